This design comes from an exercise in tuning for small area on the open sky130 flow, not from production work.
At most, simulation tests tie the RTL to the original design; equivalence was not proved.
The runs stand in the order in which they began. Some may have run side by side, so a run need not build on the results above it, and the first need not be the original design.
Some runs may be left out. An edit can pass the tests and still lose a function that they never use.
Only the layout flow was run in runs 3 to 5; the RTL was not checked for function there.
The clock cells of runs 9 to 17 come from the design's own scripts or RTL, not from TritonCTS.
The clock input has no modelled driver; a real chip could not lean on it and would need a root buffer or a full tree.
Power is estimated from default activity; no workload was simulated.

### flow/run.sh
#!/bin/bash
# synth_recipe.tcl (not shown) runs the flow's synth.tcl, then flattens the netlist and writes it again
# the make line also repeats each setting of config.mk as NAME=value (left out here)
make -C /OpenROAD-flow-scripts/flow DESIGN_CONFIG=/design/flow/config.mk WORK_HOME=/design/flow/orfs CLKGATE_MAP_FILE= SYNTH_SCRIPT=/design/flow/synth_recipe.tcl finish
### flow/config.mk
export PLATFORM = sky130hd
export DESIGN_NAME = alu_fpga_top
export DESIGN_NICKNAME = alu_fpga_top
export VERILOG_FILES = /design/flow/design.v
export SDC_FILE = /design/flow/constraint.sdc
export NUM_CORES = 4
export LEC_CHECK = 0
export CAP_MARGIN = 20
export CORE_MARGIN = 2
export CORE_UTILIZATION = 40
export SLEW_MARGIN = 20
### flow/constraint.sdc
create_clock -name core_clock -period 10.0 [get_ports {clk}]
set_input_delay 2.0000 -clock core_clock [delete_from_list [all_inputs] [get_ports {clk}]]
set_output_delay 2.0000 -clock core_clock [all_outputs]
set_load 0.01 [all_outputs]
### flow/design.v
`timescale 1ns / 1ps
module hack_alu (
    input  logic [15:0] x,    
    input  logic [15:0] y,    
    input  logic        zx,   
    input  logic        nx,   
    input  logic        zy,   
    input  logic        ny,   
    input  logic        f,    
    input  logic        no,   
    output logic [15:0] out,  
    output logic        zr,   
    output logic        ng    
);
    logic [15:0] x_z, x_n;      
    logic [15:0] y_z, y_n;      
    logic [15:0] result_f;      
    logic [15:0] result_final;  
    always_comb begin
        x_z = zx ? 16'h0000 : x;
        x_n = nx ? ~x_z     : x_z;
        y_z = zy ? 16'h0000 : y;
        y_n = ny ? ~y_z     : y_z;
        if (f) begin
            result_f = x_n + y_n;
        end else begin
            result_f = x_n & y_n;
        end
        result_final = no ? ~result_f : result_f;
        out = result_final;
        zr = (result_final == 16'h0000);
        ng = result_final[15];
    end
endmodule
`timescale 1ns / 1ps
module button_debouncer #(
    parameter int CNT_W = 16
) (
    input  logic clk,
    input  logic reset_n,
    input  logic btn_in,
    output logic btn_out  
);
    logic sync_0, sync_1;
    always_ff @(posedge clk) begin
        if (!reset_n) begin
            sync_0 <= 1'b0;
            sync_1 <= 1'b0;
        end else begin
            sync_0 <= btn_in;
            sync_1 <= sync_0;
        end
    end
    logic [CNT_W-1:0] counter;
    logic        debounced_state;
    always_ff @(posedge clk) begin
        if (!reset_n) begin
            counter <= '0;
            debounced_state <= 1'b0;
        end else begin
            if (sync_1 != debounced_state) begin
                counter <= counter + 1;
                if (counter == {CNT_W{1'b1}}) begin
                    debounced_state <= sync_1;
                    counter <= '0;
                end
            end else begin
                counter <= '0;
            end
        end
    end
    logic prev_state;
    always_ff @(posedge clk) begin
        if (!reset_n) begin
            prev_state <= 1'b0;
            btn_out    <= 1'b0;
        end else begin
            prev_state <= debounced_state;
            btn_out    <= debounced_state & ~prev_state;  
        end
    end
endmodule
`timescale 1ns / 1ps
module alu_fpga_top (
    input  logic        clk,       
    input  logic        btnC,      
    input  logic        btnU,      
    input  logic        btnD,      
    input  logic        btnL,      
    input  logic [15:0] sw,        
    output logic [15:0] led        
);
    logic reset_n;
    assign reset_n = ~btnC;  
    logic [15:0] reg_x;
    logic [15:0] reg_y;
    logic [5:0]  reg_ctrl;
    logic pulse_load_x;
    logic pulse_load_y;
    logic pulse_load_ctrl;
    button_debouncer db_u (.clk(clk), .reset_n(reset_n), .btn_in(btnU), .btn_out(pulse_load_x));
    button_debouncer db_d (.clk(clk), .reset_n(reset_n), .btn_in(btnD), .btn_out(pulse_load_y));
    button_debouncer db_l (.clk(clk), .reset_n(reset_n), .btn_in(btnL), .btn_out(pulse_load_ctrl));
    always_ff @(posedge clk) begin
        if (!reset_n) begin
            reg_x    <= '0;
            reg_y    <= '0;
            reg_ctrl <= 6'b101010;  
        end else begin
            if (pulse_load_x)    reg_x    <= sw;
            if (pulse_load_y)    reg_y    <= sw;
            if (pulse_load_ctrl) reg_ctrl <= sw[5:0];  
        end
    end
    logic [15:0] alu_out;
    logic        zr_flag;
    logic        ng_flag;
    hack_alu u_alu (
        .x   (reg_x),
        .y   (reg_y),
        .zx  (reg_ctrl[5]),
        .nx  (reg_ctrl[4]),
        .zy  (reg_ctrl[3]),
        .ny  (reg_ctrl[2]),
        .f   (reg_ctrl[1]),
        .no  (reg_ctrl[0]),
        .out (alu_out),
        .zr  (zr_flag),
        .ng  (ng_flag)
    );
    assign led = alu_out;
endmodule
==> notes.md, run 1 <==
Status = complete, no violations
Iteration-0 DRC Markers = 190
Reg clk slew, reported paths = 60 ps
CP Data Required Time = 8000 ps
Placeable Area = 13090 um^2
WS Path Type = reg -> out
# fillers = 1272
Final HPWL DP = 7.281 mm
Max_cap viols = 0
Crit path DAT = 4110 ps
Die X = 119.2 um
Hold Path Sink = db_d.btn_out
Initial antenna violation count = 0
Drt total wl = 9.912 mm
Post-Syn Area per Cell = 8.869 um^2
Crit-path leading delay family = compound AO/OA/AOI/OAI gates
Antenna-violating nets left = 0
Htree depth = 3
Worst rel slew slack = 32.68%
Num ports = 37
Gp weighted congestion = 0.8436
Skew final = 4.761 ps
Worst Path Buf+Inv = 1
Tmin final = 6107 ps
Vias = 3911
RR Startpoint = db_l.counter[2]
Async SR Flop Fraction = 0%
CP endpoint kind = primary output
Total CTS buffers = 9
Syn Inst Count = 598
WHS Path Cells = 1
Cts repair resizes = 0
Clock root cell = clkbuf_16
Dominant synthesized flop cell = dfxtp_1
First-pass GRT wire length = 17.72 mm
Final Hold Viols = 0
CTS Hold Bufs = 0
I/O Buffers = 36
Setup Buffers After CTS = 0
Seq/Total Area, Yosys = 38.12%
Setup crit start = reg_ctrl[2]
Commonest cells after routing, fill and taps aside = 104 x nor2_1, 101 x dfxtp_1, 65 x xnor2_1
GRT Total Usage = 15.00%
Number of clock sinks = 101
Crit-path cells = xnor2_1, ha_1, fa_1, a21o_1, a221oi_2, o211ai_1, a41o_1, xor2_1, mux2i_1, xnor2_1, clkdlybuf4s50_1
Max incr delay on CP = 920 ps
DRC = 0
Clk buf depth = 2
Die area = 14200 um^2
CTS tree = done
Largest net degree at the start of global routing = 54
Worst-margin pin slew = 1008 ps
Placed cell area = 5768 um^2
Worst Hold Class = reg -> reg
Area grow syn2layout = 15.31%
Register area = 2022 um^2
Period utilization = 61.07%
Commonest non-fill, non-tap cell in the layout = nor2_1
Core Rows = 42
Slew Limit Fails = 0
YS warnings = 3
Remaining global-route overflow = 0
Clock latency at the later pin of the worst-skew pair = 330 ps
Initial Utilization = 40.53%
R2r endpoint = db_l.counter[4]
Drt pass-1 iters = 4
Area of the multi-input gates = 3129 um^2
Crit-path max FO = 17
Drt wl/cell = 12.42 um
#FFs+latches synth = 101
Final setup fails = 0
R2r setup slk = 8040 ps
DR vias/cell = 4.901
Layout Utilization = 46.74%
Total negative slack = 0 ps
Net Count, Synth = 639
Top cell by count, worst path = xnor2_1
Vias in the first global route = 3770
Fmax = 163.7 MHz
Die Ht = 119.2 um
Design area = 6116 um^2
Startpoint Class = flip-flop
Diode count = 0
Share of layout cells above drive strength 1 = 3.376%
Post-synth EDFFs = 0
Slowest cell on the critical path = dfxtp_1
Worst Reg-to-Reg Cells = 7
Post-synth cell types = 46
Hold Crit Start = db_d.prev_state
Final nets = 659
Post-synth design cell area = 5304 um^2
RSZ-0062 raised after global routing = false
[layout make-up]
class / instances / share of cell area [%]
clock buffer: 11 / 4.133
clock inverter: 4 / 1.555
inverter: 9 / 0.5524
multi-input combinational: 460 / 51.17
sequential: 101 / 33.06
tap: 176 / 3.601
timing repair buffer: 37 / 5.933
[sequential cells by signal, indices dropped and copies added (netlist names)]
signal / cells
reg_x: 16
db_u.sync_0: 1
db_d.prev_state: 1
db_d.counter: 16
db_u.prev_state: 1
db_l.debounced_state: 1
db_d.sync_1: 1
db_l.sync_0: 1
db_u.btn_out: 1
db_l.btn_out: 1
db_u.sync_1: 1
db_l.prev_state: 1
db_d.btn_out: 1
reg_y: 16
db_u.counter: 16
db_u.debounced_state: 1
db_d.debounced_state: 1
db_l.sync_1: 1
db_d.sync_0: 1
db_l.counter: 16
reg_ctrl: 6
[Yosys cell counts, drive strengths merged (2+ instances only)]
library cell    n  area [um^2]
or3             5        31.28
and3            7        43.79
o21ai           9        48.79
a21o            6        45.04
o21bai          2        15.01
buf             7        40.04
o211ai          5        37.54
inv             9        33.78
xor2           32        280.3
and2            2        13.77
xnor2          65        569.3
mux2i          46        460.4
nor3            3        15.01
ha             19        237.7
nand2b         36        225.2
a31oi           5        31.28
dfxtp         101         2022
nand3          22        110.1
nand2          20        75.07
nand4          11        68.82
a211o           4        35.03
a21oi          14        70.07
clkbuf         21        78.83
or4             2        15.01
nor2          104        390.4
nor2b          20        125.1
o22ai           2        12.51
o31ai           2        15.01
or2             3        18.77
and4            4        35.03
[through the flow]
step / cells / worst slack [ps] / hold WS, ps
after global routing: 798 / 3646 / 391.7
after CTS: 798 / 3876 / 381.9
after global placement: 783 / 4316 / 372.0
final: 798 / 3893 / 380.9
after floorplan: 598 / 4829 / 367.4
after detailed placement: 783 / 4254 / 372.6
[layer usage]
layer | GRT usage (%) | up-vias | part of all wire (%)
met3 | 2.682 | 12 | 2.7
met1 | 20.10 | 1807 | 51
li1 | - | 2044 | -
met4 | 5.580 | 0 | 1.6
met5 | 0 | - | 0
met2 | 24.10 | 48 | 45
[cells by family (layout without fill, tap and decap cells)]
| group | count (synthesis) | in the layout | share of synthesized area (%) |
|---|---|---|---|
| AO/OA/AOI/OAI | 54 | 54 | 6.841 |
| multiplexers | 46 | 46 | 8.681 |
| AND/OR/NAND/NOR | 243 | 243 | 22.60 |
| XOR/XNOR | 97 | 97 | 16.02 |
| adder cells (fa/ha/maj) | 20 | 20 | 4.860 |
| flip-flops | 101 | 101 | 38.12 |
| buffers and inverters | 37 | 61 | 2.878 |
[worst max path at each step]
stage	endpoint	slack, ps	cells after the start
4_1_cts	led[14]	3880	11
2_1_floorplan	led[14]	4830	12
3_5_place_dp	led[14]	4250	11
5_1_grt	led[14]	3650	11
3_3_place_gp	led[14]	4320	11
6_report	led[14]	3890	11
Power of run 1 is not shown: the default activity estimate is doubtful for this run.
==> inputs of run 2 (changes only) <==
==> flow/design.v (replaced) <==
module hack_alu (
    input  logic [15:0] x, y,
    input  logic zx, nx, zy, ny, f, no,
    output logic [15:0] out
);
    logic nxe, nye;
    assign nxe = nx ^ no;
    assign nye = ny ^ no;
    logic [15:0] a, b, s, co;
    logic [16:0] cg;
    assign a = (x & {16{~zx}}) ^ {16{nxe}};
    assign b = (y & {16{~zy}}) ^ {16{nye}};
    assign cg[0] = f & no;
    genvar i;
    for (i = 0; i < 16; i++) begin : g
        assign s[i]  = a[i] ^ b[i] ^ cg[i];
        assign co[i] = (a[i] & b[i]) | (a[i] & cg[i]) | (b[i] & cg[i]);
        assign cg[i+1] = f & co[i];
        assign out[i] = (s[i] & (f | no)) | (co[i] & ~f);
    end
endmodule
`timescale 1ns / 1ps
module button_debouncer (
    input  logic clk,
    input  logic rst,
    input  logic btn_in,
    output logic btn_out
);
    logic sync_0, sync_1;
    always_ff @(posedge clk) begin
        if (rst) begin
            sync_0 <= 1'b0;
            sync_1 <= 1'b0;
        end else begin
            sync_0 <= btn_in;
            sync_1 <= sync_0;
        end
    end
    localparam logic [15:0] P = 16'hAAAA;
    logic [15:0] q;
    logic [15:0] c, c_next;
    logic        debounced_state;
    logic        mismatch, term;
    assign mismatch = sync_1 ^ debounced_state;
    assign c        = q ^ P;
    assign term     = &q;
    assign c_next   = {c[14:0], c[15] ^ c[13] ^ c[12] ^ c[10] ^ (c[14:0] == 15'd0)};
    always_ff @(posedge clk) begin
        if (!mismatch) q <= '0;
        else           q <= c_next ^ P;
    end
    always_ff @(posedge clk) begin
        if (rst)                  debounced_state <= 1'b0;
        else if (mismatch & term) debounced_state <= sync_1;
    end
    logic prev_state;
    always_ff @(posedge clk) begin
        prev_state <= debounced_state;
        if (rst) btn_out <= 1'b0;
        else     btn_out <= debounced_state & ~prev_state;
    end
endmodule
`timescale 1ns / 1ps
module alu_fpga_top (
    input  logic        clk,
    input  logic        btnC,
    input  logic        btnU,
    input  logic        btnD,
    input  logic        btnL,
    input  logic [15:0] sw,
    output logic [15:0] led
);
    logic pulse_load_x, pulse_load_y, pulse_load_ctrl;
    button_debouncer db_u (.clk(clk), .rst(btnC), .btn_in(btnU), .btn_out(pulse_load_x));
    button_debouncer db_d (.clk(clk), .rst(btnC), .btn_in(btnD), .btn_out(pulse_load_y));
    button_debouncer db_l (.clk(clk), .rst(btnC), .btn_in(btnL), .btn_out(pulse_load_ctrl));
    logic [15:0] reg_x, reg_y;
    logic        x_zero, y_zero;
    logic [5:0]  reg_ctrl;
    always_ff @(posedge clk) begin
        if (pulse_load_x) reg_x <= sw;
        if (pulse_load_y) reg_y <= sw;
    end
    always_ff @(posedge clk) begin
        if (btnC) begin
            x_zero   <= 1'b1;
            y_zero   <= 1'b1;
            reg_ctrl <= 6'b101010;
        end else begin
            if (pulse_load_x)    x_zero   <= 1'b0;
            if (pulse_load_y)    y_zero   <= 1'b0;
            if (pulse_load_ctrl) reg_ctrl <= sw[5:0];
        end
    end
    hack_alu u_alu (
        .x   (reg_x),
        .y   (reg_y),
        .zx  (reg_ctrl[5] | x_zero),
        .nx  (reg_ctrl[4]),
        .zy  (reg_ctrl[3] | y_zero),
        .ny  (reg_ctrl[2]),
        .f   (reg_ctrl[1]),
        .no  (reg_ctrl[0]),
        .out (led)
    );
endmodule
==> notes.md, run 2 <==
Commonest non-fill, non-tap cell in the layout = dfxtp_1
Most frequent cell after synthesis = dfxtp_1
I/O Buffers = 36
# fillers = 926
Peak supply drop = 0.08818 mV
Leakage power = 1.930 nW
Final HPWL DP = 5.139 mm
Die Ht = 106.3 um
Clock power share = 34.6%
CP endpoint kind = primary output
Max incr delay on CP = 520 ps
Worst rel slew slack = 40.74%
Die X = 106.3 um
Vias in the first global route = 2640
Placeable Area = 10230 um^2
Worst-margin pin slew = 887.7 ps
Die area = 11300 um^2
Crit path DAT = 9200 ps
Clk buf depth = 2
Iteration-0 DRC Markers = 113
DR vias/cell = 4.713
Remaining global-route overflow = 0
PwrDens = 139.0 nW/um^2
Max_cap viols = 0
Startpoint Class = flip-flop
CP Data Required Time = 8000 ps
#FFs+latches synth = 103
Core Rows = 37
Skew final = 13.45 ps
Design area = 5172 um^2
Period utilization = 112.0%
Area grow syn2layout = 23.59%
Commonest cells after routing, fill and taps aside = 68 x dfxtp_1, 54 x nor2_1, 34 x nand2_1
Syn Inst Count = 361
Top cell by count, worst path = fa_2
Seq/Total Area, Yosys = 56.92%
Htree depth = 3
Clock root cell = clkbuf_8
Sw Ratio = 20.97%
Largest net degree at the start of global routing = 34
Worst Hold Class = reg -> reg
Post-synth cell types = 24
Logic pwr share = 3.5%
Post-synth design cell area = 4185 um^2
Setup ws final = -1205 ps
Synth cell count leaders = 71 x dfxtp_1, 57 x nor2_1, 36 x nand2_1, 33 x xor2_1, 32 x edfxtp_1
Layout Utilization = 50.56%
CTS tree = done
GRT Total Usage = 13.93%
Largest cells by area after synthesis = dfxtp_1 34%, edfxtp_1 23%, fa_1 7.7%
Tmin final = 11200 ps
Total CTS buffers = 9
WS Path Type = reg -> out
Initial antenna violation count = 0
Dominant synthesized flop cell = dfxtp_1
Part of the power in registers = 61.8%
Internal power = 568.0 uW
Number of clock sinks = 103
Fmax = 89.25 MHz
Final Hold Viols = 0
Diode count = 0
Drt pass-1 iters = 4
Post-Syn Area per Cell = 11.59 um^2
Net Switching = 150.7 uW
DP Worst Slack = -1401 ps
Synth top area share = 33.96%
Placed cell area = 4866 um^2
Async SR Flop Fraction = 0%
Slowest cell on the critical path = fa_1
YS warnings = 2
Worst Reg-to-Reg Cells = 4
WHS Path Cells = 1
Gp weighted congestion = 0.7692
Worst Hold Margin = 384.8 ps
Final nets = 453
RSZ-0062 raised after global routing = true
Reg clk slew, reported paths = 90 ps
Antenna-violating nets left = 0
DRC = 0
Dominant cell type by area after synthesis = dfxtp_1
Num ports = 37
Share of layout cells above drive strength 1 = 21.62%
Slew Limit Fails = 0
Blocking Checks = setup timing
Vias = 2625
Crit-path max FO = 3
Initial Utilization = 40.91%
Clock latency at the later pin of the worst-skew pair = 360 ps
Status = complete, but fails checks
CTS Hold Bufs = 0
Net Count, Synth = 398
Drt wl/cell = 13.17 um
Drt total wl = 7.334 mm
Post-synth EDFFs = 32
First-pass GRT wire length = 12.33 mm
Final setup fails = 3
==> run 2: cell count changes after synthesis, sizes merged, moves of 11 or more <==
cell / previous run / this run
nor2: 104 / 57
xnor2: 65 / 14
edfxtp: 0 / 32
a21oi: 14 / 0
o22ai: 2 / 15
nand2: 20 / 36
ha: 19 / 0
nand2b: 36 / 20
mux2i: 46 / 6
nand3: 22 / 3
fa: 1 / 16
dfxtp: 101 / 71
nor2b: 20 / 9
==> run 2: critical path: cells and delay by family, from the launching register on <==
| family | cells | cell delay [ps] |
|---|---|---|
| adders and majority gates | 16 | 5710 |
| and+or+nand+nor | 15 | 2170 |
| DFF | 1 | 390 |
| xor gates and xnor gates | 2 | 360 |
| buffers and inverters | 1 | 170 |
| AOI/OAI and AO/OA | 1 | 60 |
==> run 2: kinds of logic (layout without fill, tap and decap cells) <==
kind of cell | after synthesis | in the layout | synth area share [%]
muxes | 6 | 6 | 1.435
adders and majority gates | 16 | 16 | 7.653
buffers and inverters | 18 | 78 | 2.392
xor gates and xnor gates | 49 | 49 | 11.15
AOI/OAI and AO/OA | 22 | 22 | 3.468
DFF | 103 | 103 | 56.92
and+or+nand+nor | 147 | 147 | 16.98
==> run 2: through the flow <==
stage               instances  power [mW]  TNS (ps)
floorplan                 361      0.4664     -1102
global placement          537      0.4787     -2163
detailed placement        537      0.4798     -2737
CTS                       556      0.7266     -2265
global route              557      0.7471     -3017
finish                    557      0.7187     -2146
==> run 2: worst paths after layout <==
| kind | endpoint | slack [ps] | start |
|---|---|---|---|
| max reg2reg | db_l.q[0] | 8550 | db_l.q[0] |
| min | db_l.btn_out | 380 | db_l.prev_state |
| max | led[15] | -1200 | reg_ctrl[0] |
| min reg2reg | db_l.btn_out | 380 | db_l.prev_state |
==> run 2: repair_timing <==
action | 4_1_cts | 5_1_grt
cloned | 0 | 0
setup buffers | 3 | 1
gates resized for setup | 25 | 3
pin swaps | 5 | 0
setup endpoints to repair | 4 | 4
==> run 2: final cells by class <==
class,instances,area (um^2),share of cell area (%)
clock buffer,10,127.6,2.467
clock inverter,6,61.31,1.185
inverter,3,11.26,0.2177
multi-input combinational,240,1901,36.74
sequential,103,2389,46.18
tap,136,170.2,3.290
timing repair buffer,59,513.0,9.918
==> run 2: layer usage <==
metal | track usage [%] | vias up | part of all wire, %
li1 | - | 1316 | -
met1 | 18.28 | 1263 | 47
met2 | 22.53 | 36 | 48
met3 | 2.514 | 10 | 2.9
met4 | 6.203 | 0 | 1.6
met5 | 0 | - | 0
==> run 2: power groups by stage <==
stage          combinational [mW]  sequential, mW  clock [mW]
3_3_place_gp               0.0248           0.454           0
5_1_grt                    0.0282           0.446       0.273
3_5_place_dp               0.0257           0.454           0
4_1_cts                    0.0257           0.444       0.256
2_1_floorplan              0.0139           0.453           0
6_report                   0.0253           0.445       0.249
==> inputs of run 3 (changes only) <==
--- a/flow/design.v
+++ b/flow/design.v
@@ -8,13 +8,17 @@
     assign nye = ny ^ no;
-    logic [15:0] a, b, s, co;
-    logic [16:0] cg;
+    logic [15:0] a, b, p, g, s;
+    logic [16:0] c;
+    logic k1, k2;
+    assign k1 = f | no;
+    assign k2 = ~f;
     assign a = (x & {16{~zx}}) ^ {16{nxe}};
     assign b = (y & {16{~zy}}) ^ {16{nye}};
-    assign cg[0] = f & no;
+    assign p = a ^ b;
+    assign g = a & b;
+    assign c[0] = f & no;
     genvar i;
-    for (i = 0; i < 16; i++) begin : g
-        assign s[i]  = a[i] ^ b[i] ^ cg[i];
-        assign co[i] = (a[i] & b[i]) | (a[i] & cg[i]) | (b[i] & cg[i]);
-        assign cg[i+1] = f & co[i];
-        assign out[i] = (s[i] & (f | no)) | (co[i] & ~f);
+    for (i = 0; i < 16; i++) begin : gg
+        assign c[i+1] = (f & g[i]) | (p[i] & c[i]);
+        assign s[i] = p[i] ^ c[i];
+        assign out[i] = (s[i] & k1) | (g[i] & k2);
     end
@@ -38,5 +42,7 @@
     end
-    localparam logic [15:0] P = 16'hAAAA;
-    logic [15:0] q;
-    logic [15:0] c, c_next;
+    localparam logic [16:0] P     = 17'h0AAAA;
+    localparam logic [16:0] TERM  = 17'h02E55;
+    localparam logic [16:0] TMASK = 17'h1BE7D;
+    logic [16:0] q;
+    logic [16:0] c;
     logic        debounced_state;
@@ -45,7 +51,6 @@
     assign c        = q ^ P;
-    assign term     = &q;
-    assign c_next   = {c[14:0], c[15] ^ c[13] ^ c[12] ^ c[10] ^ (c[14:0] == 15'd0)};
+    assign term     = (q & TMASK) == TERM;
     always_ff @(posedge clk) begin
-        if (!mismatch) q <= '0;
-        else           q <= c_next ^ P;
+        if (!mismatch || term) q <= '0;
+        else                   q <= {c[15:0], c[16] ^ c[10]} ^ P;
     end
==> flow/flow/run.sh (new file) <==
#!/bin/bash
# The standard layout (standard.sh) with these changes:
#  - synthesis maps logic with an area-oriented ABC script and without the
#    full-adder extraction (registers are mapped exactly as in standard.sh),
#  - port buffers use sky130_fd_sc_hd__buf_1,
#  - CTS uses clkbuf_8 and no dummy loads,
#  - non-critical gates are downsized after global routing.
set -euo pipefail
W=$PWD
export MY_ABC_SCRIPT=$W/flow/area.abc
export RECOVER_POWER=100
export BUFFER_PORTS_ARGS="-buffer_cell sky130_fd_sc_hd__buf_1"
export CTS_ARGS="-sink_clustering_enable -repair_clock_nets -dont_use_dummy_load -buf_list sky130_fd_sc_hd__clkbuf_8"
sed -e "s|SYNTH_SCRIPT=[^ ]*|SYNTH_SCRIPT=$W/flow/synth.tcl ADDER_MAP_FILE=|" standard.sh > own.sh
bash own.sh > own_sh.log 2>&1
==> flow/flow/area.abc (new file) <==
strash
&get -n
&st
&dc2
&syn3
&dch
&nf -p -F 8 -A 4
&put
topo
==> flow/flow/synth.tcl (new file) <==
# synth_recipe.tcl with one change: Yosys's abc runs the area-oriented script
# flow/area.abc instead of ORFS's speed script. Registers are mapped before
# abc, exactly as in the standard synthesis.
proc synth {args} { yosys synth -nofsm -noshare {*}$args }
proc abc {args} {
  set i [lsearch $args -script]
  if {$i >= 0} { lset args [expr {$i+1}] $::env(MY_ABC_SCRIPT) }
  yosys abc {*}$args
}
source $::env(SCRIPTS_DIR)/synth.tcl
# left out here: clear keep_hierarchy, flatten, clean up, hide names made inside functions, write 1_2_yosys.v
==> flow/standard.sh (new file) <==
#!/bin/bash
# synth_recipe.tcl (not shown) runs the flow's synth.tcl, then flattens the netlist and writes it again
# the make line also repeats each setting of config.mk as NAME=value (left out here)
make -C /OpenROAD-flow-scripts/flow DESIGN_CONFIG=/design/flow/config.mk WORK_HOME=/design/flow/orfs CLKGATE_MAP_FILE= SYNTH_SCRIPT=/design/flow/synth_recipe.tcl "${@:-finish}"
removed: flow/run.sh
==> notes.md, run 3 <==
Final setup fails = 0
Startpoint Class = flip-flop
Diode count = 0
Die X = 105.1 um
Leakage power = 1.591 nW
Max_cap viols = 1
Total Power Consumption = 669.3 uW
DP Worst Slack = 2847 ps
Final Non-Filler Cells = 567
Dominant synthesized flop cell = dfxtp_1
Total CTS buffers = 9
Final nets = 457
Net Count, Synth = 408
Final HPWL DP = 5.178 mm
Final Hold Viols = 0
Largest regs = db_d.q x17, db_l.q x17, db_u.q x17
Area grow syn2layout = 11.05%
Remaining global-route overflow = 0
Dominant cell type by area after synthesis = dfxtp_1
CP endpoint kind = primary output
Commonest non-fill, non-tap cell in the layout = nor2_1
Core Rows = 36
Drt pass-1 iters = 6
Sw Ratio = 19.73%
Number of clock sinks = 106
Hold Path Sink = db_l.btn_out
Drt wl/cell = 12.86 um
CTS tree = done
Tmin final = 8142 ps
Crit path DAT = 6140 ps
Setup Buffers After CTS = 0
Worst Reg-to-Reg Cells = 5
YS warnings = 2
Post-Syn Area per Cell = 10.56 um^2
Seq/Total Area, Yosys = 59.75%
Htree depth = 3
Clock root cell = clkbuf_8
Num ports = 37
Total negative slack = 0 ps
Largest net degree at the start of global routing = 22
Synth top area share = 36.24%
Iteration-0 DRC Markers = 133
First-pass GRT wire length = 12.07 mm
Gp weighted congestion = 0.8164
Post-synth cell types = 29
Syn Inst Count = 387
Net Switching = 132.1 uW
Vias = 2686
Reg clk slew, reported paths = 110 ps
Die Ht = 105.1 um
Initial Utilization = 41.44%
Post-synth EDFFs = 32
Skew final = 34.31 ps
Crit-path max FO = 16
R2r setup slk = 8130 ps
Internal power = 537.2 uW
Largest cells by area after synthesis = dfxtp_1 36%, edfxtp_1 24%, xor2_1 7.5%
WS Path Type = reg -> out
Drt total wl = 7.290 mm
Setup ws final = 1858 ps
#FFs+latches synth = 106
Most frequent cell after synthesis = nor2_1
DR vias/cell = 4.737
RSZ-0062 raised after global routing = false
Peak supply drop = 0.07141 mV
Post-synth design cell area = 4088 um^2
Worst rel slew slack = -18.19%
Clock latency at the later pin of the worst-skew pair = 370 ps
CTS Hold Bufs = 0
Clk buf depth = 2
Commonest cells after routing, fill and taps aside = 79 x nor2_1, 74 x dfxtp_1, 36 x nand2_1
Part of the power in registers = 68.1%
GRT Total Usage = 13.89%
Period utilization = 81.42%
Cts repair resizes = 0
Async SR Flop Fraction = 0%
WHS Path Cells = 1
Hold Crit Start = db_l.prev_state
Worst-margin pin slew = 1767 ps
Logic pwr share = 2.0%
Share of layout cells above drive strength 1 = 2.765%
Status = complete, but fails checks
Antenna-violating nets left = 0
I/O Buffers = 36
PwrDens = 147.4 nW/um^2
RR Startpoint = db_l.q[5]
Fmax = 122.8 MHz
Blocking Checks = capacitance limit, slew limit
Worst Hold Class = reg -> reg
Placeable Area = 9864 um^2
Clock power share = 29.9%
Slew Limit Fails = 17
Initial antenna violation count = 0
Synth cell count leaders = 79 x nor2_1, 74 x dfxtp_1, 36 x nand2_1, 35 x xor2_1, 32 x edfxtp_1
Cells after DPL = 557
Vias in the first global route = 2467
Setup crit start = reg_ctrl[0]
Die area = 11040 um^2
CP Data Required Time = 8000 ps
R2r endpoint = db_l.q[13]
DRC = 0
-- run 3: cell count changes after synthesis, sizes merged, moves of 5 or more --
cell,before,now
nor2,57,79
nand2b,20,2
fa,16,0
nor3,0,15
clkinv,0,14
clkbuf,13,0
o22ai,15,2
o32ai,0,12
nor3b,0,9
o21a,0,9
xnor2,14,23
or4,6,0
a21oi,0,5
o21ai,2,7
-- run 3: power groups by stage --
stage | logic [mW] | registers, mW | clock network (mW)
after floorplan | 0.00652 | 0.464 | 0
after global placement | 0.0131 | 0.465 | 0
final | 0.0134 | 0.456 | 0.200
after global routing | 0.0157 | 0.457 | 0.230
after CTS | 0.0137 | 0.456 | 0.210
after detailed placement | 0.0137 | 0.465 | 0
-- run 3: cell families (layout without fill, tap and decap cells) --
logic type | after synthesis | count (layout) | synth area share (%)
simple gates | 161 | 161 | 17.57
flops | 106 | 106 | 59.75
xor+xnor | 58 | 58 | 12.43
compound gates | 41 | 41 | 7.254
buf+inv | 14 | 61 | 1.286
mux | 7 | 7 | 1.714
-- run 3: worst max-delay path, cell delays in order, from the launching register on --
cell	delay, ps
dfxtp_1	500
xor2_1	1390
xnor2_1	390
xor2_1	280
o2111a_1	170
o21a_1	210
o21a_1	210
o21ai_0	230
a21oi_1	130
o21a_1	230
o21a_1	210
o21a_1	210
o21a_1	220
o21a_1	210
o21a_1	220
o21a_1	220
o21ai_0	270
o21ai_0	150
o32ai_1	140
buf_1	190
-- run 3: worst max-delay path by stage --
stage | to | cells past startpoint
3_3_place_gp | led[14] | 19
3_5_place_dp | led[14] | 19
5_1_grt | led[14] | 19
4_1_cts | led[14] | 19
6_report | led[14] | 19
2_1_floorplan | led[14] | 18
-- run 3: cell type report --
cell class                      instances  area [um^2]
Tap cell                              133        166.4
Fill cell                             953         5325
Clock buffer                            9        123.9
Sequential cell                       106         2442
Multi-Input combinational cell        267         1600
Timing Repair Buffer                   38        153.9
Inverter                               14        52.55
-- run 3: routing by layer --
metal,vias to the layer above,GRT usage [%],part of all wire (%)
met1,1209,19.11,51
li1,1413,-,-
met4,0,6.857,2.1
met5,-,0,0
met2,53,19.94,43
met3,11,3.930,4.5
-- run 3: metrics by stage --
| step | utilization (%) | instance area (um^2) | hold WS [ps] |
|---|---|---|---|
| 2_1_floorplan | - | 4088 | 368.2 |
| 3_3_place_gp | 44.72 | 4412 | 369.2 |
| 3_5_place_dp | 44.72 | 4412 | 371.0 |
| 4_1_cts | 45.98 | 4536 | 368.8 |
| 5_1_grt | 46.02 | 4539 | 376.9 |
| 6_report | 46.02 | 4539 | 366.9 |
==> inputs of run 4 (changes only) <==
--- a/flow/config.mk
+++ b/flow/config.mk
@@ -7,5 +7,5 @@
 export LEC_CHECK = 0
-export CAP_MARGIN = 20
+export CAP_MARGIN = 50
 export CORE_MARGIN = 2
 export CORE_UTILIZATION = 40
-export SLEW_MARGIN = 20
+export SLEW_MARGIN = 50
==> notes.md, run 4 <==
Status = complete, but fails checks
Blocking Checks = capacitance limit, slew limit
Post-Syn Area per Cell = 10.56 um^2
Cts repair resizes = 0
Commonest cells after routing, fill and taps aside = 76 x nor2_1, 74 x dfxtp_1, 36 x nand2_1
Total Power Consumption = 666.1 uW
Design area = 4547 um^2
Share of layout cells above drive strength 1 = 3.233%
Drt wl/cell = 12.71 um
Total CTS buffers = 9
CP Data Required Time = 8000 ps
Synth cell count leaders = 79 x nor2_1, 74 x dfxtp_1, 36 x nand2_1, 35 x xor2_1, 32 x edfxtp_1
Largest cells by area after synthesis = dfxtp_1 36%, edfxtp_1 24%, xor2_1 7.5%
CTS Hold Bufs = 0
Net Count, Synth = 408
Num ports = 37
GR Layer Usage met1 = 18.81%
Remaining global-route overflow = 0
Die Ht = 105.1 um
Area grow syn2layout = 11.23%
DR vias/cell = 4.726
Drt total wl = 7.194 mm
CTS tree = done
Seq/Total Area, Yosys = 59.75%
Global routing's busiest layer = met2
Peak supply drop = 0.08270 mV
Final HPWL DP = 5.183 mm
Synth top area share = 36.24%
Crit-path cells = xor2_1, xnor2_1, xor2_1, o2111a_1, o21a_1, o21a_1, o21ai_0, a21oi_1, o21a_1, o21a_1, o21a_1, o21a_1, o21a_1, o21a_1, o21a_1, o21ai_0, o21ai_0, o32ai_1, buf_1
Commonest non-fill, non-tap cell in the layout = nor2_1
Reg clk slew, reported paths = 80 ps
Initial Utilization = 41.44%
Period utilization = 81.33%
Worst Hold Class = reg -> reg
Post-synth design cell area = 4088 um^2
Top cell by count, worst path = o21a_1
Max incr delay on CP = 1360 ps
PwrDens = 146.5 nW/um^2
Drt pass-1 iters = 4
Iteration-0 DRC Markers = 102
Syn Inst Count = 387
Vias in the first global route = 2534
#FFs+latches synth = 106
Worst-margin pin slew = 1721 ps
WS Path Type = reg -> out
Dominant synthesized flop cell = dfxtp_1
Antenna-violating nets left = 0
Setup Buffers After CTS = 0
Tmin final = 8133 ps
GRT Total Usage = 13.70%
I/O Buffers = 36
Initial antenna violation count = 0
Hold Crit Start = db_u.q[8]
Total negative slack = 0 ps
Slew Limit Fails = 17
Most frequent cell after synthesis = nor2_1
Slowest cell on the critical path = xor2_1
Met3 Use GR = 4.055%
Largest net degree at the start of global routing = 22
Startpoint Class = flip-flop
DRC = 0
Leakage power = 1.586 nW
Final Hold Viols = 0
Fmax = 123.0 MHz
Vias = 2675
Post-synth cell types = 29
Dominant cell type by area after synthesis = dfxtp_1
RSZ-0062 raised after global routing = false
CP endpoint kind = primary output
Clock root cell = clkbuf_8
Max_cap viols = 1
Die X = 105.1 um
Core Rows = 36
Final setup fails = 0
YS warnings = 2
Final nets = 456
Crit path DAT = 6130 ps
Worst rel slew slack = -15.11%
Gp weighted congestion = 0.8164
Number of clock sinks = 106
Clk buf depth = 2
Skew final = 32.50 ps
Diode count = 0
Largest regs = db_d.q x17, db_l.q x17, db_u.q x17
RR Startpoint = db_l.q[5]
Met2 Use GR = 20.50%
Die area = 11040 um^2
Async SR Flop Fraction = 0%
Clock latency at the later pin of the worst-skew pair = 360 ps
Crit-path max FO = 16
Setup crit start = reg_ctrl[0]
Post-synth EDFFs = 32
Placed cell area = 4446 um^2
First-pass GRT wire length = 12.08 mm
Placeable Area = 9864 um^2
Htree depth = 3
-- run 4: cell types whose count changed in the layout (fill, tap and decap cells not counted) --
| cell | previous run | this run |
|---|---|---|
| xnor2_4 | 0 | 1 |
| xnor2_2 | 1 | 0 |
| nor2_1 | 79 | 76 |
| nor2_2 | 0 | 3 |
| buf_6 | 1 | 0 |
-- run 4: power by group --
| part | internal (mW) | switching [mW] | leakage [nW] |
|---|---|---|---|
| logic | 0.00513 | 0.00825 | 0.629 |
| registers | 0.451 | 0.00438 | 0.892 |
| clock network | 0.0810 | 0.116 | 0.0647 |
-- run 4: worst paths after layout --
path                     end  slack [ps]  cells after the start
hold reg to reg    db_u.q[9]         380                      1
setup reg to reg  db_l.q[14]        8130                      5
setup / recovery     led[14]        1870                     19
hold / removal     db_u.q[9]         380                      1
-- run 4: layout make-up --
class / count / area, um^2
Tap cell: 133 / 166.4
Sequential cell: 106 / 2442
Timing Repair Buffer: 37 / 142.6
Multi-Input combinational cell: 267 / 1619
Inverter: 14 / 52.55
Fill cell: 914 / 5318
Clock buffer: 9 / 123.9
-- run 4: critical path, delay by kind of cell (launching register included) --
| kind | cells | cell delay, ps |
|---|---|---|
| flops | 1 | 550 |
| compound gates | 15 | 3050 |
| buf+inv | 1 | 190 |
| xor+xnor | 3 | 1990 |
-- run 4: cells by family (layout without fill, tap and decap cells) --
group	after synthesis	in the layout	share of synthesized area (%)
flip-flops	106	106	59.75
AO/OA/AOI/OAI	41	41	7.254
multiplexers	7	7	1.714
buffers and inverters	14	60	1.286
XOR/XNOR	58	58	12.43
AND/OR/NAND/NOR	161	161	17.57
-- run 4: layer usage --
layer / vias up / share of wire, %
met4: 0 / 1.4
met3: 7 / 3.9
met2: 44 / 43
met1: 1221 / 52
li1: 1403 / -
met5: - / 0
-- run 4: per-stage QoR --
stage	std cells	setup WS, ps	utilization [%]	hold WS, ps
3_5_place_dp	557	3040	45.07	371.0
5_1_grt	566	1320	46.09	393.4
2_1_floorplan	387	3119	-	368.2
3_3_place_gp	557	2963	44.72	369.2
6_report	566	1867	46.09	381.6
4_1_cts	566	2641	46.32	382.6
==> inputs of run 5 (changes only) <==
--- a/flow/flow/run.sh
+++ b/flow/flow/run.sh
@@ -12,3 +12,3 @@
 export BUFFER_PORTS_ARGS="-buffer_cell sky130_fd_sc_hd__buf_1"
-export CTS_ARGS="-sink_clustering_enable -repair_clock_nets -dont_use_dummy_load -buf_list sky130_fd_sc_hd__clkbuf_8"
+export CTS_ARGS="-sink_clustering_enable -repair_clock_nets -dont_use_dummy_load -buf_list sky130_fd_sc_hd__clkbuf_8 -sink_clustering_size 30 -sink_clustering_max_diameter 100"
 sed -e "s|SYNTH_SCRIPT=[^ ]*|SYNTH_SCRIPT=$W/flow/synth.tcl ADDER_MAP_FILE=|" standard.sh > own.sh
==> notes.md, run 5 <==
Status = complete, but fails checks
Blocking Checks = capacitance limit, slew limit
Num ports = 37
Drt wl/cell = 12.71 um
GRT Total Usage = 13.70%
Cells after DPL = 557
Drt pass-1 iters = 4
Post-synth design cell area = 4088 um^2
Crit-path cells = xor2_1, xnor2_1, xor2_1, o2111a_1, o21a_1, o21a_1, o21ai_0, a21oi_1, o21a_1, o21a_1, o21a_1, o21a_1, o21a_1, o21a_1, o21a_1, o21ai_0, o21ai_0, o32ai_1, buf_1
PwrDens = 146.5 nW/um^2
Commonest cells after routing, fill and taps aside = 76 x nor2_1, 74 x dfxtp_1, 36 x nand2_1
Final nets = 456
I/O Buffers = 36
Final Non-Filler Cells = 566
Slowest cell on the critical path = xor2_1
Tmin final = 8133 ps
#FFs+latches synth = 106
Worst rel slew slack = -15.11%
Setup Buffers After CTS = 0
Final setup fails = 0
Slew Limit Fails = 17
Startpoint Class = flip-flop
Htree depth = 3
Area grow syn2layout = 11.23%
Die X = 105.1 um
Top cell by count, worst path = o21a_1
Initial Utilization = 41.44%
CP endpoint kind = primary output
Iteration-0 DRC Markers = 102
Die Ht = 105.1 um
Most frequent cell after synthesis = nor2_1
DP Worst Slack = 3040 ps
DR vias/cell = 4.726
Max incr delay on CP = 1360 ps
Dominant cell type by area after synthesis = dfxtp_1
RSZ-0062 raised after global routing = false
Post-Syn Area per Cell = 10.56 um^2
CTS tree = done
Dominant synthesized flop cell = dfxtp_1
Largest cells by area after synthesis = dfxtp_1 36%, edfxtp_1 24%, xor2_1 7.5%
Commonest non-fill, non-tap cell in the layout = nor2_1
Initial antenna violation count = 0
WS Path Type = reg -> out
Net Count, Synth = 408
Placeable Area = 9864 um^2
Seq/Total Area, Yosys = 59.75%
Synth top area share = 36.24%
Total negative slack = 0 ps
Share of layout cells above drive strength 1 = 3.233%
Remaining global-route overflow = 0
Drt total wl = 7.194 mm
Vias in the first global route = 2534
Final Hold Viols = 0
Diode count = 0
Leakage power = 1.586 nW
Worst-margin pin slew = 1721 ps
Crit path DAT = 6130 ps
Antenna-violating nets left = 0
Setup ws final = 1867 ps
Peak supply drop = 0.08270 mV
Core Rows = 36
First-pass GRT wire length = 12.08 mm
CP Data Required Time = 8000 ps
CTS Hold Bufs = 0
YS warnings = 2
Post-synth EDFFs = 32
DRC = 0
Number of clock sinks = 106
Cts repair resizes = 0
Period utilization = 81.33%
Largest regs = db_d.q x17, db_l.q x17, db_u.q x17
Gp weighted congestion = 0.8164
Crit-path max FO = 16
Max_cap viols = 1
Die area = 11040 um^2
Post-synth cell types = 29
Async SR Flop Fraction = 0%
Total CTS buffers = 9
Fmax = 123.0 MHz
Clock latency at the later pin of the worst-skew pair = 360 ps
Clock root cell = clkbuf_8
Skew final = 32.50 ps
Reg clk slew, reported paths = 80 ps
Worst Hold Margin = 381.6 ps
Vias = 2675
Worst Hold Class = reg -> reg
Synth cell count leaders = 79 x nor2_1, 74 x dfxtp_1, 36 x nand2_1, 35 x xor2_1, 32 x edfxtp_1
Syn Inst Count = 387
Final HPWL DP = 5.183 mm
Largest net degree at the start of global routing = 22
Clk buf depth = 2
-- run 5: final timing paths --
check	startpoint	to	slack, ps	depth (start not counted)
max	reg_ctrl[0]	led[14]	1870	19
min	db_u.q[8]	db_u.q[9]	380	1
max reg2reg	db_l.q[5]	db_l.q[14]	8130	5
min reg2reg	db_u.q[8]	db_u.q[9]	380	1
-- run 5: cells by family after synthesis --
| logic type | Yosys count | share of synthesized area (%) |
|---|---|---|
| and+or+nand+nor | 161 | 17.57 |
| xor gates and xnor gates | 58 | 12.43 |
| AOI/OAI and AO/OA | 41 | 7.254 |
| buffers and inverters | 14 | 1.286 |
| muxes | 7 | 1.714 |
| DFF | 106 | 59.75 |
-- run 5: power by group --
group,internal (mW),total (mW),switching [mW]
clock network,0.0810,0.197,0.116
logic,0.00513,0.0134,0.00825
registers,0.451,0.455,0.00438
total,0.537,0.666,0.129
-- run 5: layout make-up --
cell class	instances	area, um^2
fillers	914	5318
flip-flops and latches	106	2442
multi-input cells	267	1619
well taps	133	166.4
repair buffers	37	142.6
clock buffers	9	123.9
inverters	14	52.55
-- run 5: metrics by stage --
step / util (%) / power, mW / area, um^2
after global placement: 44.72 / 0.4782 / 4412
final: 46.09 / 0.6661 / 4547
after CTS: 46.32 / 0.6771 / 4569
after global routing: 46.09 / 0.6965 / 4547
after detailed placement: 45.07 / 0.4791 / 4446
after floorplan: - / 0.4708 / 4088
-- run 5: routing by layer --
layer | GRT usage, % | vias to the layer above | share of wire [%]
li1 | - | 1403 | -
met1 | 18.81 | 1221 | 52
met2 | 20.50 | 44 | 43
met3 | 4.055 | 7 | 3.9
met4 | 4.857 | 0 | 1.4
met5 | 0 | - | 0
-- run 5: worst max-delay path: cells and delay by family, from the launching register on --
| kind | cells | cell delay (ps) |
|---|---|---|
| buffers and inverters | 1 | 190 |
| xor gates and xnor gates | 3 | 1990 |
| AOI/OAI and AO/OA | 15 | 3050 |
| DFF | 1 | 550 |
==> inputs of run 6 (changes only) <==
--- a/flow/design.v
+++ b/flow/design.v
@@ -1,25 +1,86 @@
+`timescale 1ns / 1ps
 module hack_alu (
-    input  logic [15:0] x, y,
-    input  logic zx, nx, zy, ny, f, no,
+    input  logic [15:0] x,
+    input  logic [15:0] y,
+    input  logic        zx,
+    input  logic        nx,
+    input  logic        zy,
+    input  logic        ny,
+    input  logic        f,
+    input  logic        no,
     output logic [15:0] out
 );
-    logic nxe, nye;
-    assign nxe = nx ^ no;
-    assign nye = ny ^ no;
-    logic [15:0] a, b, p, g, s;
-    logic [16:0] c;
-    logic k1, k2;
-    assign k1 = f | no;
-    assign k2 = ~f;
-    assign a = (x & {16{~zx}}) ^ {16{nxe}};
-    assign b = (y & {16{~zy}}) ^ {16{nye}};
-    assign p = a ^ b;
-    assign g = a & b;
-    assign c[0] = f & no;
+    logic nxe, nye, nxen, nyen;
+    alu_xor2 u_nxe (.a(nx), .b(no), .y(nxe));
+    alu_xor2 u_nye (.a(ny), .b(no), .y(nye));
+    alu_inv  u_nxen (.a(nxe), .y(nxen));
+    alu_inv  u_nyen (.a(nye), .y(nyen));
+    logic ka1, ka0, kb1, kb0, ka1n, ka0n, kb1n, kb0n;
+    alu_xnor2 u_ka1 (.a(nxe), .b(zx), .y(ka1));
+    alu_xnor2 u_kb1 (.a(nye), .b(zy), .y(kb1));
+    alu_inv   u_ka1n (.a(ka1), .y(ka1n));
+    alu_inv   u_kb1n (.a(kb1), .y(kb1n));
+    assign ka0 = nxe;
+    assign kb0 = nye;
+    assign ka0n = nxen;
+    assign kb0n = nyen;
+    logic k1, k1n, k2, k2n;
+    alu_nor2 u_k1n (.a(f), .b(no), .y(k1n));
+    alu_inv  u_k1 (.a(k1n), .y(k1));
+    alu_inv  u_k2 (.a(f), .y(k2));
+    assign k2n = f;
+    logic [16:0] cc;   
+    assign cc[0] = f & no;
     genvar i;
-    for (i = 0; i < 16; i++) begin : gg
-        assign c[i+1] = (f & g[i]) | (p[i] & c[i]);
-        assign s[i] = p[i] ^ c[i];
-        assign out[i] = (s[i] & k1) | (g[i] & k2);
+    for (i = 0; i < 16; i++) begin : bit_
+        logic av, bv, pv, gv, sv;
+        if (i % 2 == 0) begin : ev
+            alu_mux2i ma (.a0(ka0), .a1(ka1), .s(x[i]), .y(av));
+            alu_mux2i mb (.a0(kb0), .a1(kb1), .s(y[i]), .y(bv));
+            alu_xor2  xp (.a(av), .b(bv), .y(pv));
+            alu_nor2  ng (.a(av), .b(bv), .y(gv));
+            alu_xor2  xs (.a(pv), .b(cc[i]), .y(sv));
+            alu_a22o  oo (.a1(sv), .a2(k1), .b1(gv), .b2(k2), .y(out[i]));
+            if (i < 15) begin : cy
+                alu_a22oi cn (.a1(pv), .a2(cc[i]), .b1(f), .b2(gv), .y(cc[i+1]));
+            end
+        end else begin : od
+            alu_mux2i ma (.a0(ka0n), .a1(ka1n), .s(x[i]), .y(av));
+            alu_mux2i mb (.a0(kb0n), .a1(kb1n), .s(y[i]), .y(bv));
+            alu_xnor2 xp (.a(av), .b(bv), .y(pv));
+            alu_nand2 ng (.a(av), .b(bv), .y(gv));
+            alu_xnor2 xs (.a(pv), .b(cc[i]), .y(sv));
+            alu_o22ai oo (.a1(sv), .a2(k1n), .b1(gv), .b2(k2n), .y(out[i]));
+            if (i < 15) begin : cy
+                alu_o22ai cn (.a1(pv), .a2(cc[i]), .b1(k2), .b2(gv), .y(cc[i+1]));
+            end
+        end
     end
+endmodule
+module alu_mux2i (input logic a0, input logic a1, input logic s, output logic y);
+    assign y = ~(s ? a1 : a0);
+endmodule
+module alu_inv (input logic a, output logic y);
+    assign y = ~a;
+endmodule
+module alu_xor2 (input logic a, input logic b, output logic y);
+    assign y = a ^ b;
+endmodule
+module alu_xnor2 (input logic a, input logic b, output logic y);
+    assign y = ~(a ^ b);
+endmodule
+module alu_nor2 (input logic a, input logic b, output logic y);
+    assign y = ~(a | b);
+endmodule
+module alu_nand2 (input logic a, input logic b, output logic y);
+    assign y = ~(a & b);
+endmodule
+module alu_a22o (input logic a1, input logic a2, input logic b1, input logic b2, output logic y);
+    assign y = (a1 & a2) | (b1 & b2);
+endmodule
+module alu_a22oi (input logic a1, input logic a2, input logic b1, input logic b2, output logic y);
+    assign y = ~((a1 & a2) | (b1 & b2));
+endmodule
+module alu_o22ai (input logic a1, input logic a2, input logic b1, input logic b2, output logic y);
+    assign y = ~((a1 | a2) & (b1 | b2));
 endmodule
==> flow/flow/run.sh (replaced) <==
#!/bin/bash
# The standard layout (standard.sh) with these changes:
#  - synthesis maps logic with an area-oriented ABC script, without the
#    full-adder extraction, and keeps the ALU's one-cell modules (alu_*) apart
#    while mapping so each becomes its cell; registers are mapped exactly as
#    in standard.sh, and the netlist is flattened as standard.sh does,
#  - port buffers use sky130_fd_sc_hd__buf_1,
#  - CTS uses clkbuf_8 and no dummy loads.
set -euo pipefail
W=$PWD
export MY_ABC_SCRIPT=$W/flow/area.abc
export SYNTH_KEEP_MODULES="alu_inv alu_mux2i alu_xor2 alu_xnor2 alu_nor2 alu_nand2 alu_a22o alu_a22oi alu_o22ai"
export BUFFER_PORTS_ARGS="-buffer_cell sky130_fd_sc_hd__buf_1"
export CTS_ARGS="-sink_clustering_enable -repair_clock_nets -dont_use_dummy_load -buf_list sky130_fd_sc_hd__clkbuf_8"
sed -e "s|SYNTH_SCRIPT=[^ ]*|SYNTH_SCRIPT=$W/flow/synth.tcl ADDER_MAP_FILE=|" standard.sh > own.sh
bash own.sh > own_sh.log 2>&1
==> notes.md, run 6 <==
DR vias/cell = 4.760
Peak supply drop = 0.1173 mV
CTS Hold Bufs = 0
DRC = 0
Max_cap viols = 0
Vias in the first global route = 2453
Dominant synthesized flop cell = dfxtp_1
Top cell by count, worst path = o22ai_1
Drt total wl = 7.082 mm
Largest net degree at the start of global routing = 21
Commonest non-fill, non-tap cell in the layout = dfxtp_1
I/O Buffers = 36
Total Power Consumption = 666.5 uW
Post-synth design cell area = 3984 um^2
Part of the power in registers = 68.3%
Async SR Flop Fraction = 0%
Final Hold Viols = 0
Setup Buffers After CTS = 0
Cells after DPL = 511
Worst rel slew slack = 54.00%
Tmin final = 7962 ps
Synth cell count leaders = 74 x dfxtp_1, 66 x nor2_1, 36 x mux2i_1, 32 x edfxtp_1
Skew final = 23.42 ps
Post-Syn Area per Cell = 11.65 um^2
Reg clk slew, reported paths = 90 ps
Final Non-Filler Cells = 520
RSZ-0062 raised after global routing = false
Most frequent cell after synthesis = dfxtp_1
Drt pass-1 iters = 4
Slew Limit Fails = 0
Area grow syn2layout = 11.53%
Max incr delay on CP = 480 ps
GRT Total Usage = 13.87%
Internal power = 537.9 uW
Antenna-violating nets left = 0
Drt wl/cell = 13.62 um
PwrDens = 150.0 nW/um^2
Iteration-0 DRC Markers = 105
Logic pwr share = 2.1%
Clock power share = 29.6%
R2r setup slk = 8140 ps
Commonest cells after routing, fill and taps aside = 72 x dfxtp_1, 66 x nor2_1, 36 x mux2i_1
Period utilization = 79.62%
Initial antenna violation count = 0
R2r endpoint = db_u.q[0]
Worst Path Buf+Inv = 2
Worst Hold Class = reg -> reg
Final setup fails = 0
Sw Ratio = 19.30%
Slowest cell on the critical path = dfxtp_1
Diode count = 0
Remaining global-route overflow = 0
RR Startpoint = db_u.q[12]
Synth top area share = 37.19%
Startpoint Class = flip-flop
Placed cell area = 4289 um^2
Post-synth EDFFs = 32
Share of layout cells above drive strength 1 = 4.134%
Num ports = 37
Total CTS buffers = 9
Die X = 103.8 um
Largest cells by area after synthesis = dfxtp_1 37%, edfxtp_1 24%, mux2i_1 9.0%
Setup crit start = reg_ctrl[0]
Net Count, Synth = 363
Crit-path leading delay family = compound AO/OA/AOI/OAI gates
Cts repair resizes = 0
Placeable Area = 9729 um^2
CP endpoint kind = primary output
First-pass GRT wire length = 11.89 mm
Htree depth = 3
CTS tree = done
Leakage power = 1.693 nW
Die Ht = 103.8 um
Layout Utilization = 45.67%
Clock root cell = clkbuf_8
YS warnings = 2
Clk buf depth = 2
Core Rows = 36
Worst Reg-to-Reg Cells = 4
Number of clock sinks = 106
Final nets = 410
Crit-path cells = xor2_2, xnor2_2, clkinv_1, mux2i_1, xnor2_1, o22ai_1, a22oi_1, o22ai_1, a22oi_1, o22ai_1, a22oi_1, o22ai_1, a22oi_1, o22ai_1, a22oi_1, o22ai_1, a22oi_1, o22ai_1, a22oi_1, xnor2_1, o22ai_1, buf_1
Dominant cell type by area after synthesis = dfxtp_1
Vias = 2475
WS Path Type = reg -> out
CP Data Required Time = 8000 ps
Clock latency at the later pin of the worst-skew pair = 350 ps
Worst-margin pin slew = 689.1 ps
Final HPWL DP = 5.135 mm
Crit path depth = 22
Total negative slack = 0 ps
Net Switching = 128.6 uW
Crit path DAT = 5960 ps
Post-synth cell types = 30
Design area = 4443 um^2
Largest regs = db_d.q x17, db_l.q x17, db_u.q x17
Fmax = 125.6 MHz
Status = complete, no violations
Crit-path max FO = 10
Syn Inst Count = 342
Seq/Total Area, Yosys = 61.31%
Initial Utilization = 40.95%
Critical Path End = led[15]
#FFs+latches synth = 106
Die area = 10770 um^2
Gp weighted congestion = 0.8083
-- run 6: cell types whose count changed after synthesis, sizes merged, moves of 4 or more --
cell | previous run | this run
o32ai | 12 | 0
a22o | 0 | 8
nor3 | 15 | 2
mux2i | 7 | 36
a22oi | 0 | 8
o21ai | 7 | 3
nor2 | 79 | 66
o22ai | 2 | 15
o21a | 9 | 0
xor2 | 35 | 21
nand2 | 36 | 11
nor3b | 9 | 3
-- run 6: logic make-up after synthesis --
kind of cell / share of synthesized area, %
compound gates: 6.941
xor+xnor: 9.234
buf+inv: 1.131
flops: 61.31
mux: 9.045
simple gates: 12.34
-- run 6: through the flow --
stage / hold WS (ps) / setup slack, ps
2_1_floorplan: 366.5 / 3051
3_3_place_gp: 370.1 / 2374
3_5_place_dp: 372.3 / 2017
4_1_cts: 386.8 / 1622
5_1_grt: 397.4 / 1373
6_report: 382.0 / 2038
-- run 6: worst min path at each step --
stage	from	end	slack [ps]	depth (start not counted)
2_1_floorplan	db_d.debounced_state	db_d.prev_state	370	0
3_3_place_gp	db_u.q[8]	db_u.q[9]	370	1
3_5_place_dp	db_u.prev_state	db_u.btn_out	370	1
4_1_cts	db_d.prev_state	db_d.btn_out	390	1
5_1_grt	db_l.prev_state	db_l.btn_out	400	1
6_report	db_d.prev_state	db_d.btn_out	380	1
-- run 6: power groups by stage --
stage | Clock [mW] | Combinational, mW | Sequential [mW]
after floorplan | 0 | 0.00720 | 0.464
after global placement | 0 | 0.0136 | 0.465
after detailed placement | 0 | 0.0141 | 0.465
after CTS | 0.206 | 0.0142 | 0.455
after global routing | 0.225 | 0.0162 | 0.456
final | 0.197 | 0.0138 | 0.455
-- run 6: worst reg2reg max path: stages, from the launching register on --
cell and delay (ps):
dfxtp_1 310, or3_1 370, or4_1 520, nand2_1 410, nor2_1 90
-- run 6: modules after synthesis, one instance, submodules excluded --
module	flip-flops and latches	cell area (um^2)
alu_o22ai	0	6.256
alu_a22o	0	8.758
alu_fpga_top	106	3038
alu_nand2	0	3.754
alu_xor2	0	8.758
alu_mux2i	0	10.01
alu_a22oi	0	7.507
alu_nor2	0	3.754
alu_inv	0	3.754
alu_xnor2	0	8.758
-- run 6: layer usage --
| metal | global-route usage [%] | routed length (um) | up-vias |
|---|---|---|---|
| li1 | - | - | 1277 |
| met1 | 17.67 | 3333 | 1151 |
| met2 | 22.33 | 3348 | 40 |
| met3 | 5.098 | 329 | 7 |
| met4 | 3.764 | 71 | 0 |
| met5 | 0 | 0 | - |
-- run 6: final cells by class --
type | count | area (um^2)
repair buffers | 36 | 136.4
flip-flops and latches | 106 | 2445
well taps | 133 | 166.4
inverters | 12 | 45.04
fillers | 979 | 5286
multi-input cells | 224 | 1526
clock buffers | 9 | 123.9
==> inputs of run 7 (changes only) <==
--- a/flow/flow/run.sh
+++ b/flow/flow/run.sh
@@ -13,3 +13,3 @@
 export BUFFER_PORTS_ARGS="-buffer_cell sky130_fd_sc_hd__buf_1"
-export CTS_ARGS="-sink_clustering_enable -repair_clock_nets -dont_use_dummy_load -buf_list sky130_fd_sc_hd__clkbuf_8"
+export CTS_ARGS="-sink_clustering_enable -repair_clock_nets -dont_use_dummy_load -buf_list \"sky130_fd_sc_hd__clkbuf_4 sky130_fd_sc_hd__clkbuf_8\""
 sed -e "s|SYNTH_SCRIPT=[^ ]*|SYNTH_SCRIPT=$W/flow/synth.tcl ADDER_MAP_FILE=|" standard.sh > own.sh
==> notes.md, run 7 <==
Hold Path Sink = db_d.btn_out
Initial antenna violation count = 0
Num ports = 37
Leakage power = 1.693 nW
Seq/Total Area, Yosys = 61.31%
Status = complete, no violations
Synth top area share = 37.19%
Worst Hold Class = reg -> reg
Dominant synthesized flop cell = dfxtp_1
Top layer in use = met4
Worst Path Buf+Inv = 2
Register area = 2445 um^2
Number of clock sinks = 106
Net Count, Synth = 363
Max incr delay on CP = 480 ps
Total Power Consumption = 666.5 uW
Share of layout cells above drive strength 1 = 4.134%
Clock root cell = clkbuf_8
Vias = 2475
WS Path Type = reg -> out
Async SR Flop Fraction = 0%
Diode count = 0
First-pass GRT wire length = 11.89 mm
Post-Syn Area per Cell = 11.65 um^2
Max_cap viols = 0
Total negative slack = 0 ps
Initial Utilization = 40.95%
WHS Path Cells = 1
Final HPWL DP = 5.135 mm
Area grow syn2layout = 11.53%
Skew final = 23.42 ps
Logic pwr share = 2.1%
Cts repair resizes = 0
Die Ht = 103.8 um
Post-synth EDFFs = 32
Post-synth design cell area = 3984 um^2
GRT Total Usage = 13.87%
Final setup fails = 0
# fillers = 979
Hold Crit Start = db_d.prev_state
Final nets = 410
Slowest cell on the critical path = dfxtp_1
#FFs+latches synth = 106
Drt pass-1 iters = 4
Synth cell count leaders = 74 x dfxtp_1, 66 x nor2_1, 36 x mux2i_1, 32 x edfxtp_1
Drt total wl = 7.082 mm
Sw Ratio = 19.30%
Crit path DAT = 5960 ps
Most frequent cell after synthesis = dfxtp_1
Final Hold Viols = 0
Clock power share = 29.6%
Htree depth = 3
WL met3 = 329 um
I/O Buffers = 36
Fmax = 125.6 MHz
Worst rel slew slack = 54.00%
Crit-path max FO = 10
Slew Limit Fails = 0
Core Rows = 36
Largest net degree at the start of global routing = 21
Gp weighted congestion = 0.8083
Largest regs = db_d.q x17, db_l.q x17, db_u.q x17
Total CTS buffers = 9
Met2 wire len = 3.348 mm
YS warnings = 2
Remaining global-route overflow = 0
Startpoint Class = flip-flop
Commonest non-fill, non-tap cell in the layout = dfxtp_1
Worst-margin pin slew = 689.1 ps
RSZ-0062 raised after global routing = false
CTS Hold Bufs = 0
Metal-1 WL = 3.333 mm
CTS tree = done
Clk buf depth = 2
Antenna-violating nets left = 0
Internal power = 537.9 uW
CP endpoint kind = primary output
Crit-path leading delay family = compound AO/OA/AOI/OAI gates
Clock latency at the later pin of the worst-skew pair = 350 ps
Iteration-0 DRC Markers = 105
Syn Inst Count = 342
Dominant cell type by area after synthesis = dfxtp_1
RR Startpoint = db_u.q[12]
Period utilization = 79.62%
R2r endpoint = db_u.q[0]
Die X = 103.8 um
Area of the multi-input gates = 1526 um^2
Peak supply drop = 0.1173 mV
R2r setup slk = 8140 ps
Post-synth cell types = 30
Die area = 10770 um^2
Vias in the first global route = 2453
Reg clk slew, reported paths = 90 ps
Part of the power in registers = 68.3%
Drt wl/cell = 13.62 um
CP Data Required Time = 8000 ps
Net Switching = 128.6 uW
Placeable Area = 9729 um^2
DRC = 0
Largest cells by area after synthesis = dfxtp_1 37%, edfxtp_1 24%, mux2i_1 9.0%
Commonest cells after routing, fill and taps aside = 72 x dfxtp_1, 66 x nor2_1, 36 x mux2i_1
Setup Buffers After CTS = 0
Worst Reg-to-Reg Cells = 4
PwrDens = 150.0 nW/um^2
Top cell by count, worst path = o22ai_1
DR vias/cell = 4.760
Crit-path cells = xor2_2, xnor2_2, clkinv_1, mux2i_1, xnor2_1, o22ai_1, a22oi_1, o22ai_1, a22oi_1, o22ai_1, a22oi_1, o22ai_1, a22oi_1, o22ai_1, a22oi_1, o22ai_1, a22oi_1, o22ai_1, a22oi_1, xnor2_1, o22ai_1, buf_1
Tmin final = 7962 ps
[run 7: cell counts after synthesis]
Identical to the previous run, type by type.
[run 7: cell families (layout without fill, tap and decap cells)]
logic type                Yosys count  after routing  synth area share (%)
DFF                               106            106                 61.31
and+or+nand+nor                   106            106                 12.34
AOI/OAI and AO/OA                  40             40                 6.941
muxes                              36             36                 9.045
xor gates and xnor gates           42             42                 9.234
buffers and inverters              12             57                 1.131
[run 7: routing by layer]
metal / GRT usage, % / vias to the layer above
met5: 0 / -
met2: 22.33 / 40
met4: 3.764 / 0
met1: 17.67 / 1151
li1: - / 1277
met3: 5.098 / 7
[run 7: cell type report]
class	instances	share of cell area [%]
clock buffers	9	2.788
inverters	12	1.014
multi-input cells	224	34.36
flip-flops and latches	106	55.03
well taps	133	3.745
repair buffers	36	3.070
[run 7: how the worst max path moves through the flow]
stage,from,to,slack (ps),cells past startpoint
detailed placement,reg_ctrl[0],led[15],2020,22
global route,reg_ctrl[0],led[15],1370,22
global placement,reg_ctrl[0],led[15],2370,22
floorplan,reg_ctrl[0],led[15],3050,21
finish,reg_ctrl[0],led[15],2040,22
CTS,reg_ctrl[0],led[15],1620,22
[run 7: Yosys stat by module, one instance, submodules excluded]
module	cells inside	area [um^2]	times used
alu_inv	1	3.754	6
alu_a22oi	1	7.507	8
alu_nor2	1	3.754	9
alu_fpga_top	220	3038	1
alu_nand2	1	3.754	8
alu_xor2	1	8.758	18
alu_o22ai	1	6.256	15
alu_a22o	1	8.758	8
alu_xnor2	1	8.758	18
alu_mux2i	1	10.01	32
[run 7: power by group through the flow]
stage	sequential (mW)	combinational (mW)	clock (mW)
2_1_floorplan	0.464	0.00720	0
6_report	0.455	0.0138	0.197
4_1_cts	0.455	0.0142	0.206
3_5_place_dp	0.465	0.0141	0
5_1_grt	0.456	0.0162	0.225
3_3_place_gp	0.465	0.0136	0
[run 7: metrics by stage]
stage	cells	area (um^2)	util [%]	setup slack [ps]	hold slack [ps]
after detailed placement	511	4289	44.08	2017	372.3
after floorplan	342	3984	-	3051	366.5
final	520	4443	45.67	2038	382.0
after CTS	520	4413	45.36	1622	386.8
after global placement	511	4285	44.05	2374	370.1
after global routing	520	4443	45.67	1373	397.4
==> inputs of run 8 (changes only) <==
--- a/flow/flow/run.sh
+++ b/flow/flow/run.sh
@@ -13,3 +13,3 @@
 export BUFFER_PORTS_ARGS="-buffer_cell sky130_fd_sc_hd__buf_1"
-export CTS_ARGS="-sink_clustering_enable -repair_clock_nets -dont_use_dummy_load -buf_list \"sky130_fd_sc_hd__clkbuf_4 sky130_fd_sc_hd__clkbuf_8\""
+export CTS_ARGS="-sink_clustering_enable -repair_clock_nets -dont_use_dummy_load -buf_list sky130_fd_sc_hd__clkbuf_16"
 sed -e "s|SYNTH_SCRIPT=[^ ]*|SYNTH_SCRIPT=$W/flow/synth.tcl ADDER_MAP_FILE=|" standard.sh > own.sh
==> notes.md, run 8 <==
Post-synth cell types = 30
Slew Limit Fails = 0
PwrDens = 166.6 nW/um^2
Max incr delay on CP = 470 ps
DRC = 0
I/O Buffers = 36
CTS tree = done
WS Path Type = reg -> out
Vias in the first global route = 2489
Setup Buffers After CTS = 0
Startpoint Class = flip-flop
Final nets = 410
Worst-margin pin slew = 685.9 ps
Async SR Flop Fraction = 0%
Post-Syn Area per Cell = 11.65 um^2
Design area = 4544 um^2
RSZ-0062 raised after global routing = false
Leakage power = 1.739 nW
Drt total wl = 7.142 mm
Setup crit start = reg_ctrl[0]
Dominant synthesized flop cell = dfxtp_1
Hold Crit Start = db_d.prev_state
Num ports = 37
Period utilization = 79.65%
Iteration-0 DRC Markers = 84
CP Data Required Time = 8000 ps
Post-synth design cell area = 3984 um^2
Worst rel slew slack = 54.21%
Core Rows = 36
Diode count = 0
Number of clock sinks = 106
DP Worst Slack = 2017 ps
Cts repair resizes = 0
Die Ht = 103.8 um
Gp weighted congestion = 0.8083
Placeable Area = 9729 um^2
Synth cell count leaders = 74 x dfxtp_1, 66 x nor2_1, 36 x mux2i_1, 32 x edfxtp_1
RR Startpoint = db_u.q[12]
Peak supply drop = 0.1114 mV
Worst Hold Class = reg -> reg
Total negative slack = 0 ps
Placed cell area = 4289 um^2
Die X = 103.8 um
Top cell by count, worst path = o22ai_1
Drt pass-1 iters = 4
#FFs+latches synth = 106
Post-synth EDFFs = 32
Synth top area share = 37.19%
Max_cap viols = 0
Fmax = 125.6 MHz
GRT Total Usage = 13.98%
Vias = 2499
Initial Utilization = 40.95%
Setup ws final = 2035 ps
Commonest non-fill, non-tap cell in the layout = dfxtp_1
Area grow syn2layout = 14.07%
Crit-path max FO = 10
Slowest cell on the critical path = dfxtp_1
Final Non-Filler Cells = 520
Syn Inst Count = 342
Clock latency at the later pin of the worst-skew pair = 330 ps
R2r setup slk = 8140 ps
Worst Reg-to-Reg Cells = 4
YS warnings = 2
Hold Path Sink = db_d.btn_out
Final setup fails = 0
Antenna-violating nets left = 0
Largest net degree at the start of global routing = 21
CTS Hold Bufs = 0
Htree depth = 3
Total CTS buffers = 9
Clock root cell = clkbuf_16
Final HPWL DP = 5.135 mm
# fillers = 967
Reg clk slew, reported paths = 60 ps
Share of layout cells above drive strength 1 = 4.134%
Net Count, Synth = 363
Largest cells by area after synthesis = dfxtp_1 37%, edfxtp_1 24%, mux2i_1 9.0%
Clk buf depth = 2
Drt wl/cell = 13.73 um
Die area = 10770 um^2
Skew final = 14.78 ps
Status = complete, no violations
Register area = 2445 um^2
First-pass GRT wire length = 12.01 mm
Seq/Total Area, Yosys = 61.31%
Commonest cells after routing, fill and taps aside = 72 x dfxtp_1, 66 x nor2_1, 36 x mux2i_1
Worst Hold Margin = 379.1 ps
DR vias/cell = 4.806
Largest regs = db_d.q x17, db_l.q x17, db_u.q x17
Remaining global-route overflow = 0
Final Hold Viols = 0
Crit-path cells = xor2_2, xnor2_2, clkinv_1, mux2i_1, xnor2_1, o22ai_1, a22oi_1, o22ai_1, a22oi_1, o22ai_1, a22oi_1, o22ai_1, a22oi_1, o22ai_1, a22oi_1, o22ai_1, a22oi_1, o22ai_1, a22oi_1, xnor2_1, o22ai_1, buf_1
CP endpoint kind = primary output
R2r endpoint = db_u.q[0]
Most frequent cell after synthesis = dfxtp_1
Cells after DPL = 511
Tmin final = 7965 ps
Crit path DAT = 5960 ps
WHS Path Cells = 1
Initial antenna violation count = 0
Area of the multi-input gates = 1526 um^2
Dominant cell type by area after synthesis = dfxtp_1
## run 8: modules after synthesis (local to each module, per instance)
module        cells  area (um^2)  flip-flops and latches
alu_o22ai         1        6.256                       0
alu_mux2i         1        10.01                       0
alu_a22o          1        8.758                       0
alu_inv           1        3.754                       0
alu_fpga_top    220         3038                     106
alu_a22oi         1        7.507                       0
alu_xnor2         1        8.758                       0
alu_nor2          1        3.754                       0
alu_nand2         1        3.754                       0
alu_xor2          1        8.758                       0
## run 8: critical path: cells and delay by family, from the launching register on
kind / cells / cell delay, ps
flops: 1 / 470
compound gates: 15 / 3330
mux: 1 / 290
buf+inv: 2 / 520
xor+xnor: 4 / 1030
## run 8: report_power, final
part / leakage [nW] / switching, mW / internal [mW]
Clock: 0.111 / 0.129 / 0.159
Sequential: 0.893 / 0.00407 / 0.452
Combinational: 0.735 / 0.00813 / 0.00572
## run 8: cell families after synthesis
group,Yosys count,share of synthesized area [%]
buffers and inverters,12,1.131
muxes,36,9.045
and+or+nand+nor,106,12.34
DFF,106,61.31
AOI/OAI and AO/OA,40,6.941
xor gates and xnor gates,42,9.234
## run 8: how the worst max path moves through the flow
stage | to | cells after the start
final | led[15] | 22
after global routing | led[15] | 22
after CTS | led[15] | 22
after detailed placement | led[15] | 22
after global placement | led[15] | 22
after floorplan | led[15] | 21
## run 8: layout make-up
type | count | area share [%]
multi-input combinational | 224 | 33.59
timing repair buffer | 36 | 3.001
tap | 133 | 3.662
clock buffer | 9 | 4.956
inverter | 12 | 0.9912
sequential | 106 | 53.80
## run 8: per-layer routing
metal,vias to the layer above,routed length (um),global-route usage (%)
met5,-,0,0
met4,0,85,4.633
met3,9,316,4.531
met2,40,3360,22.61
met1,1170,3381,17.75
li1,1280,-,-
## run 8: stage by stage
stage | total power [mW] | util (%)
3_3_place_gp | 0.4786 | 44.05
2_1_floorplan | 0.4713 | -
6_report | 0.7573 | 46.71
5_1_grt | 0.7865 | 46.71
4_1_cts | 0.7667 | 46.40
3_5_place_dp | 0.4792 | 44.08
==> inputs of run 9 (changes only) <==
--- a/flow/design.v
+++ b/flow/design.v
@@ -93,10 +93,10 @@
 );
-    logic sync_0, sync_1;
+    logic sync_0_n, sync_1;
     always_ff @(posedge clk) begin
         if (rst) begin
-            sync_0 <= 1'b0;
-            sync_1 <= 1'b0;
+            sync_0_n <= 1'b1;
+            sync_1   <= 1'b0;
         end else begin
-            sync_0 <= btn_in;
-            sync_1 <= sync_0;
+            sync_0_n <= ~btn_in;
+            sync_1   <= ~sync_0_n;
         end
--- a/flow/flow/run.sh
+++ b/flow/flow/run.sh
@@ -7,3 +7,5 @@
 #  - port buffers use sky130_fd_sc_hd__buf_1,
-#  - CTS uses clkbuf_8 and no dummy loads.
+#  - after CTS (clkbuf_8, no dummy loads), flow/clocktree.tcl replaces the
+#    clock tree with a root inverter driving 7 balanced clusters of registers
+#    through one clkinv_4 each.
 set -euo pipefail
@@ -13,3 +15,7 @@
 export BUFFER_PORTS_ARGS="-buffer_cell sky130_fd_sc_hd__buf_1"
-export CTS_ARGS="-sink_clustering_enable -repair_clock_nets -dont_use_dummy_load -buf_list sky130_fd_sc_hd__clkbuf_16"
+export POST_CTS_TCL=$W/flow/clocktree.tcl
+export CT_LEAVES=7
+export CT_LEAF_CELL=sky130_fd_sc_hd__clkinv_4
+export CT_ROOT_CELL=sky130_fd_sc_hd__clkinv_8
+export CTS_ARGS="-sink_clustering_enable -repair_clock_nets -dont_use_dummy_load -buf_list sky130_fd_sc_hd__clkbuf_8"
 sed -e "s|SYNTH_SCRIPT=[^ ]*|SYNTH_SCRIPT=$W/flow/synth.tcl ADDER_MAP_FILE=|" standard.sh > own.sh
==> flow/flow/clocktree.tcl (new file) <==
# Rebuild the clock tree as two levels of inverters: the clock port drives
# one root inverter, which drives a few leaf inverters, each of which drives
# the clock pins of one cluster of nearby registers (k-means on their
# positions). Replaces the buffers and nets clock_tree_synthesis made.
proc ct_env {name default} {
  if {[info exists ::env($name)] && $::env($name) ne ""} { return $::env($name) }
  return $default
}
set ct_leaves    [ct_env CT_LEAVES 5]
set ct_leaf_cell [ct_env CT_LEAF_CELL sky130_fd_sc_hd__clkinv_8]
set ct_root_cell [ct_env CT_ROOT_CELL sky130_fd_sc_hd__clkinv_8]

set block [ord::get_db_block]
set db [ord::get_db]
set clk_bterm [$block findBTerm clk]
set clk_net [$clk_bterm getNet]

# Clock sinks: the CLK pins of all registers.
set sinks {}
foreach inst [$block getInsts] {
  if {![[$inst getMaster] isSequential]} { continue }
  foreach it [$inst getITerms] {
    if {[[$it getMTerm] getName] eq "CLK"} { lappend sinks $it }
  }
}

# Remove what clock_tree_synthesis built.
set old_nets {}
foreach inst [$block getInsts] {
  set n [$inst getName]
  if {[string match "clkbuf_*" $n] || [string match "clkload*" $n]} {
    foreach it [$inst getITerms] {
      set net [$it getNet]
      if {$net ne "NULL" && $net ne "" && [$net getName] ne [$clk_net getName] && [$net getSigType] eq "CLOCK"} {
        lappend old_nets $net
      }
    }
    odb::dbInst_destroy $inst
  }
}
foreach it $sinks { $it disconnect }
foreach net [lsort -unique $old_nets] {
  if {[llength [$net getITerms]] == 0 && [llength [$net getBTerms]] == 0} { odb::dbNet_destroy $net }
}

# k-means on sink positions.
set pts {}
foreach it $sinks {
  set loc [[$it getInst] getLocation]
  lappend pts [list [lindex $loc 0] [lindex $loc 1]]
}
set n [llength $pts]
set sorted [lsort -integer -index 0 $pts]
set cents {}
for {set k 0} {$k < $ct_leaves} {incr k} {
  lappend cents [lindex $sorted [expr {int(($k + 0.5) * $n / $ct_leaves)}]]
}
set assign [lrepeat $n 0]
for {set iter 0} {$iter < 50} {incr iter} {
  for {set i 0} {$i < $n} {incr i} {
    set p [lindex $pts $i]
    set best 0; set bd 1e30
    for {set k 0} {$k < $ct_leaves} {incr k} {
      set c [lindex $cents $k]
      set d [expr {abs([lindex $p 0] - [lindex $c 0]) + abs([lindex $p 1] - [lindex $c 1])}]
      if {$d < $bd} { set bd $d; set best $k }
    }
    lset assign $i $best
  }
  set newc {}
  for {set k 0} {$k < $ct_leaves} {incr k} {
    set sx 0; set sy 0; set m 0
    for {set i 0} {$i < $n} {incr i} {
      if {[lindex $assign $i] == $k} {
        set p [lindex $pts $i]
        set sx [expr {$sx + [lindex $p 0]}]; set sy [expr {$sy + [lindex $p 1]}]; incr m
      }
    }
    if {$m > 0} { lappend newc [list [expr {$sx / $m}] [expr {$sy / $m}]] } else { lappend newc [lindex $cents $k] }
  }
  set cents $newc
}

# Balance the clusters: reassign registers, nearest first, to leaves with
# room left (at most ceil(n / leaves) + 1 registers each).
set cap [expr {($n + $ct_leaves - 1) / $ct_leaves + 1}]
set pairs {}
for {set i 0} {$i < $n} {incr i} {
  set p [lindex $pts $i]
  for {set k 0} {$k < $ct_leaves} {incr k} {
    set c [lindex $cents $k]
    lappend pairs [list [expr {abs([lindex $p 0] - [lindex $c 0]) + abs([lindex $p 1] - [lindex $c 1])}] $i $k]
  }
}
set pairs [lsort -real -index 0 $pairs]
set done [lrepeat $n 0]
set fill [lrepeat $ct_leaves 0]
foreach pr $pairs {
  lassign $pr d i k
  if {[lindex $done $i] || [lindex $fill $k] >= $cap} { continue }
  lset assign $i $k
  lset done $i 1
  lset fill $k [expr {[lindex $fill $k] + 1}]
}
# Move each leaf to the centre of the registers it got.
set newc {}
for {set k 0} {$k < $ct_leaves} {incr k} {
  set sx 0; set sy 0; set m 0
  for {set i 0} {$i < $n} {incr i} {
    if {[lindex $assign $i] == $k} {
      set p [lindex $pts $i]
      set sx [expr {$sx + [lindex $p 0]}]; set sy [expr {$sy + [lindex $p 1]}]; incr m
    }
  }
  if {$m > 0} { lappend newc [list [expr {$sx / $m}] [expr {$sy / $m}]] } else { lappend newc [lindex $cents $k] }
}
set cents $newc

# Root inverter near the middle of the leaves, leaf inverters at the
# cluster centres.
set rx 0; set ry 0
foreach c $cents { set rx [expr {$rx + [lindex $c 0]}]; set ry [expr {$ry + [lindex $c 1]}] }
set rx [expr {int($rx / $ct_leaves)}]; set ry [expr {int($ry / $ct_leaves)}]

set root_net [odb::dbNet_create $block "clknet_root"]
$root_net setSigType CLOCK
set root [odb::dbInst_create $block [$db findMaster $ct_root_cell] "clkinv_root"]
$root setLocation $rx $ry
$root setPlacementStatus PLACED
[$root findITerm A] connect $clk_net
[$root findITerm Y] connect $root_net

for {set k 0} {$k < $ct_leaves} {incr k} {
  set c [lindex $cents $k]
  set net [odb::dbNet_create $block "clknet_leaf_$k"]
  $net setSigType CLOCK
  set leaf [odb::dbInst_create $block [$db findMaster $ct_leaf_cell] "clkinv_leaf_$k"]
  $leaf setLocation [expr {int([lindex $c 0])}] [expr {int([lindex $c 1])}]
  $leaf setPlacementStatus PLACED
  [$leaf findITerm A] connect $root_net
  [$leaf findITerm Y] connect $net
  for {set i 0} {$i < $n} {incr i} {
    if {[lindex $assign $i] == $k} { [lindex $sinks $i] connect $net }
  }
  puts "clocktree: leaf $k drives [llength [$net getITerms]] pins"
}
global_connect
detailed_placement
check_placement
estimate_parasitics -placement
==> notes.md, run 9 <==
Die Ht = 103.4 um
Worst rel slew slack = 54.19%
Peak supply drop = 0.08528 mV
Reg clk slew, reported paths = 110 ps
Final setup fails = 0
Area grow syn2layout = 10.85%
Final HPWL DP = 5.276 mm
#FFs+latches synth = 106
GRT Total Usage = 14.07%
Xor/xnor cell area share of the yosys netlist = 9.301%
Drt wl/cell = 14.22 um
Diode count = 0
First-pass GRT wire length = 11.84 mm
Crit-path cells = xor2_2, xnor2_2, clkinv_1, mux2i_1, xnor2_1, o22ai_1, a22oi_1, o22ai_1, a22oi_1, o22ai_1, a22oi_1, o22ai_1, a22oi_1, o22ai_1, a22oi_1, o22ai_1, a22oi_1, o22ai_1, a22oi_1, xnor2_1, o22ai_1, buf_1
Vias in the first global route = 2452
YS warnings = 2
I/O Buffers = 36
Tmin final = 7816 ps
Main combinational cell family by area after synthesis = simple AND/OR/NAND/NOR gates
Number of clock sinks = 106
Commonest cells after routing, fill and taps aside = 71 x dfxtp_1, 69 x nor2_1, 35 x mux2i_1, 35 x buf_1, 32 x edfxtp_1
Initial Utilization = 40.84%
Worst-margin pin slew = 684.7 ps
Die area = 10700 um^2
Total Power Consumption = 626.4 uW
Share of layout cells above drive strength 1 = 4.639%
Vias = 2539
CP Data Required Time = 8000 ps
Seq/Total Area, Yosys = 61.75%
DR vias/cell = 4.873
Core Rows = 36
Area of the multi-input gates = 1494 um^2
Placeable Area = 9684 um^2
Max_cap viols = 0
Async SR Flop Fraction = 0%
Final Hold Viols = 0
Remaining global-route overflow = 0
Placed cell area = 4274 um^2
Simple-Gate Fraction of Synth Area = 10.85%
Dominant cell type by area after synthesis = dfxtp_1
Synth top area share = 37.46%
Register area = 2446 um^2
Drt pass-1 iters = 4
Post-Syn Area per Cell = 11.56 um^2
# fillers = 942
Leakage power = 1.660 nW
Largest regs = db_d.q x17, db_l.q x17, db_u.q x17
Final nets = 411
Crit-path max FO = 10
Post-synth cell types = 26
Syn Inst Count = 342
Skew final = 32.54 ps
Dominant synthesized flop cell = dfxtp_1
Total negative slack = 0 ps
CP endpoint kind = primary output
Synth Area in Adders = 0%
Top cell by count, worst path = o22ai_1
Gp weighted congestion = 0.8633
PwrDens = 142.9 nW/um^2
Crit path DAT = 5820 ps
Post-synth EDFFs = 32
Commonest non-fill, non-tap cell in the layout = dfxtp_1
Startpoint Class = flip-flop
Num ports = 37
Slowest cell on the critical path = dfxtp_1
Largest cells by area after synthesis = dfxtp_1 37%, edfxtp_1 24%, mux2i_1 8.9%
Post-synth design cell area = 3955 um^2
Net Count, Synth = 363
DRC = 0
Slew Limit Fails = 0
RSZ-0062 raised after global routing = false
Fmax = 127.9 MHz
Period utilization = 78.16%
Iteration-0 DRC Markers = 60
Worst Hold Class = reg -> reg
Max incr delay on CP = 510 ps
Largest net degree at the start of global routing = 21
Initial antenna violation count = 0
Most frequent cell after synthesis = dfxtp_1
Clock latency at the later pin of the worst-skew pair = 220 ps
Drt total wl = 7.408 mm
Antenna-violating nets left = 0
Design area = 4384 um^2
Synth cell count leaders = 74 x dfxtp_1, 69 x nor2_1, 35 x mux2i_1, 32 x edfxtp_1
WS Path Type = reg -> out
Compound-Gate Fraction of Synth Area = 8.004%
Die X = 103.4 um
Mux share of post-synthesis cell area = 8.858%
Status = complete, no violations
-- run 9: final cells by class --
type / instances / share of cell area [%]
Sequential cell: 106 / 55.79
Timing Repair Buffer: 38 / 3.453
Inverter: 21 / 2.882
Multi-Input combinational cell: 223 / 34.08
Tap cell: 133 / 3.796
-- run 9: stage by stage --
stage | setup slack (ps) | hold slack, ps | utilization, % | std cells
floorplan | 3051 | 365.4 | - | 342
global placement | 2430 | 369.0 | 44.11 | 513
detailed placement | 2049 | 371.8 | 44.13 | 513
global route | 1597 | 397.1 | 45.27 | 521
finish | 2184 | 386.3 | 45.27 | 521
-- run 9: power by group --
| part | internal, mW | switching [mW] |
|---|---|---|
| registers | 0.451 | 0.00432 |
| logic | 0.00540 | 0.00833 |
| clock network | 0.0197 | 0.137 |
| total | 0.477 | 0.150 |
-- run 9: final timing paths --
path,from,to,slack (ps),cells after the start
worst max register to register,db_d.q[12],db_d.q[0],8050,4
worst min register to register,db_d.q[14],db_d.q[15],390,1
worst max-delay path,reg_ctrl[0],led[15],2180,22
worst min-delay path,db_d.q[14],db_d.q[15],390,1
-- run 9: critical path: cells and delay by family (launching register included) --
kind | cells | cell delay [ps]
flops | 1 | 510
buf+inv | 2 | 520
xor+xnor | 4 | 980
mux | 1 | 300
compound gates | 15 | 3280
-- run 9: kinds of logic after synthesis --
logic type | after synthesis
flip-flops | 106
AND/OR/NAND/NOR | 100
AO/OA/AOI/OAI | 46
XOR/XNOR | 42
multiplexers | 35
buffers and inverters | 13
-- run 9: metal layers --
layer  share of wire (%)  vias up  GRT usage (%)
li1                    -     1289              -
met1                  47     1200          18.85
met2                  47       41          23.77
met3                 4.3        9          2.621
met4                 1.4        0          3.138
met5                   0        -              0
-- run 9: Yosys stat by module, one instance, submodules excluded, excerpt --
module,cells,flops+latches
alu_o22ai,1,0
alu_nand2,1,0
alu_fpga_top,220,106
alu_a22oi,1,0
alu_inv,1,0
alu_xnor2,1,0
==> inputs of run 10 (changes only) <==
--- a/flow/config.mk
+++ b/flow/config.mk
@@ -9,3 +9,3 @@
 export CORE_MARGIN = 2
-export CORE_UTILIZATION = 40
+export CORE_UTILIZATION = 60
 export SLEW_MARGIN = 50
==> notes.md, run 10 <==
Seq/Total Area, Yosys = 61.75%
Total negative slack = 0 ps
#FFs+latches synth = 106
Tmin final = 7856 ps
Syn Inst Count = 342
Core Rows = 29
Dominant synthesized flop cell = dfxtp_1
Post-synth EDFFs = 32
Largest regs = db_d.q x17, db_l.q x17, db_u.q x17
Commonest non-fill, non-tap cell in the layout = dfxtp_1
Max_cap viols = 0
Iteration-0 DRC Markers = 73
Largest net degree at the start of global routing = 21
DRC = 0
Placeable Area = 6350 um^2
Status = complete, no violations
Crit path depth = 22
Drt total wl = 6.843 mm
Crit path DAT = 5860 ps
First-pass GRT wire length = 11.25 mm
GRT Total Usage = 19.14%
Layout Utilization = 68.02%
Commonest cells after routing, fill and taps aside = 72 x dfxtp_1, 69 x nor2_1, 36 x buf_1
Peak supply drop = 0.1501 mV
Total Power Consumption = 618.0 uW
Final Hold Viols = 0
Slew Limit Fails = 0
Drt wl/cell = 14.68 um
Diode count = 0
Post-synth cell types = 26
PwrDens = 143.1 nW/um^2
Vias in the first global route = 2494
CP endpoint kind = primary output
WHS Path Cells = 1
Net Count, Synth = 363
Async SR Flop Fraction = 0%
Initial Utilization = 62.29%
Startpoint Class = flip-flop
Share of layout cells above drive strength 1 = 4.370%
Crit-path cells = xor2_2, xnor2_2, clkinv_1, mux2i_1, xnor2_1, o22ai_1, a22oi_1, o22ai_1, a22oi_1, o22ai_1, a22oi_1, o22ai_1, a22oi_1, o22ai_1, a22oi_1, o22ai_1, a22oi_1, o22ai_1, a22oi_1, xnor2_1, o22ai_1, buf_1
Skew final = 27.10 ps
Gp weighted congestion = 0.8567
Post-Syn Area per Cell = 11.56 um^2
Crit-path leading delay family = compound AO/OA/AOI/OAI gates
Die area = 7257 um^2
RSZ-0062 raised after global routing = false
Drt pass-1 iters = 6
Dominant cell type by area after synthesis = dfxtp_1
Synth cell count leaders = 74 x dfxtp_1, 69 x nor2_1, 35 x mux2i_1, 32 x edfxtp_1
Largest cells by area after synthesis = dfxtp_1 37%, edfxtp_1 24%, mux2i_1 8.9%
WS Path Type = reg -> out
Area grow syn2layout = 9.206%
Worst Hold Class = reg -> reg
YS warnings = 2
Final Non-Filler Cells = 466
Num ports = 37
Post-synth design cell area = 3955 um^2
Cells after DPL = 458
Max incr delay on CP = 500 ps
Crit-path max FO = 10
DR vias/cell = 5.513
Slowest cell on the critical path = dfxtp_1
CP Data Required Time = 8000 ps
Fmax = 127.3 MHz
Die Ht = 85.19 um
Worst Path Buf+Inv = 2
Die X = 85.19 um
Reg clk slew, reported paths = 100 ps
Initial antenna violation count = 0
Final setup fails = 0
Remaining global-route overflow = 0
Number of clock sinks = 106
Final HPWL DP = 4.829 mm
Worst-margin pin slew = 634.2 ps
Clock latency at the later pin of the worst-skew pair = 220 ps
Period utilization = 78.56%
Leakage power = 1.661 nW
Top cell by count, worst path = o22ai_1
Most frequent cell after synthesis = dfxtp_1
Antenna-violating nets left = 0
I/O Buffers = 36
Vias = 2569
Synth top area share = 37.46%
Worst rel slew slack = 57.56%
Final nets = 412
Worst Reg-to-Reg Cells = 4
==> run 10: worst reg2reg max path: cells and delay by family, from the launching register on <==
kind / cells / cell delay [ps]
simple gates: 4 / 1510
flops: 1 / 330
==> run 10: metrics by stage <==
step | setup WS (ps) | cell area, um^2 | hold slack [ps]
3_3_place_gp | 2509 | 4209 | 369.5
5_1_grt | 1619 | 4319 | 396.8
2_1_floorplan | 3051 | 3955 | 365.4
6_report | 2144 | 4319 | 385.8
3_5_place_dp | 2168 | 4212 | 371.2
==> run 10: modules after synthesis, one instance, submodules excluded <==
module	times used	area [um^2]	flops+latches
alu_fpga_top	1	3009	106
alu_mux2i	32	10.01	0
alu_a22o	8	8.758	0
alu_xnor2	18	8.758	0
alu_xor2	18	8.758	0
alu_a22oi	8	7.507	0
alu_o22ai	15	6.256	0
alu_inv	6	3.754	0
alu_nand2	8	3.754	0
alu_nor2	9	3.754	0
==> run 10: per-layer routing <==
metal	global-route usage, %	share of wire [%]	vias to the layer above
li1	-	-	1294
met1	24.24	45	1218
met2	32.95	48	49
met3	4.377	5.5	8
met4	5.483	1.2	0
met5	0	0	-
==> run 10: power breakdown <==
| group | internal (mW) | switching, mW |
|---|---|---|
| Combinational | 0.00534 | 0.00806 |
| Clock | 0.0195 | 0.129 |
| Sequential | 0.451 | 0.00444 |
| Total | 0.476 | 0.142 |
==> run 10: cell type report <==
| cell class | count | area [um^2] |
|---|---|---|
| tap | 77 | 96.34 |
| timing repair buffer | 39 | 157.7 |
| multi-input combinational | 223 | 1494 |
| fill | 520 | 2031 |
| inverter | 21 | 126.4 |
| sequential | 106 | 2445 |
==> run 10: final timing paths <==
path	start	endpoint	slack (ps)
min	db_l.q[8]	db_l.q[9]	390
max	reg_ctrl[0]	led[15]	2140
max reg2reg	db_d.q[12]	db_d.q[0]	8030
min reg2reg	db_l.q[8]	db_l.q[9]	390
==> run 10: logic make-up (layout without fill, tap and decap cells) <==
kind of cell	after synthesis	in the layout	synth area share [%]
AND/OR/NAND/NOR	100	100	10.85
XOR/XNOR	42	42	9.301
buffers and inverters	13	60	1.234
AO/OA/AOI/OAI	46	46	8.004
multiplexers	35	35	8.858
flip-flops	106	106	61.75
==> inputs of run 11 (changes only) <==
--- a/flow/config.mk
+++ b/flow/config.mk
@@ -7,5 +7,5 @@
 export LEC_CHECK = 0
-export CAP_MARGIN = 50
+export CAP_MARGIN = 20
 export CORE_MARGIN = 2
-export CORE_UTILIZATION = 60
-export SLEW_MARGIN = 50
+export CORE_UTILIZATION = 40
+export SLEW_MARGIN = 20
==> notes.md, run 11 <==
Reg clk slew, reported paths = 100 ps
Compound-Gate Fraction of Synth Area = 8.004%
Commonest non-fill, non-tap cell in the layout = dfxtp_1
Num ports = 37
Clock power share = 24.5%
Final Hold Viols = 0
Remaining global-route overflow = 0
Synth cell count leaders = 74 x dfxtp_1, 69 x nor2_1, 35 x mux2i_1, 32 x edfxtp_1
Slowest cell on the critical path = xor2_1
Crit-path cells = xor2_1, xnor2_1, clkinv_1, mux2i_1, xnor2_1, o22ai_1, a22oi_1, o22ai_1, a22oi_1, o22ai_1, a22oi_1, o22ai_1, a22oi_1, o22ai_1, a22oi_1, o22ai_1, a22oi_1, o22ai_1, a22oi_1, xnor2_1, o22ai_1, buf_1
Syn Inst Count = 342
Worst-margin pin slew = 864.7 ps
Die X = 103.4 um
Largest net degree at the start of global routing = 21
Period utilization = 82.89%
Tmin final = 8289 ps
Drt total wl = 7.330 mm
Internal power = 476.4 uW
Clock latency at the later pin of the worst-skew pair = 220 ps
Commonest cells after routing, fill and taps aside = 74 x dfxtp_1, 69 x nor2_1, 36 x buf_1
Net Switching = 145.4 uW
Dominant synthesized flop cell = dfxtp_1
Final HPWL DP = 5.282 mm
Skew final = 29.17 ps
PwrDens = 143.0 nW/um^2
Drt pass-1 iters = 4
Fmax = 120.6 MHz
Sw Ratio = 23.38%
First-pass GRT wire length = 11.83 mm
Antenna-violating nets left = 0
Total negative slack = 0 ps
CP endpoint kind = primary output
Gp weighted congestion = 0.8633
CP Data Required Time = 8000 ps
Initial antenna violation count = 0
Die area = 10700 um^2
Status = complete, no violations
Crit path DAT = 6290 ps
Largest cells by area after synthesis = dfxtp_1 37%, edfxtp_1 24%, mux2i_1 8.9%
Crit-path max FO = 10
Startpoint Class = flip-flop
DRC = 0
Cells after DPL = 513
Design area = 4349 um^2
Dominant cell type by area after synthesis = dfxtp_1
YS warnings = 2
Net Count, Synth = 363
WS Path Type = reg -> out
Leakage power = 1.641 nW
Post-Syn Area per Cell = 11.56 um^2
Worst Hold Class = reg -> reg
Share of layout cells above drive strength 1 = 2.577%
Final nets = 411
Vias in the first global route = 2467
Die Ht = 103.4 um
Largest regs = db_d.q x17, db_l.q x17, db_u.q x17
Diode count = 0
Synth top area share = 37.46%
Slew Limit Fails = 0
Final setup fails = 0
Mux share of post-synthesis cell area = 8.858%
Simple-Gate Fraction of Synth Area = 10.85%
Drt wl/cell = 14.07 um
RSZ-0062 raised after global routing = false
Iteration-0 DRC Markers = 62
Placed cell area = 4272 um^2
#FFs+latches synth = 106
GRT Total Usage = 13.97%
# fillers = 954
Seq/Total Area, Yosys = 61.75%
Post-synth cell types = 26
Max incr delay on CP = 610 ps
Async SR Flop Fraction = 0%
Worst rel slew slack = 42.28%
Part of the power in registers = 73.3%
Main combinational cell family by area after synthesis = simple AND/OR/NAND/NOR gates
Post-synth EDFFs = 32
Core Rows = 36
Top cell by count, worst path = o22ai_1
Final Non-Filler Cells = 521
Most frequent cell after synthesis = dfxtp_1
Synth Area in Adders = 0%
Placeable Area = 9684 um^2
I/O Buffers = 36
Number of clock sinks = 106
DR vias/cell = 4.856
Peak supply drop = 0.08822 mV
Post-synth design cell area = 3955 um^2
Layout Utilization = 44.91%
Max_cap viols = 0
Logic pwr share = 2.2%
Initial Utilization = 40.84%
Vias = 2530
Xor/xnor cell area share of the yosys netlist = 9.301%
Area grow syn2layout = 9.965%
## run 11: cell counts after synthesis
Identical to the previous run, type by type.
## run 11: worst paths after layout
path,endpoint,slack [ps],cells past startpoint,from
worst max-delay path,led[15],1710,22,reg_ctrl[0]
worst min-delay path,db_d.q[15],380,1,db_d.q[14]
worst max register to register,db_d.q[14],8030,4,db_d.q[12]
worst min register to register,db_d.q[15],380,1,db_d.q[14]
## run 11: final cells by class
| cell class | instances | area, um^2 | share of cell area [%] |
|---|---|---|---|
| flip-flops and latches | 106 | 2442 | 56.16 |
| multi-input cells | 223 | 1464 | 33.66 |
| well taps | 133 | 166.4 | 3.826 |
| repair buffers | 38 | 150.1 | 3.452 |
| inverters | 21 | 126.4 | 2.906 |
## run 11: power groups by stage
stage	registers [mW]	clock network, mW	logic [mW]
after floorplan	0.464	0	0.00704
after global placement	0.465	0	0.0134
after detailed placement	0.465	0	0.0139
after global routing	0.457	0.178	0.0159
final	0.456	0.152	0.0137
## run 11: metal layers
layer  part of all wire [%]  GRT usage, %
met4                    1.8         3.138
met3                    5.1         2.890
met5                      0             0
met1                     46         18.29
met2                     47         23.87
## run 11: logic make-up after synthesis
kind of cell | after synthesis
xor gates and xnor gates | 42
DFF | 106
and+or+nand+nor | 100
AOI/OAI and AO/OA | 46
buffers and inverters | 13
muxes | 35
## run 11: per-stage QoR
stage	total power [mW]	hold slack, ps	setup WS, ps
after global placement	0.4787	369.0	2430
final	0.6218	382.0	1711
after floorplan	0.4714	365.4	3051
after detailed placement	0.4792	371.8	2031
after global routing	0.6514	395.9	1093
## run 11: worst max-delay path: cells and delay by family (launching register included)
| kind | cells | cell delay, ps |
|---|---|---|
| flops | 1 | 450 |
| compound gates | 15 | 3350 |
| xor+xnor | 4 | 1350 |
| buf+inv | 2 | 610 |
| mux | 1 | 320 |
## run 11: per-module statistics from Yosys (local to each module, per instance)
module	cell area, um^2	times used
alu_fpga_top	3009	1
alu_mux2i	10.01	32
alu_a22o	8.758	8
alu_xnor2	8.758	18
alu_xor2	8.758	18
alu_a22oi	7.507	8
alu_o22ai	6.256	15
alu_inv	3.754	6
alu_nand2	3.754	8
alu_nor2	3.754	9
==> inputs of run 12 (changes only) <==
--- a/flow/flow/run.sh
+++ b/flow/flow/run.sh
@@ -8,3 +8,3 @@
 #  - after CTS (clkbuf_8, no dummy loads), flow/clocktree.tcl replaces the
-#    clock tree with a root inverter driving 7 balanced clusters of registers
+#    clock tree with a root inverter driving 6 balanced clusters of registers
 #    through one clkinv_4 each.
@@ -16,3 +16,3 @@
 export POST_CTS_TCL=$W/flow/clocktree.tcl
-export CT_LEAVES=7
+export CT_LEAVES=6
 export CT_LEAF_CELL=sky130_fd_sc_hd__clkinv_4
--- a/flow/config.mk
+++ b/flow/config.mk
@@ -10,2 +10,3 @@
 export CORE_UTILIZATION = 40
+export GPL_TIMING_DRIVEN = 0
 export SLEW_MARGIN = 20
==> notes.md, run 12 <==
Status = complete, no violations
Net Count, Synth = 363
PwrDens = 143.4 nW/um^2
Post-synth design cell area = 3955 um^2
CP Data Required Time = 8000 ps
Period utilization = 88.26%
DP Worst Slack = 1518 ps
GRT Total Usage = 14.23%
I/O Buffers = 36
Initial antenna violation count = 0
Vias in the first global route = 2553
#FFs+latches synth = 106
Clock latency at the later pin of the worst-skew pair = 210 ps
Final setup fails = 0
Gp weighted congestion = 0.7320
Dominant cell type by area after synthesis = dfxtp_1
First-pass GRT wire length = 12.11 mm
Reg clk slew, reported paths = 120 ps
Leakage power = 1.636 nW
Xor/xnor cell area share of the yosys netlist = 9.301%
RSZ-0062 raised after global routing = false
Crit-path max FO = 10
Async SR Flop Fraction = 0%
Largest regs = db_d.q x17, db_l.q x17, db_u.q x17
Max_cap viols = 0
Cells after DPL = 513
Placed cell area = 4272 um^2
DRC = 0
Post-Syn Area per Cell = 11.56 um^2
Design area = 4340 um^2
WS Path Type = reg -> out
Number of clock sinks = 106
Worst Hold Class = reg -> reg
Final HPWL DP = 5.082 mm
Placeable Area = 9684 um^2
Mux share of post-synthesis cell area = 8.858%
Most frequent cell after synthesis = dfxtp_1
Drt wl/cell = 14.11 um
Main combinational cell family by area after synthesis = simple AND/OR/NAND/NOR gates
Syn Inst Count = 342
Tmin final = 8826 ps
Post-synth EDFFs = 32
Synth top area share = 37.46%
Skew final = 7.530 ps
Setup ws final = 1174 ps
R2r setup slk = 8020 ps
Total negative slack = 0 ps
Antenna-violating nets left = 0
Die area = 10700 um^2
Share of layout cells above drive strength 1 = 2.326%
Commonest cells after routing, fill and taps aside = 74 x dfxtp_1, 69 x nor2_1, 36 x buf_1
Iteration-0 DRC Markers = 68
Top cell by count, worst path = o22ai_1
Die X = 103.4 um
Post-synth cell types = 26
Commonest non-fill, non-tap cell in the layout = dfxtp_1
Crit path DAT = 6830 ps
Simple-Gate Fraction of Synth Area = 10.85%
Initial Utilization = 40.84%
Seq/Total Area, Yosys = 61.75%
Remaining global-route overflow = 0
Synth Area in Adders = 0%
Crit-path cells = xor2_1, xnor2_1, clkinv_1, mux2i_1, xnor2_1, o22ai_1, a22oi_1, o22ai_1, a22oi_1, o22ai_1, a22oi_1, o22ai_1, a22oi_1, o22ai_1, a22oi_1, o22ai_1, a22oi_1, o22ai_1, a22oi_1, xnor2_1, o22ai_1, buf_1
Final Hold Viols = 0
Fmax = 113.3 MHz
Drt total wl = 7.335 mm
Num ports = 37
Core Rows = 36
Area grow syn2layout = 9.744%
Drt pass-1 iters = 4
Worst rel slew slack = 37.90%
Slowest cell on the critical path = xor2_1
Largest cells by area after synthesis = dfxtp_1 37%, edfxtp_1 24%, mux2i_1 8.9%
Worst-margin pin slew = 928.3 ps
Slew Limit Fails = 0
Max incr delay on CP = 760 ps
Synth cell count leaders = 74 x dfxtp_1, 69 x nor2_1, 35 x mux2i_1, 32 x edfxtp_1
Final Non-Filler Cells = 520
Vias = 2528
Largest net degree at the start of global routing = 21
Dominant synthesized flop cell = dfxtp_1
Compound-Gate Fraction of Synth Area = 8.004%
CP endpoint kind = primary output
Final nets = 410
DR vias/cell = 4.862
Peak supply drop = 0.1047 mV
Die Ht = 103.4 um
Diode count = 0
YS warnings = 2
Startpoint Class = flip-flop
## run 12: cell counts after synthesis
No cell type changed its count.
## run 12: worst paths after layout
| check | cells after the start | to | start |
|---|---|---|---|
| worst max-delay path | 22 | led[15] | reg_ctrl[0] |
| worst min-delay path | 1 | db_d.q[9] | db_d.q[8] |
| worst max register to register | 4 | db_d.q[0] | db_d.q[12] |
| worst min register to register | 1 | db_d.q[9] | db_d.q[8] |
## run 12: stage by stage
stage               total power, mW  hold slack (ps)  utilization, %
global route                 0.6531            400.3           44.82
floorplan                    0.4714            365.4               -
finish                       0.6224            385.9           44.82
global placement             0.4784            369.6           43.95
detailed placement           0.4794            372.6           44.11
## run 12: power breakdown
part	internal [mW]	leakage, nW	total [mW]	switching, mW
Combinational	0.00539	0.713	0.0138	0.00841
Clock	0.0182	0.0316	0.153	0.135
Sequential	0.452	0.892	0.456	0.00429
## run 12: logic make-up after synthesis
family	count (synthesis)
compound gates	46
xor+xnor	42
buf+inv	13
flops	106
mux	35
simple gates	100
## run 12: modules after synthesis (local to each module, per instance)
| module | copies in the design | cells |
|---|---|---|
| alu_a22oi | 8 | 1 |
| alu_xor2 | 18 | 1 |
| alu_nor2 | 9 | 1 |
| alu_inv | 6 | 1 |
| alu_mux2i | 32 | 1 |
| alu_fpga_top | 1 | 220 |
| alu_o22ai | 15 | 1 |
| alu_nand2 | 8 | 1 |
| alu_a22o | 8 | 1 |
| alu_xnor2 | 18 | 1 |
## run 12: area by class of cell
class | count | area, um^2
Inverter | 20 | 117.6
Sequential cell | 106 | 2442
Multi-Input combinational cell | 223 | 1464
Fill cell | 924 | 5344
Tap cell | 133 | 166.4
Timing Repair Buffer | 38 | 150.1
## run 12: metal layers
layer,GRT usage [%],wire length [um],up-vias
li1,-,-,1287
met1,19.68,3517,1192
met2,24.22,3451,41
met3,2.487,322,8
met4,1.619,44,0
met5,0,0,-
## run 12: worst max-delay path, delay by kind of cell, from the launching register on
kind            cells  cell delay (ps)
mux                 1              370
flops               1              450
xor+xnor            4             1590
buf+inv             2              670
compound gates     15             3510
==> inputs of run 13 (changes only) <==
--- a/flow/flow/run.sh
+++ b/flow/flow/run.sh
@@ -8,3 +8,3 @@
 #  - after CTS (clkbuf_8, no dummy loads), flow/clocktree.tcl replaces the
-#    clock tree with a root inverter driving 6 balanced clusters of registers
+#    clock tree with a root inverter driving 7 balanced clusters of registers
 #    through one clkinv_4 each.
@@ -16,3 +16,3 @@
 export POST_CTS_TCL=$W/flow/clocktree.tcl
-export CT_LEAVES=6
+export CT_LEAVES=7
 export CT_LEAF_CELL=sky130_fd_sc_hd__clkinv_4
==> notes.md, run 13 <==
Status = complete, no violations
Share of layout cells above drive strength 1 = 2.577%
Commonest cells after routing, fill and taps aside = 74 x dfxtp_1, 69 x nor2_1, 36 x buf_1
Final setup fails = 0
Final nets = 411
Remaining global-route overflow = 0
Clock latency at the later pin of the worst-skew pair = 210 ps
Total Power Consumption = 621.3 uW
Most frequent cell after synthesis = dfxtp_1
Post-synth EDFFs = 32
Startpoint Class = flip-flop
Die X = 103.4 um
Worst-margin pin slew = 938.0 ps
Iteration-0 DRC Markers = 65
Dominant synthesized flop cell = dfxtp_1
Internal power = 476.4 uW
Leakage power = 1.641 nW
Vias in the first global route = 2545
I/O Buffers = 36
YS warnings = 2
Logic pwr share = 2.2%
Area grow syn2layout = 9.965%
Final HPWL DP = 5.082 mm
Syn Inst Count = 342
RSZ-0062 raised after global routing = false
Max_cap viols = 0
Synth cell count leaders = 74 x dfxtp_1, 69 x nor2_1, 35 x mux2i_1, 32 x edfxtp_1
Largest net degree at the start of global routing = 21
Synth top area share = 37.46%
Number of clock sinks = 106
Final Hold Viols = 0
Vias = 2523
Net Switching = 144.9 uW
Seq/Total Area, Yosys = 61.75%
Worst rel slew slack = 37.02%
Slew Limit Fails = 0
Crit path DAT = 6790 ps
Placeable Area = 9684 um^2
Tmin final = 8787 ps
Worst Hold Margin = 383.0 ps
Antenna-violating nets left = 0
Total negative slack = 0 ps
Largest regs = db_d.q x17, db_l.q x17, db_u.q x17
Num ports = 37
Part of the power in registers = 73.3%
Post-synth cell types = 26
Period utilization = 87.87%
#FFs+latches synth = 106
Fmax = 113.8 MHz
Worst Hold Class = reg -> reg
Commonest non-fill, non-tap cell in the layout = dfxtp_1
Post-synth design cell area = 3955 um^2
CP Data Required Time = 8000 ps
Drt total wl = 7.226 mm
Drt wl/cell = 13.87 um
Core Rows = 36
PwrDens = 142.8 nW/um^2
DR vias/cell = 4.843
Die area = 10700 um^2
Diode count = 0
Drt pass-1 iters = 4
Crit-path max FO = 10
Dominant cell type by area after synthesis = dfxtp_1
Initial antenna violation count = 0
GRT Total Usage = 13.93%
Post-Syn Area per Cell = 11.56 um^2
Skew final = 13.36 ps
Initial Utilization = 40.84%
Net Count, Synth = 363
Async SR Flop Fraction = 0%
CP endpoint kind = primary output
Die Ht = 103.4 um
Clock power share = 24.4%
Gp weighted congestion = 0.7320
Reg clk slew, reported paths = 100 ps
Sw Ratio = 23.32%
WS Path Type = reg -> out
Peak supply drop = 0.1316 mV
First-pass GRT wire length = 11.87 mm
DRC = 0
Largest cells by area after synthesis = dfxtp_1 37%, edfxtp_1 24%, mux2i_1 8.9%
run 13: kinds of logic (layout without fill, tap and decap cells):
kind of cell	count (synthesis)	in the layout	share of synthesized area [%]
AO/OA/AOI/OAI	46	46	8.004
XOR/XNOR	42	42	9.301
buffers and inverters	13	59	1.234
flip-flops	106	106	61.75
multiplexers	35	35	8.858
AND/OR/NAND/NOR	100	100	10.85
run 13: through the flow:
stage	cell area [um^2]	utilization (%)	worst slack [ps]	cells
after global routing	4349	44.91	614.2	521
after global placement	4257	43.95	1574	511
after detailed placement	4272	44.11	1518	513
final	4349	44.91	1213	521
after floorplan	3955	-	3051	342
run 13: Yosys stat by module (local to each module, per instance):
module,area [um^2],cells inside
alu_a22oi,7.507,1
alu_o22ai,6.256,1
alu_xor2,8.758,1
alu_xnor2,8.758,1
alu_fpga_top,3009,220
alu_a22o,8.758,1
alu_nand2,3.754,1
alu_inv,3.754,1
alu_mux2i,10.01,1
alu_nor2,3.754,1
run 13: final timing paths:
| path | cells past startpoint | endpoint | from | slack [ps] |
|---|---|---|---|---|
| worst max-delay path | 22 | led[15] | reg_ctrl[0] | 1210 |
| worst min-delay path | 0 | db_d.prev_state | db_d.debounced_state | 380 |
| worst max register to register | 4 | db_d.q[0] | db_d.q[12] | 8050 |
| worst min register to register | 0 | db_d.prev_state | db_d.debounced_state | 380 |
run 13: area by class of cell:
class | count | area, um^2
Fill cell | 929 | 5335
Sequential cell | 106 | 2442
Inverter | 21 | 126.4
Multi-Input combinational cell | 223 | 1464
Timing Repair Buffer | 38 | 150.1
Tap cell | 133 | 166.4
run 13: per-layer routing:
metal / global-route usage, % / routed length, um
met1: 18.61 / 3402
met2: 24.27 / 3415
met3: 2.554 / 333
met4: 1.822 / 75
met5: 0 / 0
run 13: worst max-delay path, stage by stage, from the launching register on:
cell,delay (ps)
dfxtp_1,440
xor2_1,750
xnor2_1,500
clkinv_1,500
mux2i_1,360
xnor2_1,150
o22ai_1,240
a22oi_1,180
o22ai_1,310
a22oi_1,180
o22ai_1,300
a22oi_1,200
o22ai_1,290
a22oi_1,180
o22ai_1,310
a22oi_1,190
o22ai_1,300
a22oi_1,190
o22ai_1,290
a22oi_1,180
xnor2_1,180
o22ai_1,160
buf_1,170
run 13: power by group through the flow:
| stage | Clock (mW) | Combinational (mW) | Sequential, mW |
|---|---|---|---|
| floorplan | 0 | 0.00704 | 0.464 |
| global placement | 0 | 0.0132 | 0.465 |
| detailed placement | 0 | 0.0140 | 0.465 |
| global route | 0.179 | 0.0162 | 0.457 |
| finish | 0.152 | 0.0138 | 0.456 |
==> inputs of run 14 (changes only) <==
--- a/flow/flow/run.sh
+++ b/flow/flow/run.sh
@@ -18,3 +18,3 @@
 export CT_LEAF_CELL=sky130_fd_sc_hd__clkinv_4
-export CT_ROOT_CELL=sky130_fd_sc_hd__clkinv_8
+export CT_ROOT_CELL=sky130_fd_sc_hd__clkinv_4
 export CTS_ARGS="-sink_clustering_enable -repair_clock_nets -dont_use_dummy_load -buf_list sky130_fd_sc_hd__clkbuf_8"
==> notes.md, run 14 <==
Die Ht = 103.4 um
Die area = 10700 um^2
Most frequent cell after synthesis = dfxtp_1
Synth top area share = 37.46%
Diode count = 0
Gp weighted congestion = 0.7320
Num ports = 37
Startpoint Class = flip-flop
Seq/Total Area, Yosys = 61.75%
Mux share of post-synthesis cell area = 8.858%
Dominant cell type by area after synthesis = dfxtp_1
Max_cap viols = 0
Slew Limit Fails = 0
Iteration-0 DRC Markers = 63
Leakage power = 1.638 nW
Largest net degree at the start of global routing = 21
Worst Hold Class = reg -> reg
Initial Utilization = 40.84%
Post-synth EDFFs = 32
Initial antenna violation count = 0
Tmin final = 8909 ps
CP Data Required Time = 8000 ps
Vias = 2535
Final nets = 411
Compound-Gate Fraction of Synth Area = 8.004%
RSZ-0062 raised after global routing = false
Net Count, Synth = 363
Post-synth design cell area = 3955 um^2
Synth cell count leaders = 74 x dfxtp_1, 69 x nor2_1, 35 x mux2i_1, 32 x edfxtp_1
Die X = 103.4 um
PwrDens = 142.8 nW/um^2
Core Rows = 36
Final HPWL DP = 5.082 mm
WS Path Type = reg -> out
Period utilization = 89.09%
Post-synth cell types = 26
Commonest cells after routing, fill and taps aside = 74 x dfxtp_1, 69 x nor2_1, 36 x buf_1
YS warnings = 2
Drt wl/cell = 13.96 um
Clock latency at the later pin of the worst-skew pair = 310 ps
#FFs+latches synth = 106
Crit-path max FO = 10
I/O Buffers = 36
Placeable Area = 9684 um^2
Skew final = 15.18 ps
Crit path DAT = 6910 ps
Worst rel slew slack = 38.49%
Total negative slack = 0 ps
Syn Inst Count = 342
DRC = 0
Worst-margin pin slew = 919.5 ps
Drt pass-1 iters = 4
Status = complete, no violations
Final Hold Viols = 0
Antenna-violating nets left = 0
Final setup fails = 0
Simple-Gate Fraction of Synth Area = 10.85%
R2r setup slk = 8040 ps
Layout Utilization = 44.83%
Reg clk slew, reported paths = 110 ps
Peak supply drop = 0.1318 mV
Fmax = 112.3 MHz
Xor/xnor cell area share of the yosys netlist = 9.301%
# fillers = 928
Area grow syn2layout = 9.775%
Async SR Flop Fraction = 0%
First-pass GRT wire length = 11.90 mm
Vias in the first global route = 2543
GRT Total Usage = 14.03%
Largest regs = db_d.q x17, db_l.q x17, db_u.q x17
Drt total wl = 7.273 mm
Post-Syn Area per Cell = 11.56 um^2
Synth Area in Adders = 0%
Dominant synthesized flop cell = dfxtp_1
DR vias/cell = 4.866
Largest cells by area after synthesis = dfxtp_1 37%, edfxtp_1 24%, mux2i_1 8.9%
CP endpoint kind = primary output
Main combinational cell family by area after synthesis = simple AND/OR/NAND/NOR gates
Share of layout cells above drive strength 1 = 2.577%
Number of clock sinks = 106
Commonest non-fill, non-tap cell in the layout = dfxtp_1
Remaining global-route overflow = 0
run 14: cell counts after synthesis:
Identical to the previous run, type by type.
run 14: Yosys stat by module (local to each module, per instance):
module / cell area, um^2 / cells / times used
alu_nor2: 3.754 / 1 / 9
alu_xnor2: 8.758 / 1 / 18
alu_nand2: 3.754 / 1 / 8
alu_xor2: 8.758 / 1 / 18
alu_a22o: 8.758 / 1 / 8
alu_inv: 3.754 / 1 / 6
alu_mux2i: 10.01 / 1 / 32
alu_o22ai: 6.256 / 1 / 15
alu_fpga_top: 3009 / 220 / 1
alu_a22oi: 7.507 / 1 / 8
run 14: worst paths after layout:
path,from,to,cells past startpoint
hold reg to reg,db_d.debounced_state,db_d.prev_state,0
hold / removal,db_d.debounced_state,db_d.prev_state,0
setup / recovery,reg_ctrl[0],led[15],22
setup reg to reg,db_d.q[12],db_d.q[0],4
run 14: worst max-delay path, cell delays in order, from the launching register on:
cell and delay, ps:
dfxtp_1 450, xor2_1 760, xnor2_1 490, clkinv_1 490, mux2i_1 360, xnor2_1 150
o22ai_1 240, a22oi_1 180, o22ai_1 310, a22oi_1 180, o22ai_1 300, a22oi_1 190
o22ai_1 300, a22oi_1 180, o22ai_1 310, a22oi_1 190, o22ai_1 320, a22oi_1 200
o22ai_1 290, a22oi_1 180, xnor2_1 180, o22ai_1 160, buf_1 170
run 14: per-layer routing:
layer | wire length [um] | global-route usage, %
met3 | 355 | 2.554
met4 | 85 | 2.429
met5 | 0 | 0
met2 | 3447 | 24.32
met1 | 3384 | 18.61
run 14: metrics by stage:
step	std cells	hold WS, ps	setup slack (ps)	power, mW	cell area (um^2)
2_1_floorplan	342	365.4	3051	0.4714	3955
3_3_place_gp	511	369.6	1574	0.4784	4257
3_5_place_dp	513	372.6	1518	0.4794	4272
5_1_grt	521	403.3	506.6	0.6488	4342
6_report	521	384.7	1091	0.6200	4342
run 14: logic make-up (layout without fill, tap and decap cells):
family                 count (synthesis)  count (layout)
buffers and inverters                 13              59
flip-flops                           106             106
multiplexers                          35              35
AND/OR/NAND/NOR                      100             100
AO/OA/AOI/OAI                         46              46
XOR/XNOR                              42              42
run 14: cell type report:
class,instances,area [um^2],share of cell area (%)
well taps,133,166.4,3.833
repair buffers,38,150.1,3.458
inverters,21,118.9,2.738
multi-input cells,223,1464,33.72
flip-flops and latches,106,2442,56.25
run 14: power by group:
group | internal [mW] | leakage (nW) | switching, mW
combinational | 0.00539 | 0.713 | 0.00839
sequential | 0.452 | 0.892 | 0.00429
clock | 0.0166 | 0.0329 | 0.134
total | 0.474 | 1.64 | 0.146
==> inputs of run 15 (changes only) <==
--- a/flow/flow/run.sh
+++ b/flow/flow/run.sh
@@ -8,3 +8,3 @@
 #  - after CTS (clkbuf_8, no dummy loads), flow/clocktree.tcl replaces the
-#    clock tree with a root inverter driving 7 balanced clusters of registers
+#    clock tree with a root inverter driving 6 balanced clusters of registers
 #    through one clkinv_4 each.
@@ -16,5 +16,5 @@
 export POST_CTS_TCL=$W/flow/clocktree.tcl
-export CT_LEAVES=7
+export CT_LEAVES=6
 export CT_LEAF_CELL=sky130_fd_sc_hd__clkinv_4
-export CT_ROOT_CELL=sky130_fd_sc_hd__clkinv_4
+export CT_ROOT_CELL=sky130_fd_sc_hd__clkinv_8
 export CTS_ARGS="-sink_clustering_enable -repair_clock_nets -dont_use_dummy_load -buf_list sky130_fd_sc_hd__clkbuf_8"
--- a/flow/config.mk
+++ b/flow/config.mk
@@ -9,3 +9,3 @@
 export CORE_MARGIN = 2
-export CORE_UTILIZATION = 40
+export CORE_UTILIZATION = 60
 export GPL_TIMING_DRIVEN = 0
==> notes.md, run 15 <==
Status = complete, no violations
Initial antenna violation count = 0
Iteration-0 DRC Markers = 117
Tmin final = 8739 ps
Largest cells by area after synthesis = dfxtp_1 37%, edfxtp_1 24%, mux2i_1 8.9%
Most frequent cell after synthesis = dfxtp_1
Die Ht = 85.19 um
Total negative slack = 0 ps
Reg clk slew, reported paths = 110 ps
Worst Hold Class = reg -> reg
Dominant synthesized flop cell = dfxtp_1
WS Path Type = reg -> out
Vias in the first global route = 2557
CP endpoint kind = primary output
Remaining global-route overflow = 0
DR vias/cell = 5.537
Commonest cells after routing, fill and taps aside = 74 x dfxtp_1, 69 x nor2_1, 36 x buf_1
Fmax = 114.4 MHz
Drt pass-1 iters = 4
Post-synth design cell area = 3955 um^2
Core Rows = 29
Final setup fails = 0
Clock latency at the later pin of the worst-skew pair = 210 ps
Crit-path max FO = 10
Layout Utilization = 67.25%
Antenna-violating nets left = 0
DP Worst Slack = 1553 ps
Startpoint Class = flip-flop
Final nets = 410
#FFs+latches synth = 106
Diode count = 0
Largest regs = db_d.q x17, db_l.q x17, db_u.q x17
Skew final = 13.98 ps
Slew Limit Fails = 0
Async SR Flop Fraction = 0%
Worst rel slew slack = 36.20%
Die area = 7257 um^2
Commonest non-fill, non-tap cell in the layout = dfxtp_1
Seq/Total Area, Yosys = 61.75%
Final Hold Viols = 0
Total Power Consumption = 616.9 uW
Leakage power = 1.636 nW
Die X = 85.19 um
Post-Syn Area per Cell = 11.56 um^2
Crit path DAT = 6740 ps
Max_cap viols = 0
YS warnings = 2
DRC = 0
Drt wl/cell = 15.06 um
Area grow syn2layout = 7.972%
Post-synth cell types = 26
Placeable Area = 6350 um^2
GRT Total Usage = 19.75%
RSZ-0062 raised after global routing = false
Dominant cell type by area after synthesis = dfxtp_1
Worst-margin pin slew = 950.2 ps
Largest net degree at the start of global routing = 21
I/O Buffers = 36
Initial Utilization = 62.29%
Syn Inst Count = 342
Synth top area share = 37.46%
Number of clock sinks = 106
Gp weighted congestion = 0.8084
PwrDens = 144.5 nW/um^2
# fillers = 527
Register area = 2442 um^2
Synth cell count leaders = 74 x dfxtp_1, 69 x nor2_1, 35 x mux2i_1, 32 x edfxtp_1
Drt total wl = 6.986 mm
Area of the multi-input gates = 1464 um^2
Final HPWL DP = 4.928 mm
Post-synth EDFFs = 32
CP Data Required Time = 8000 ps
Peak supply drop = 0.1240 mV
Net Count, Synth = 363
Share of layout cells above drive strength 1 = 2.326%
First-pass GRT wire length = 11.62 mm
Period utilization = 87.39%
Setup ws final = 1261 ps
Num ports = 37
Vias = 2569
==> run 15: critical path, stage by stage (launching register included) <==
cell and delay [ps]:
dfxtp_1 430, xor2_1 770, xnor2_1 510, clkinv_1 490, mux2i_1 350, xnor2_1 210, o22ai_1 160, a22oi_1 290
o22ai_1 170, a22oi_1 300, o22ai_1 180, a22oi_1 300, o22ai_1 180, a22oi_1 290, o22ai_1 170, a22oi_1 340
o22ai_1 180, a22oi_1 260, o22ai_1 190, a22oi_1 320, xnor2_1 120, o22ai_1 150, buf_1 170
==> run 15: cell type report <==
type	instances	share of cell area (%)
inverter	20	2.754
multi-input combinational	223	34.28
sequential	106	57.19
tap	77	2.256
timing repair buffer	38	3.516
==> run 15: Yosys stat by module, one instance, submodules excluded, excerpt <==
module / flip-flops and latches / cell area (um^2) / times used
alu_xor2: 0 / 8.758 / 18
alu_a22oi: 0 / 7.507 / 8
alu_o22ai: 0 / 6.256 / 15
alu_a22o: 0 / 8.758 / 8
alu_mux2i: 0 / 10.01 / 32
alu_fpga_top: 106 / 3009 / 1
==> run 15: where the power goes <==
| group | internal, mW | switching [mW] |
|---|---|---|
| registers | 0.452 | 0.00449 |
| clock network | 0.0180 | 0.129 |
| logic | 0.00539 | 0.00817 |
| total | 0.475 | 0.142 |
==> run 15: kinds of logic (layout without fill, tap and decap cells) <==
kind of cell	after synthesis	count (layout)	synth area share, %
AO/OA/AOI/OAI	46	46	8.004
XOR/XNOR	42	42	9.301
buffers and inverters	13	58	1.234
flip-flops	106	106	61.75
multiplexers	35	35	8.858
AND/OR/NAND/NOR	100	100	10.85
==> run 15: worst paths after layout <==
| kind | from | to | cells past startpoint | slack [ps] |
|---|---|---|---|---|
| worst min register to register | db_d.q[8] | db_d.q[9] | 1 | 380 |
| worst min-delay path | db_d.q[8] | db_d.q[9] | 1 | 380 |
| worst max-delay path | reg_ctrl[0] | led[15] | 22 | 1260 |
| worst max register to register | db_d.q[12] | db_d.q[0] | 4 | 8050 |
==> run 15: stage by stage <==
step / area (um^2) / hold WS, ps / std cells
final: 4270 / 383.9 / 464
after global routing: 4270 / 394.5 / 464
after detailed placement: 4202 / 373.0 / 457
after global placement: 4187 / 369.4 / 455
after floorplan: 3955 / 365.4 / 342
==> run 15: metal layers <==
layer / wire length (um) / global-route usage [%] / share of wire [%]
met5: 0 / 0 / 0
met4: 177 / 7.215 / 2.5
met3: 245 / 2.918 / 3.5
met2: 3365 / 33.31 / 48
met1: 3198 / 25.98 / 46
==> inputs of run 16 (changes only) <==
--- a/flow/flow/run.sh
+++ b/flow/flow/run.sh
@@ -8,3 +8,3 @@
 #  - after CTS (clkbuf_8, no dummy loads), flow/clocktree.tcl replaces the
-#    clock tree with a root inverter driving 6 balanced clusters of registers
+#    clock tree with a root inverter driving 7 balanced clusters of registers
 #    through one clkinv_4 each.
@@ -16,5 +16,5 @@
 export POST_CTS_TCL=$W/flow/clocktree.tcl
-export CT_LEAVES=6
+export CT_LEAVES=7
 export CT_LEAF_CELL=sky130_fd_sc_hd__clkinv_4
-export CT_ROOT_CELL=sky130_fd_sc_hd__clkinv_8
+export CT_ROOT_CELL=sky130_fd_sc_hd__clkinv_4
 export CTS_ARGS="-sink_clustering_enable -repair_clock_nets -dont_use_dummy_load -buf_list sky130_fd_sc_hd__clkbuf_8"
==> notes.md, run 16 <==
Status = complete, no violations
Met2 wire len = 3.400 mm
YS warnings = 2
Crit path DAT = 6820 ps
Remaining global-route overflow = 0
Post-synth cell types = 26
Syn Inst Count = 342
Area grow syn2layout = 8.004%
Number of clock sinks = 106
Clock latency at the later pin of the worst-skew pair = 310 ps
Design area = 4272 um^2
Internal power = 473.5 uW
Post-Syn Area per Cell = 11.56 um^2
Net Count, Synth = 363
Antenna-violating nets left = 0
Post-synth design cell area = 3955 um^2
Logic pwr share = 2.2%
Setup ws final = 1180 ps
Reg clk slew, reported paths = 110 ps
Max_cap viols = 0
Slew Limit Fails = 0
Die X = 85.19 um
Gp weighted congestion = 0.8084
Synth cell count leaders = 74 x dfxtp_1, 69 x nor2_1, 35 x mux2i_1, 32 x edfxtp_1
Most frequent cell after synthesis = dfxtp_1
Iteration-0 DRC Markers = 110
Leakage power = 1.638 nW
Placed cell area = 4202 um^2
Part of the power in registers = 73.8%
Drt total wl = 6.978 mm
CP endpoint kind = primary output
Largest net degree at the start of global routing = 21
Crit-path max FO = 10
RR Startpoint = db_d.q[5]
Initial Utilization = 62.29%
Post-synth EDFFs = 32
CP Data Required Time = 8000 ps
Largest cells by area after synthesis = dfxtp_1 37%, edfxtp_1 24%, mux2i_1 8.9%
Synth top area share = 37.46%
Top layer in use = met4
Sw Ratio = 23.41%
Metal-1 WL = 3.036 mm
Largest regs = db_d.q x17, db_l.q x17, db_u.q x17
Commonest cells after routing, fill and taps aside = 74 x dfxtp_1, 69 x nor2_1, 36 x buf_1
Die area = 7257 um^2
Period utilization = 88.20%
Async SR Flop Fraction = 0%
Vias in the first global route = 2584
Initial antenna violation count = 0
Cells after DPL = 457
#FFs+latches synth = 106
Startpoint Class = flip-flop
Dominant cell type by area after synthesis = dfxtp_1
Dominant synthesized flop cell = dfxtp_1
Commonest non-fill, non-tap cell in the layout = dfxtp_1
Final setup fails = 0
DP Worst Slack = 1553 ps
Total negative slack = 0 ps
Drt pass-1 iters = 4
Final Non-Filler Cells = 465
Peak supply drop = 0.1342 mV
Num ports = 37
Vias = 2589
Seq/Total Area, Yosys = 61.75%
RSZ-0062 raised after global routing = false
Drt wl/cell = 15.01 um
Net Switching = 144.7 uW
Final Hold Viols = 0
First-pass GRT wire length = 11.61 mm
WL met3 = 363 um
Clock power share = 24.0%
Hold Crit Start = db_d.sync_0_n
Setup crit start = reg_ctrl[0]
Die Ht = 85.19 um
Final HPWL DP = 4.928 mm
DRC = 0
Worst Hold Class = reg -> reg
Worst rel slew slack = 36.59%
DR vias/cell = 5.568
Share of layout cells above drive strength 1 = 2.577%
Core Rows = 29
Final nets = 411
GRT Total Usage = 19.60%
Placeable Area = 6350 um^2
PwrDens = 144.7 nW/um^2
I/O Buffers = 36
Fmax = 113.4 MHz
Skew final = 22.17 ps
Diode count = 0
Tmin final = 8820 ps
WS Path Type = reg -> out
Worst-margin pin slew = 944.4 ps
## run 16: cell types whose count changed in the layout (fill, tap and decap cells not counted)
cell,before,now
clkinv_8,1,0
clkinv_4,6,8
## run 16: kinds of logic (layout without fill, tap and decap cells)
group | count (synthesis) | in the layout | synth area share [%]
buffers and inverters | 13 | 59 | 1.234
AND/OR/NAND/NOR | 100 | 100 | 10.85
AO/OA/AOI/OAI | 46 | 46 | 8.004
XOR/XNOR | 42 | 42 | 9.301
multiplexers | 35 | 35 | 8.858
flip-flops | 106 | 106 | 61.75
## run 16: area by class of cell
| class | instances | area, um^2 |
|---|---|---|
| fill | 518 | 2078 |
| inverter | 21 | 118.9 |
| multi-input combinational | 223 | 1464 |
| sequential | 106 | 2442 |
| tap | 77 | 96.34 |
| timing repair buffer | 38 | 150.1 |
## run 16: critical path, stage by stage (launching register included)
cell,delay [ps]
dfxtp_1,430
xor2_1,760
xnor2_1,510
clkinv_1,480
mux2i_1,340
xnor2_1,210
o22ai_1,160
a22oi_1,290
o22ai_1,170
a22oi_1,300
o22ai_1,180
a22oi_1,300
o22ai_1,180
a22oi_1,300
o22ai_1,180
a22oi_1,350
o22ai_1,190
a22oi_1,270
o22ai_1,180
a22oi_1,310
xnor2_1,120
o22ai_1,150
buf_1,170
## run 16: per-module statistics from Yosys (local to each module, per instance)
| module | cells inside | times used |
|---|---|---|
| alu_a22o | 1 | 8 |
| alu_a22oi | 1 | 8 |
| alu_fpga_top | 220 | 1 |
| alu_inv | 1 | 6 |
| alu_mux2i | 1 | 32 |
| alu_nand2 | 1 | 8 |
| alu_nor2 | 1 | 9 |
| alu_o22ai | 1 | 15 |
| alu_xnor2 | 1 | 18 |
| alu_xor2 | 1 | 18 |
## run 16: power by group through the flow
stage | Sequential (mW) | Clock [mW] | Combinational, mW
after floorplan | 0.464 | 0 | 0.00704
after global placement | 0.465 | 0 | 0.0130
after detailed placement | 0.466 | 0 | 0.0139
after global routing | 0.457 | 0.170 | 0.0158
final | 0.456 | 0.149 | 0.0136
## run 16: per-layer routing
metal / GRT usage (%) / up-vias
met3: 2.821 / 16
met5: 0 / -
met2: 33.81 / 59
li1: - / 1293
met4: 7.071 / 0
met1: 25.21 / 1221
## run 16: final timing paths
path | endpoint | slack (ps) | depth (start not counted)
setup / recovery | led[15] | 1180 | 22
hold / removal | db_d.sync_1 | 390 | 1
setup reg to reg | db_d.q[0] | 8050 | 4
hold reg to reg | db_d.sync_1 | 390 | 1
## run 16: metrics by stage
| step | hold slack [ps] | util [%] | power (mW) |
|---|---|---|---|
| after detailed placement | 373.0 | 66.17 | 0.4794 |
| after floorplan | 365.4 | - | 0.4714 |
| after global routing | 393.7 | 67.27 | 0.6430 |
| after global placement | 369.4 | 65.93 | 0.4783 |
| final | 386.1 | 67.27 | 0.6182 |
==> inputs of run 17 (changes only) <==
--- a/flow/flow/run.sh
+++ b/flow/flow/run.sh
@@ -8,3 +8,3 @@
 #  - after CTS (clkbuf_8, no dummy loads), flow/clocktree.tcl replaces the
-#    clock tree with a root inverter driving 7 balanced clusters of registers
+#    clock tree with a root inverter driving 6 balanced clusters of registers
 #    through one clkinv_4 each.
@@ -16,3 +16,3 @@
 export POST_CTS_TCL=$W/flow/clocktree.tcl
-export CT_LEAVES=7
+export CT_LEAVES=6
 export CT_LEAF_CELL=sky130_fd_sc_hd__clkinv_4
==> notes.md, run 17 <==
Worst Path Buf+Inv = 2
Drt wl/cell = 14.97 um
CP endpoint kind = primary output
Tmin final = 8820 ps
Commonest non-fill, non-tap cell in the layout = dfxtp_1
Worst-margin pin slew = 965.3 ps
Core Rows = 29
Die area = 7257 um^2
Crit path DAT = 6820 ps
Synth top area share = 37.46%
PwrDens = 143.8 nW/um^2
Reg clk slew, reported paths = 120 ps
Final Hold Viols = 0
# fillers = 523
Total negative slack = 0 ps
Dominant synthesized flop cell = dfxtp_1
YS warnings = 2
Share of layout cells above drive strength 1 = 2.326%
Skew final = 13.95 ps
Drt total wl = 6.946 mm
GRT Total Usage = 19.69%
Leakage power = 1.634 nW
Die Ht = 85.19 um
Synth cell count leaders = 74 x dfxtp_1, 69 x nor2_1, 35 x mux2i_1, 32 x edfxtp_1
Post-synth design cell area = 3955 um^2
First-pass GRT wire length = 11.61 mm
I/O Buffers = 36
Peak supply drop = 0.1235 mV
RSZ-0062 raised after global routing = false
Largest net degree at the start of global routing = 21
Post-synth EDFFs = 32
Placeable Area = 6350 um^2
Seq/Total Area, Yosys = 61.75%
Remaining global-route overflow = 0
Post-synth cell types = 26
Die X = 85.19 um
CP Data Required Time = 8000 ps
Status = complete, no violations
Number of clock sinks = 106
Commonest cells after routing, fill and taps aside = 74 x dfxtp_1, 69 x nor2_1, 36 x buf_1
Most frequent cell after synthesis = dfxtp_1
Dominant cell type by area after synthesis = dfxtp_1
Vias = 2573
DR vias/cell = 5.545
Iteration-0 DRC Markers = 108
Top cell by count, worst path = o22ai_1
DRC = 0
Antenna-violating nets left = 0
Num ports = 37
Post-Syn Area per Cell = 11.56 um^2
Crit-path cells = xor2_1, xnor2_1, clkinv_1, mux2i_1, xnor2_1, o22ai_1, a22oi_1, o22ai_1, a22oi_1, o22ai_1, a22oi_1, o22ai_1, a22oi_1, o22ai_1, a22oi_1, o22ai_1, a22oi_1, o22ai_1, a22oi_1, xnor2_1, o22ai_1, buf_1
Initial Utilization = 62.29%
Period utilization = 88.20%
Diode count = 0
Layout Utilization = 67.13%
#FFs+latches synth = 106
Max_cap viols = 0
Gp weighted congestion = 0.8084
WS Path Type = reg -> out
Syn Inst Count = 342
Vias in the first global route = 2557
Max incr delay on CP = 770 ps
Slowest cell on the critical path = xor2_1
Fmax = 113.4 MHz
Async SR Flop Fraction = 0%
Clock latency at the later pin of the worst-skew pair = 290 ps
Largest regs = db_d.q x17, db_l.q x17, db_u.q x17
Worst rel slew slack = 35.18%
Final HPWL DP = 4.928 mm
Worst Hold Class = reg -> reg
Final nets = 410
Drt pass-1 iters = 4
Largest cells by area after synthesis = dfxtp_1 37%, edfxtp_1 24%, mux2i_1 8.9%
Startpoint Class = flip-flop
Final setup fails = 0
Crit-path max FO = 10
Net Count, Synth = 363
Initial antenna violation count = 0
Area grow syn2layout = 7.782%
Crit-path leading delay family = compound AO/OA/AOI/OAI gates
Slew Limit Fails = 0
run 17: final cells by class:
cell class	count	area (um^2)	share of cell area, %
repair buffers	38	150.1	3.522
multi-input cells	223	1464	34.34
well taps	77	96.34	2.260
inverters	20	110.1	2.583
flip-flops and latches	106	2442	57.29
run 17: power breakdown:
| group | switching [mW] | total, mW | internal, mW |
|---|---|---|---|
| sequential | 0.00449 | 0.456 | 0.452 |
| combinational | 0.00810 | 0.0135 | 0.00539 |
| clock | 0.129 | 0.143 | 0.0148 |
| total | 0.141 | 0.613 | 0.472 |
run 17: routing by layer:
metal / vias to the layer above / GRT usage [%] / routed length [um]
li1: 1294 / - / -
met1: 1209 / 25.98 / 3066
met2: 53 / 33.45 / 3366
met3: 17 / 2.529 / 313
met4: 0 / 7.071 / 198
met5: - / 0 / 0
run 17: cell families (layout without fill, tap and decap cells):
group	after synthesis	count (layout)	share of synthesized area [%]
DFF	106	106	61.75
xor gates and xnor gates	42	42	9.301
muxes	35	35	8.858
buffers and inverters	13	58	1.234
AOI/OAI and AO/OA	46	46	8.004
and+or+nand+nor	100	100	10.85
run 17: path summary, 6_finish.rpt:
kind / start / end / slack, ps / depth (start not counted)
setup / recovery: reg_ctrl[0] / led[15] / 1180 / 22
hold / removal: db_d.q[8] / db_d.q[9] / 390 / 1
setup reg to reg: db_d.q[12] / db_d.q[0] / 8040 / 4
hold reg to reg: db_d.q[8] / db_d.q[9] / 390 / 1
run 17: Yosys stat by module, one instance, submodules excluded:
module        area, um^2  copies in the design
alu_xor2           8.758                    18
alu_a22o           8.758                     8
alu_inv            3.754                     6
alu_nand2          3.754                     8
alu_a22oi          7.507                     8
alu_mux2i          10.01                    32
alu_o22ai          6.256                    15
alu_fpga_top        3009                     1
alu_xnor2          8.758                    18
alu_nor2           3.754                     9
run 17: stage by stage:
stage | worst slack (ps) | power [mW] | instances | hold slack (ps) | instance area [um^2]
3_3_place_gp | 1588 | 0.4783 | 455 | 369.4 | 4187
6_report | 1180 | 0.6130 | 464 | 385.7 | 4263
3_5_place_dp | 1553 | 0.4794 | 457 | 373.0 | 4202
5_1_grt | 594.5 | 0.6401 | 464 | 395.3 | 4263
2_1_floorplan | 3051 | 0.4714 | 342 | 365.4 | 3955

[afterwards: timing with drivers on the ports]
How much do the figures lean on ideal ports? The routed layouts below were timed once more, with nothing changed but the port constraints. Step 1: set_driving_cell puts a clkbuf_16 on clk and a buf_2 on each other input, an assumption about the parent block. Step 2 adds t to the input delays and takes it off the output delays; t is the mean of the earliest and latest rising clock arrival at the registers after step 1. Input paths then give back, and output paths get back, about the clock's delay inside the block. a / b / c = ideal / step 1 / step 2; a / b = the first two.
| run | shift t [ns] | setup WS [ns] | hold WS [ns] | slew at the worst register clock pin (ns) | pins driven straight from the clock port |
|---|---|---|---|---|---|
| run 1 | 0.367 | 3.893 / 3.858 / 4.225 | 0.381 / 0.381 / 0.381 | 0.07 / 0.07 | 1 |
| run 2 | 0.382 | -1.205 / -1.236 / -0.854 | 0.385 / 0.385 / 0.385 | 0.10 / 0.10 | 1 |
| run 3 | 0.386 | 1.858 / 1.827 / 2.213 | 0.367 / 0.367 / 0.367 | 0.11 / 0.11 | 1 |
| run 4 | 0.374 | 1.867 / 1.834 / 2.209 | 0.382 / 0.382 / 0.382 | 0.10 / 0.10 | 1 |
| run 5 | 0.374 | 1.867 / 1.834 / 2.209 | 0.382 / 0.382 / 0.382 | 0.10 / 0.10 | 1 |
| run 6 | 0.370 | 2.038 / 2.008 / 2.379 | 0.382 / 0.382 / 0.382 | 0.10 / 0.10 | 1 |
| run 7 | 0.370 | 2.038 / 2.008 / 2.379 | 0.382 / 0.382 / 0.382 | 0.10 / 0.10 | 1 |
| run 8 | 0.362 | 2.035 / 2.002 / 2.364 | 0.379 / 0.379 / 0.379 | 0.07 / 0.07 | 1 |
| run 9 | 0.258 | 2.184 / 2.132 / 2.390 | 0.386 / 0.386 / 0.386 | 0.11 / 0.11 | 1 |
| run 10 | 0.257 | 2.144 / 2.094 / 2.350 | 0.386 / 0.386 / 0.386 | 0.10 / 0.10 | 1 |
| run 11 | 0.251 | 1.711 / 1.661 / 1.912 | 0.382 / 0.382 / 0.382 | 0.10 / 0.10 | 1 |
| run 12 | 0.255 | 1.174 / 1.126 / 1.381 | 0.386 / 0.386 / 0.386 | 0.12 / 0.12 | 1 |
| run 13 | 0.256 | 1.213 / 1.165 / 1.421 | 0.383 / 0.383 / 0.383 | 0.10 / 0.10 | 1 |
| run 14 | 0.344 | 1.091 / 1.055 / 1.398 | 0.385 / 0.385 / 0.385 | 0.11 / 0.11 | 1 |
| run 15 | 0.257 | 1.261 / 1.210 / 1.467 | 0.384 / 0.384 / 0.384 | 0.11 / 0.11 | 1 |
| run 16 | 0.335 | 1.180 / 1.144 / 1.479 | 0.386 / 0.386 / 0.386 | 0.12 / 0.12 | 1 |
| run 17 | 0.322 | 1.180 / 1.144 / 1.466 | 0.386 / 0.386 / 0.386 | 0.12 / 0.12 | 1 |
